Source: an optimization exercise on an open RTL-to-GDS flow (aim: small area, a short achievable clock period and few clock cycles). Production flows keep margins and buffers that such runs may drop.
Only simulation tests tie the RTL to the original design; equivalence was not proved.
Runs are listed by start time; runs that overlapped did not see each other's results, and the first one shown may already differ from the original design.
Not every run is shown, and edits may drop behaviour that the tests do not exercise.
Power figures rest on the tool's default switching activity, not on a simulated workload.

===== flow/run.sh =====
#!/bin/bash
# synth_recipe.tcl (not shown) runs the flow's synth.tcl, then flattens the netlist and writes it again
# the make line also repeats each setting of config.mk as NAME=value (left out here)
make -C /OpenROAD-flow-scripts/flow DESIGN_CONFIG=/design/flow/config.mk WORK_HOME=/design/flow/orfs CLKGATE_MAP_FILE= SYNTH_SCRIPT=/design/flow/synth_recipe.tcl finish

===== flow/config.mk =====
export PLATFORM = sky130hd
export DESIGN_NAME = mips_cpu
export DESIGN_NICKNAME = mips_cpu
export VERILOG_FILES = /design/flow/design.v
export SDC_FILE = /design/flow/constraint.sdc
export NUM_CORES = 4
export LEC_CHECK = 0
export CAP_MARGIN = 20
export CORE_MARGIN = 2
export CORE_UTILIZATION = 40
export SLEW_MARGIN = 20

===== flow/constraint.sdc =====
create_clock -name core_clock -period 6.0 [get_ports {clock}]
set_input_delay 1.2000 -clock core_clock [delete_from_list [all_inputs] [get_ports {clock}]]
set_output_delay 1.2000 -clock core_clock [all_outputs]
set_load 0.01 [all_outputs]

===== flow/design.v =====
module mips_file (
	input clock,
	input [4:0] rd, input [3:0] we, input [31:0] D,
	input [4:0] rs, rt, output [31:0] S, T
);
	reg [7:0] R0[32], R1[32], R2[32], R3[32];
	always @(posedge clock) begin
		if (we[0])  R0[rd] <= D[7:0];
		if (we[1])  R1[rd] <= D[15:8];
		if (we[2])  R2[rd] <= D[23:16];
		if (we[3])  R3[rd] <= D[31:24];
	end
	wire [31:0] RS = {R3[rs], R2[rs], R1[rs], R0[rs]};
	wire [31:0] RT = {R3[rt], R2[rt], R1[rt], R0[rt]};
	wire [3:0] bs = (rs == rd) ? we : 4'b0;	 
	wire [3:0] bt = (rt == rd) ? we : 4'b0;
	assign S = (rs == 5'b0) ? 32'b0 : {bs[3] ? D[31:24] : RS[31:24],
					   bs[2] ? D[23:16] : RS[23:16],
					   bs[1] ? D[15: 8] : RS[15: 8],
					   bs[0] ? D[ 7: 0] : RS[ 7: 0]};
	assign T = (rt == 5'b0) ? 32'b0 : {bt[3] ? D[31:24] : RT[31:24],
					   bt[2] ? D[23:16] : RT[23:16],
					   bt[1] ? D[15: 8] : RT[15: 8],
					   bt[0] ? D[ 7: 0] : RT[ 7: 0]};
endmodule
module mips_if #(
	parameter START = 32'b0
) (
	input clock, reset,
	output reg [31:0] PC, input [31:0] op,	 
	output reg [31:0] RO, RN,		 
	input FV, input [31:0] FA		 
);
	localparam NOP = 32'b0;
	wire [31:0] next = PC + 4;		 
	always @(posedge clock) begin
		PC <= reset ? START : FV ? FA  : next;
		RO <= reset ? NOP   : FV ? NOP : op;
		RN <= next;
	end
endmodule
module mips_rf (
	input clock, input [31:0] op,
	input [4:0] ET, input [31:0] ER,	 
	input [4:0] MT, input [31:0] MR,	 
	output [4:0] rs, rt, input [31:0] GS, GT,   
	output [31:0] S, T
);
	assign rs = op[25:21];
	assign rt = op[20:16];
	assign S = (rs == 0) ? 32'b0 : (rs == ET) ? ER : (rs == MT) ? MR : GS;
	assign T = (rt == 0) ? 32'b0 : (rt == ET) ? ER : (rt == MT) ? MR : GT;
endmodule
module mips_pipe_jump (
	input clock, reset, input [31:0] op, next,
	input [31:0] S, T,				 
	output reg [31:0] result,			 
	output reg [4:0] target,			 
	output reg branch,				 
	output reg [31:0] address			 
);
	wire [5:0] C  = op[31:26];
	wire [4:0] rd = op[15:11];
	wire [5:0] F  = op[5:0];
	wire jr = !reset & C[5:0] == 6'b000000 & F[5:3] == 3'b001;
	wire ja = !reset & C[5:1] == 5'b00001;
	wire lr = jr & F[0];			 
	wire la = ja & C[0];			 
	always @(posedge clock) begin
		result  <= (lr | la) ? next + 4 : 32'b0;
		target  <= (lr ? rd : 0) | (la ? 31 : 0);
		branch  <= (jr | ja);
		address <= (jr ? S : 32'b0) | (ja ? {next[31:28], op[25:0], 2'b00} : 32'b0);
	end
endmodule
module mips_adder (
	input [2:0] F, input [31:0] S, T, output [31:0] R, output ov
);
	wire [33:0] s = {1'b0, S, F[1]} + {1'b0, F[1] ? ~T : T, F[1]};
	wire lt = F[0] ? !s[33] : (S[31] != T[31]) ? S[31] : s[32];   
	assign R  = F[2] ? {31'b0, lt} : s[32:1];   
	assign ov = F[0] ? 0 : T[31] == S[31] && T[31] != R[31];
endmodule
module mips_pipe_adder (
	input clock, reset, input [31:0] op, next,
	input [31:0] S, T,				 
	output [31:0] result,				 
	output reg [4:0] target,			 
	output [31:0] address				 
);
	wire [5:0] C  = op[31:26];
	wire [4:0] rt = op[20:16];
	wire [4:0] rd = op[15:11];
	wire [5:0] F  = op[5:0];
	wire add  = !reset & C[5:0] == 6'b000000 & F[5:4] == 2'b10 & !F[2];
	wire regi = !reset & C[5:0] == 6'b000001;
	wire cond = !reset & C[5:2] == 4'b0001;
	wire addi = !reset & C[5:2] == 4'b0010;
	wire mem  = !reset & C[5:5] == 1'b1;
	wire BO = (regi | cond);			 
	wire AO = (add | BO | addi | mem);		 
	reg AV, MV; reg [2:0] AF; reg [31:0] AS, AT;
	wire [31:0] SI = {{16 {op[15]}}, op[15:0]};	 
	always @(posedge clock) begin
		{AV, MV} <= {add | addi, BO | mem};
		if (AO)  AF <= add ? {F[3], F[1:0]} : addi ? {C[1], C[1:0]} : 3'b001;
		if (AO)  AS <= BO ? next : S;
		if (AO)  AT <= add ? T : BO ? SI << 2 : SI;
		target <= (add ? rd : 0) | (addi ? rt : 0);
	end
	wire [31:0] AR; mips_adder EX (AF, AS, AT, AR, );   
	assign result  = (AV ? AR : 32'b0);
	assign address = (MV ? AR : 32'b0);
endmodule
module mips_logic (
	input [2:0] F, input [31:0] S, T, output [31:0] R
);
	wire LU = F[2];   
	assign R = F[1] ? (F[0] ? LU ? T << 16 : ~(S | T) : S ^ T) :
			  (F[0] ? S | T : S & T);
endmodule
module mips_pipe_logic (
	input clock, reset, input [31:0] op, next,
	input [31:0] S, T,				 
	output [31:0] result,				 
	output reg [4:0] target				 
);
	wire [5:0] C  = op[31:26];
	wire [4:0] rt = op[20:16];
	wire [4:0] rd = op[15:11];
	wire [5:0] F  = op[5:0];
	wire log  = !reset & C[5:0] == 6'b000000 & F[5:2] == 4'b1001;
	wire logi = !reset & C[5:2] == 4'b0011;
	wire LO = (log | logi);				 
	reg LV; reg [2:0] LF; reg [31:0] LS, LT;
	always @(posedge clock) begin
		LV <= LO;
		if (LO)  LF <= {logi, log ? F[1:0] : C[1:0]};
		if (LO)  LS <= S;
		if (LO)  LT <= log ? T : {16'b0, op[15:0]};
		target <= (log ? rd : 0) | (logi ? rt : 0);
	end
	wire [31:0] LR; mips_logic EX (LF, LS, LT, LR);
	assign result = (LV ? LR : 32'b0);
endmodule
module mips_shift (
	input [1:0] F, input [31:0] T, input [4:0] sa, output [31:0] R
);
	wire [31:0] A = $signed(T) >>> sa;	 
	assign R = F[1] ? F[0] ? A : T >> sa : T << sa;
endmodule
module mips_pipe_shift (
	input clock, reset, input [31:0] op, next,
	input [31:0] S, T,				 
	output [31:0] result,				 
	output reg [4:0] target				 
);
	wire [5:0] C  = op[31:26];
	wire [4:0] rd = op[15:11];
	wire [4:0] sa = op[10:6];
	wire [5:0] F  = op[5:0];
	wire SO = !reset & C[5:0] == 6'b000000 & F[5:3] == 3'b000;
	reg SV; reg [1:0] SF; reg [31:0] ST; reg [4:0] SA;
	always @(posedge clock) begin
		SV <= SO;
		if (SO)  SF <= F[1:0];
		if (SO)  ST <= T;
		if (SO)  SA <= F[2] ? S[4:0] : sa;
		target <= (SO ? rd : 0);
	end
	wire [31:0] SR; mips_shift EX (SF, ST, SA, SR);
	assign result = (SV ? SR : 32'b0);
endmodule
module mips_cond (
	input [2:0] F, input [31:0] S, T, output R
);
	assign R = ((F[2] & (S == T)) | (F[1] & S[31])) ^ F[0];
endmodule
module mips_pipe_branch (
	input clock, reset, input [31:0] op, next,
	input [31:0] S, T,				 
	output reg [31:0] link,				 
	output reg [4:0] target,			 
	output branch					 
);
	wire [5:0] C  = op[31:26];
	wire [4:0] rt = op[20:16];
	wire [5:0] F  = op[5:0];
	wire regi = !reset & C[5:0] == 6'b000001;
	wire cond = !reset & C[5:2] == 4'b0001;
	wire BO = (regi | cond);			 
	wire bl = regi & rt[4];				 
	reg BV; reg [2:0] BF; reg [31:0] BS, BT;
	always @(posedge clock) begin
		BV <= BO;
		if (BO)  BF <= {C[2], C[2] == C[1], C[2] ? C[0] : rt[0]};	 
		if (BO)  BS <= S;
		if (BO)  BT <= T;
		link   <= bl ? next + 4 : 32'b0;
		target <= bl ? 31   : 0;
	end
	wire BB; mips_cond EX (BF, BS, BT, BB);
	assign branch = BV & BB;
endmodule
module mips_pipe_xfer (
	input clock, reset, input [31:0] op, next,
	input [31:0] S, T,				 
	output reg [31:0] result,			 
	output reg [4:0] target,			 
	output reg [3:0] SM, LM,			 
	output reg SE					 
);
	wire [5:0] C  = op[31:26];
	wire [4:0] rt = op[20:16];
	wire LO = !reset & C[5:3] == 3'b100;		 
	wire SO = !reset & C[5:3] == 3'b101;		 
	wire [3:0] BM = C[1] ? 15 : C[0] ? 3 : 1;	 
	always @(posedge clock) begin
		result  <= SO ? T : 32'b0;
		target  <= LO ? rt : 0;
		SM      <= SO ? BM : 0;
		LM      <= LO ? BM : 0;
		SE      <= LO ? C[2:1] == 2'b00 : SE;
	end
endmodule
module mips_mem (
	input clock,
	input [31:0] EA, ER,			 
	input [3:0] SM, LM,			 
	input SE,				 
	output [31:0] DA,			 
	output [3:0] we, output [31:0] DO,	 
	output re, input [31:0] DI,		 
	output [31:0] MR			 
);
	reg [31:0] MA, MD; reg [3:0] WE, RE; reg se;	 
	always @(posedge clock)
		{MA, MD, WE, RE, se} <= {EA, ER, SM, LM, SE};
	wire [1:0] sa = MA[1:0];
	assign DA = {MA[31:2], 2'b0};
	assign we = WE << sa;
	assign DO = MD << {sa, 3'b0};
	assign re = RE[0];
	wire [31:0] x = DI >> {sa, 3'b0};
	wire [7:0] a = RE[0] ? x[ 7: 0] : 0;
	wire [7:0] b = RE[1] ? x[15: 8] : {8 {a[7] & se}};
	wire [7:0] c = RE[2] ? x[23:16] : {8 {b[7] & se}};
	wire [7:0] d = RE[3] ? x[31:24] : {8 {b[7] & se}};
	assign MR = re ? {d, c, b, a} : MD;
endmodule
module mips_core (
	input clock, input reset,
	output reg [4:0] rd, output reg [31:0] GD,	 
	output [4:0] rs, rt, input [31:0] GS, GT,	 
	output reg [31:0] PC, input [31:0] op,		 
	output [31:0] DA,				 
	output [3:0] we, output [31:0] DO,		 
	output re, input [31:0] DI			 
);
	wire [31:0] RO, RN;		 
	wire [31:0] EA;				 
	wire EB;				 
	mips_if IC (clock, reset, PC, op, RO, RN, EB, EA);
	wire [4:0] ET; wire [31:0] ER;		 
	reg  [4:0] MT; wire [31:0] MR;		 
	wire [31:0] S, T;			 
	mips_rf RF (clock, RO, ET, ER, MT, MR, rs, rt, GS, GT, S, T);
	wire [31:0] JR, AR, LR, SR, BR, XR;	 
	wire [4:0]  JT, AT, LT, ST, BT, XT;	 
	wire        JV, BV;			 
	wire [31:0] JA, AA;			 
	wire [3:0]  SM, LM; wire SE;		 
	mips_pipe_jump   PJ (clock, reset, RO, RN, S, T, JR, JT, JV, JA);
	mips_pipe_adder  PA (clock, reset, RO, RN, S, T, AR, AT, AA);
	mips_pipe_logic  PL (clock, reset, RO, RN, S, T, LR, LT);
	mips_pipe_shift  PS (clock, reset, RO, RN, S, T, SR, ST);
	mips_pipe_branch PB (clock, reset, RO, RN, S, T, BR, BT, BV);
	mips_pipe_xfer   PX (clock, reset, RO, RN, S, T, XR, XT, SM, LM, SE);
	assign ER = JR | AR | LR | SR | BR | XR;	 
	assign ET = JT | AT | LT | ST | BT | XT;	 
	assign EB = JV | BV;				 
	assign EA = JA | AA;				 
	mips_mem MEM (clock, AA, ER, SM, LM, SE, DA, we, DO, re, DI, MR);
	always @(posedge clock)
		{MT, rd, GD} <= {ET, MT, MR};
endmodule
module mips_cpu (
	input clock, input reset,
	output [31:0] PC, input [31:0] op,		 
	output [31:0] DA,				 
	output [3:0] we, output [31:0] DO,		 
	output re, input [31:0] DI			 
);
	wire [4:0] rd, rs, rt;
	wire [31:0] GD, GS, GT;
	mips_file F (clock, rd, 4'b1111, GD, rs, rt, GS, GT);
	mips_core C (clock, reset, rd, GD, rs, rt, GS, GT, PC, op,
		     DA, we, DO, re, DI);
endmodule

==> results_dict.tcl, run 1 <==
set metrics [dict create \
    numCtsBuffers 176 \
    path_clk_slew_ns 0.06 \
    yosysWarnings 10 \
    grt_pass1_wl_um 408000 \
    wl_met2_um 140000 \
    totalWireLength_um 294000 \
    fmax_mhz 192 \
    highest_layer "met5" \
    max-cap-violations 0 \
    ys.flop_type "edfxtp_1" \
    path_common_cell "buf_4" \
    globalplace.congestion 1.01 \
    cellPowerDensity_nw_per_um2 324 \
    synth_top_area_share_pct 47.7 \
    period_share_pct 86.7 \
    rows 163 \
    vdd_ir_drop_max_mv 0.266 \
    ys_seq_elements 1640 \
    synth.avg_cell_area_um2 14.9 \
    antenna_left 0 \
    drcViolationCount 0 \
    vias 52400 \
    synthesis.area_um2 79600 \
    coreArea_um2 198000 \
    tightest_slew_ns 1.17 \
    min_period_ns 5.20 \
    initial_core_util_pct 40.3 \
    cp_max_fo 24 \
    synthCells 5357 \
    gr-total-overflow 0 \
    yosysMostFrequentCell "edfxtp_1" \
    ios 167 \
    setup-violations-final 0 \
    hold_class "reg -> reg" \
    clock-sinks 1640 \
    synthTopCellsByCount "edfxtp_1, mux4_2, nor2_1" \
    multi_input_area_um2 32000 \
    grt_max_degree 96 \
    htree_levels 4 \
    grt_setup_unrepaired "false" \
    cpPeakStageDelay_ns 0.73 \
    area_growth_pct 13.6 \
    cts_buffer_depth 3 \
    slew_viol_final 0 \
    drtIter0Drc 7978 \
    ys_types 90 \
    cp_data_arrival_time_ns 5.71 \
    crit_required_ns 6.51 \
    io_buffers 164 \
    worstPathCellList "buf_4 -> xor2_1 -> ha_1 -> a21o_1 -> o41ai_1 -> a2111oi_0 -> buf_4 -> o21a_1 -> a22o_1 -> a21boi_1 -> o2bb2ai_1 -> o21ai_0" \
    endpoint_kind "register" \
    fin_worst_skew_ns 0.0441 \
    nFillCells 17100 \
    status "no timing/DRC/antenna violations" \
    cts_tree "yes" \
    dr_wl_met3_um 26300 \
    grt_pass1_vias 51400 \
    die_w_um 450 \
    dp_hpwl_um 200000 \
    hold_violations 0 \
    synth_area_leaders "edfxtp_1, mux4_2, dfxtp_1, nor2_1, mux2i_1" \
    fin_tns_setup_ns 0 \
    avgRoutedWirePerCell_um 35.6 \
    insertion_delay_ns 0.85 \
    cts_root_buf "clkbuf_16" \
    post_cts_buffers 0 \
    power.leakage_uw 0.0299 \
    drive_gt1_share_pct 23.5 \
    cts_hold_buf 0 \
    wl_met1_um 107000 \
    synth_edf_count 1265 \
    critPathKind "reg -> reg" \
    antenna_found_initial 20 \
    utilization_pct 45.8 \
    critPathSlowestCell "o41ai_1" \
    synthArstFlopShare_pct 0 \
    slew_headroom_pct 20.0 \
    die_area_um2 203000 \
    seq_area_frac_synth_pct 57.1 \
    seqCellArea_um2 45600 \
    num-nets-final 5632 \
    firstDrtPassIters 8 \
    viasPerCell 6.34 \
    cp-start-kind "register" \
    cts.repair.resized 0 \
    die_y_um 450 \
    track_usage_pct 28.7 \
    yosysTopAreaCell "edfxtp_1" \
]
state kept, by name, indices dropped and copies added, names as in the netlist, 256 cells and up:
name  cells
F.R2    256
F.R3    256
F.R0    256
F.R1    256
power by group:
| group | internal [uW] | switching [uW] |
|---|---|---|
| Sequential | 12800 | 628 |
| Clock | 6170 | 4790 |
| Combinational | 1850 | 3070 |
cell families (layout without fill, tap and decap cells):
family | after synthesis | count (layout) | share of synthesized area [%]
xor+xnor | 178 | 178 | 1.96
simple gates | 1133 | 1133 | 6.45
flops | 1640 | 1640 | 57.1
buf+inv | 545 | 794 | 3.09
other cells | 1 | 8 | 0.00471
compound gates | 859 | 859 | 7.03
mux | 897 | 897 | 22.7
fa+ha+maj | 104 | 104 | 1.63
final timing paths:
check                                 from          end  slack [ns]  depth (start not counted)
worst max-delay path            C.PA.AF[1]  C.PA.AS[26]        0.80                         12
worst min register to register  C.PX.LM[1]  C.MEM.RE[1]        0.33                          0
worst max register to register  C.PA.AF[1]  C.PA.AS[26]        0.80                         12
worst min-delay path            C.PX.LM[1]  C.MEM.RE[1]        0.33                          0
critical path: cells and delay by family (launching register included):
family | cells | cell delay (ns)
compound gates | 8 | 2.91
xor+xnor | 1 | 0.13
fa+ha+maj | 1 | 0.41
buf+inv | 2 | 0.71
flops | 1 | 0.71
metal layers:
metal	global-route usage [%]	vias up
met4	15.9	12
met2	46.4	3093
met5	0	-
met1	36.4	27300
li1	-	21300
met3	5.30	701
metrics by stage:
| stage | hold WS, ns | setup WS, ns | total power, uW | instance area, um2 | cells |
|---|---|---|---|---|---|
| detailed placement | 0.314 | 1.04 | 18500 | 84600 | 7925 |
| CTS | 0.330 | 1.00 | 29300 | 90400 | 8247 |
| finish | 0.330 | 0.799 | 29300 | 90400 | 8253 |
| floorplan | 0.310 | 0.450 | 16400 | 79600 | 5358 |
| global route | 0.338 | 0.585 | 30100 | 90400 | 8251 |
| global placement | 0.317 | 1.10 | 18400 | 84600 | 7923 |
cells in the final DEF, fill, tap and decap left out, types with 77 or more instances in the layout:
master and count:
nand2_1 290, o21ai_0 209, xnor2_1 89, mux4_2 724, clkdlybuf4s50_1 163, clkbuf_16 180, buf_4 154, xor2_1 89
mux2i_1 143, and2_1 89, inv_1 128, a21oi_1 223, edfxtp_1 1265, ha_1 103, dfxtp_1 343, nor2_1 444
a211oi_1 77
final cells by class:
class | instances | area share (%)
Timing Repair Buffer | 342 | 3.63
Clock buffer | 227 | 5.18
Antenna cell | 6 | 0.0166
Tap cell | 2640 | 3.65
Multi-Input combinational cell | 3173 | 35.4
Inverter | 130 | 0.542
Sequential cell | 1640 | 50.4
Clock inverter | 95 | 1.20
Testbench counts, summed over its fixed seeds: cycles 53,254.
==> run 2: changes to the inputs <==
==> flow/design.v (replaced) <==
module mips_file (
	input clock,
	input [4:0] rd, input [31:0] D,
	input [4:0] rs, rt, output reg [31:0] S, T
);
	wire [32*32-1:0] R;
	assign R[31:0] = 32'b0;
	genvar i;
	generate
		for (i = 1; i < 32; i = i + 1) begin : g
			reg [31:0] r;
			always @(posedge clock)
				if (rd == i)  r <= D;
			assign R[i*32 +: 32] = r;
		end
	endgenerate
	integer k;
	always @(*) begin
		S = 32'b0;
		T = 32'b0;
		for (k = 1; k < 32; k = k + 1) begin
			S = S | ({32 {rs == k}} & R[k*32 +: 32]);
			T = T | ({32 {rt == k}} & R[k*32 +: 32]);
		end
	end
endmodule
module mips_core (
	input clock, input reset,
	output reg [4:0] wd, output [31:0] WD,		 
	output [4:0] rs, rt, input [31:0] GS, GT,	 
	output [31:0] PC, input [31:0] op,		 
	output [31:0] DA,				 
	output [3:0] we, output [31:0] DO,		 
	output re, input [31:0] DI			 
);
	wire [5:0] C  = op[31:26];
	wire [4:0] rd = op[15:11];
	wire [4:0] sa = op[10:6];
	wire [5:0] F  = op[5:0];
	assign rs = op[25:21];
	assign rt = op[20:16];
	wire special = C == 6'b000000;
	wire regimm  = C == 6'b000001;
	wire jump    = C[5:1] == 5'b00001;		 
	wire cond    = C[5:2] == 4'b0001;		 
	wire addi    = C[5:2] == 4'b0010;		 
	wire logi    = C[5:2] == 4'b0011;		 
	wire load    = C[5:3] == 3'b100;
	wire store   = C[5:3] == 3'b101;
	wire shift   = special & F[5:3] == 3'b000;
	wire jr      = special & F[5:3] == 3'b001;	 
	wire add     = special & F[5:4] == 2'b10 & !F[2];
	wire log     = special & F[5:2] == 4'b1001;
	wire lr = jr & F[0];				 
	wire la = jump & C[0];				 
	wire bl = regimm & rt[4];			 
	wire [4:0] dst = (shift | add | log | lr) ? rd :
			 (addi | logi | load)     ? rt :
			 (la | bl)                ? 5'd31 : 5'd0;
	reg  [4:0]  ed;				 
	reg         ev;				 
	wire [31:0] ER;				 
	wire fs = ev & (rs == ed);
	wire ft = ev & (rt == ed);
	wire [31:0] S = fs ? ER : GS;
	wire [31:0] T = ft ? ER : GT;
	wire useT = special | cond | regimm | store;
	wire [31:0] imm = jump ? {6'b0, op[25:0]} :
			  (logi & C[1:0] == 2'b11) ? {op[15:0], 16'b0} :
			  logi ? {16'b0, op[15:0]} :
			  {{16 {op[15]}}, op[15:0]};
	reg [31:0] A, B;			 
	reg [15:0] I;				 
	reg [4:0]  SA;				 
	reg x_sum, x_slt, x_sub, x_uns;		 
	reg x_and, x_or, x_xor, x_nor, x_lui;	 
	reg x_sh, x_left, x_arith;		 
	reg x_link;				 
	reg x_load, x_store, x_se;		 
	reg [3:0] x_mask;
	reg x_br, x_j, x_jr;			 
	reg [2:0] x_bf;
	wire [1:0] LF = log ? F[1:0] : C[1:0];
	always @(posedge clock) begin
		A  <= S;
		B  <= useT ? T : imm;
		I  <= op[15:0];
		SA <= F[2] ? S[4:0] : sa;
		ed <= dst;
		ev <= !reset & dst != 5'd0;
		x_sum   <= (add & !F[3]) | (addi & !C[1]);
		x_slt   <= (add &  F[3]) | (addi &  C[1]);
		x_sub   <= add ? F[1] : C[1];
		x_uns   <= add ? F[0] : C[0];
		x_and   <= (log | logi) & LF == 2'b00;
		x_or    <= (log | logi) & LF == 2'b01;
		x_xor   <= (log | logi) & LF == 2'b10;
		x_nor   <=  log         & LF == 2'b11;
		x_lui   <=        logi  & LF == 2'b11;
		x_sh    <= shift;
		x_left  <= !F[1];
		x_arith <= F[1] & F[0];
		x_link  <= lr | la | bl;
		x_load  <= !reset & load;
		x_store <= !reset & store;
		x_se    <= C[2:1] == 2'b00;
		x_mask  <= C[1] ? 4'b1111 : C[0] ? 4'b0011 : 4'b0001;
		x_br    <= !reset & (regimm | cond);
		x_j     <= !reset & jump;
		x_jr    <= !reset & jr;
		x_bf    <= {C[2], C[2] == C[1], C[2] ? C[0] : rt[0]};
	end
	wire [32:0] s = {1'b0, A} + {1'b0, x_sub ? ~B : B} + x_sub;
	wire lt = x_uns ? !s[32] : (A[31] != B[31]) ? A[31] : s[31];
	wire [31:0] lo = ({32 {x_and}} & (A & B)) |
			 ({32 {x_or }} & (A | B)) |
			 ({32 {x_xor}} & (A ^ B)) |
			 ({32 {x_nor}} & ~(A | B)) |
			 ({32 {x_lui}} & B);
	function [31:0] rev (input [31:0] x);
		integer i;
		for (i = 0; i < 32; i = i + 1)
			rev[i] = x[31 - i];
	endfunction
	wire [31:0] sx = x_left ? rev(B) : B;
	wire [63:0] sw = {{32 {x_arith & B[31]}}, sx} >> SA;
	wire [31:0] sr = x_left ? rev(sw[31:0]) : sw[31:0];
	reg  [31:2] pc;
	wire [31:2] pc4 = pc + 1;
	assign ER = ({32 {x_sum}} & s[31:0]) |
		    {31'b0, x_slt & lt} |
		    lo |
		    ({32 {x_sh}} & sr) |
		    ({32 {x_link}} & {pc4, 2'b00});
	wire [31:0] ea = A + {{16 {I[15]}}, I};
	wire [1:0]  ba = ea[1:0];
	assign DA = {ea[31:2], 2'b00};
	assign re = x_load;
	assign we = x_store ? x_mask << ba : 4'b0;
	assign DO = {x_mask[2] ? B[31:24] : x_mask[1] ? B[15:8] : B[7:0],
		     x_mask[2] ? B[23:16] : B[7:0],
		     x_mask[1] ? B[15: 8] : B[7:0],
		     B[7:0]};
	wire [15:0] dh = ba[1] ? DI[31:16] : DI[15:0];
	wire [7:0]  db = ba[0] ? dh[15:8]  : dh[7:0];
	wire        sb = x_se & (x_mask[1] ? dh[15] : db[7]);
	wire [31:0] LD = {x_mask[2] ? DI[31:16] : {16 {sb}},
			  x_mask[1] ? dh[15:8]  : { 8 {sb}},
			  db};
	assign WD = x_load ? LD : ER;
	always @(*)
		wd = ed;
	wire eq = A == B;
	wire taken = x_br & (((x_bf[2] & eq) | (x_bf[1] & A[31])) ^ x_bf[0]);
	wire [31:2] bt = pc + {{14 {I[15]}}, I};
	always @(posedge clock)
		pc <= reset ? 30'b0 :
		      x_jr  ? A[31:2] :
		      x_j   ? {pc[31:28], B[25:0]} :
		      taken ? bt : pc4;
	assign PC = {pc, 2'b00};
endmodule
module mips_cpu (
	input clock, input reset,
	output [31:0] PC, input [31:0] op,		 
	output [31:0] DA,				 
	output [3:0] we, output [31:0] DO,		 
	output re, input [31:0] DI			 
);
	wire [4:0] rd, rs, rt;
	wire [31:0] GD, GS, GT;
	mips_file F (clock, rd, GD, rs, rt, GS, GT);
	mips_core C (clock, reset, rd, GD, rs, rt, GS, GT, PC, op,
		     DA, we, DO, re, DI);
endmodule
==> run 2 against run 1 <==
Still clean on timing, DRC and antenna. Setup slack got worse by 0.58 ns. Maximum frequency decreased by 10%. Sequential power shrank 32%. Synthesized cell count decreased by 3.8%. Clock power fell by about 30%. Register-to-register slack improved by 0.02 ns. Critical path depth is 1 lower. Clock-buffer cell count decreased by 78. Wire length rose by 12%. First-iteration DRC count rose by 45%. Power down 27%. Critical endpoint is now DA[31].
==> results_dict.tcl, run 2 <==
set metrics [dict create \
    worst-path-buf-inv 1 \
    synthTopCellsByCount "edfxtp_1, a22oi_1, nand2_1" \
    vdd_ir_drop_max_mv 0.265 \
    power.leakage_uw 0.0246 \
    grt_max_degree 62 \
    path_clk_slew_ns 0.06 \
    cpPeakStageDelay_ns 0.75 \
    fin_tns_setup_ns 0 \
    setup-violations-final 0 \
    synth_top_area_share_pct 50.2 \
    synthArstFlopShare_pct 0 \
    avgRoutedWirePerCell_um 44.3 \
    synth.avg_cell_area_um2 11.5 \
    synthCells 5153 \
    insertion_delay_ns 0.83 \
    cts_hold_buf 0 \
    vias 55500 \
    setup_slack_ns 0.218 \
    ys.flop_type "edfxtp_1" \
    grt_pass1_vias 51500 \
    critPathKind "reg -> out" \
    largest_register_ffs 992 \
    period_share_pct 96.4 \
    cts_tree "yes" \
    cp_top_family "compound AO/OA/AOI/OAI gates" \
    worstPathCellList "ha_1 -> a21o_1 -> a21oi_1 -> a2bb2oi_1 -> o211ai_1 -> o211ai_1 -> o21ai_0 -> a221o_1 -> a21oi_1 -> xnor2_1 -> clkdlybuf4s50_1" \
    clock-sinks 1137 \
    nFillCells 13300 \
    cts_root_buf "clkbuf_16" \
    synth_area_leaders "edfxtp_1, a22oi_1, dfxtp_1, ha_1, nand2_1" \
    viasPerCell 7.48 \
    firstDrtPassIters 10 \
    synth_edf_count 992 \
    drcViolationCount 0 \
    die_y_um 389 \
    cp_num_cells 11 \
    final_cell_mix "edfxtp_1, a22oi_1, nand2_1" \
    cts_buffer_depth 3 \
    num-nets-final 5602 \
    initial_core_util_pct 40.2 \
    holdPathStages 2 \
    globalplace.congestion 1.07 \
    reg_top3 "F.g.r x992, C.A x32, C.B x32" \
    multi_input_area_um2 25500 \
    coreArea_um2 147000 \
    tightest_slew_ns 1.28 \
    seq_area_frac_synth_pct 55.1 \
    r2r_setup_slack_ns 0.82 \
    fmax_mhz 173 \
    min_period_ns 5.78 \
    cp_data_arrival_time_ns 4.58 \
    yosysTopAreaCell "edfxtp_1" \
    ys_seq_elements 1137 \
    ff2ff_path_depth 12 \
    grt_setup_unrepaired "false" \
    die_w_um 389 \
    max-cap-violations 0 \
    numCtsBuffers 117 \
    hold_violations 0 \
    dp_hpwl_um 214000 \
    rows 141 \
    antenna_left 0 \
    mostFrequentLayoutCell "edfxtp_1" \
    fin_worst_skew_ns 0.0830 \
    htree_levels 3 \
    yosysWarnings 2 \
    hold_class "reg -> reg" \
    cp_max_fo 5 \
    critPathSlowestCell "dfxtp_1" \
    ios 167 \
    grt_pass1_wl_um 438000 \
    cp-start-kind "register" \
    slew_viol_final 0 \
    max_flop_register "F.g.r" \
    drive_gt1_share_pct 14.2 \
    endpoint_kind "primary output" \
    yosysMostFrequentCell "edfxtp_1" \
    io_buffers 162 \
    slew_headroom_pct 13.9 \
    fin_total_pwr_uw 21300 \
    status "no timing/DRC/antenna violations" \
    area_growth_pct 17.1 \
    die_area_um2 151000 \
    totalWireLength_um 328000 \
    crit_required_ns 4.80 \
    dpl_worst_slack_ns 0.823 \
    antenna_found_initial 21 \
    synthesis.area_um2 59400 \
    ys_types 95 \
    cellPowerDensity_nw_per_um2 306 \
    drtIter0Drc 11600 \
    gr-total-overflow 0 \
    seqCellArea_um2 32700 \
    track_usage_pct 42.0 \
]
-- run 2: cell types whose count changed in the layout (fill, tap and decap cells not counted), sizes merged, moves of 80 or more --
cell | before | now
nor2 | 481 | 287
o21ai | 236 | 132
and2 | 90 | 10
dfxtp | 375 | 145
a22oi | 11 | 869
edfxtp | 1265 | 992
buf | 179 | 333
a222oi | 0 | 90
nand2 | 292 | 482
mux4 | 724 | 65
-- run 2: kinds of logic (layout without fill, tap and decap cells) --
logic type      count (synthesis)  in the layout  share of synthesized area, %
xor+xnor                      149            149                          2.20
simple gates                 1309           1309                          10.2
compound gates               1711           1711                          21.0
fa+ha+maj                     161            161                          3.43
buf+inv                       499            815                          3.40
other cells                     1             17                       0.00632
flops                        1137           1137                          55.1
mux                           186            186                          4.66
-- run 2: worst paths after layout --
kind,startpoint,end
max reg2reg,C.x_sub,F.g[29].r[25]
min,C.A[11],C.pc[11]
max,C.A[12],DA[31]
min reg2reg,C.A[11],C.pc[11]
-- run 2: metal layers --
layer / wire, um / GRT usage, %
met2: 133000 / 59.8
met1: 111000 / 51.4
met5: 217 / 0.478
met4: 32200 / 30.5
met3: 52500 / 16.5
-- run 2: worst register-to-register path, stage by stage, from the launching register on --
cell,delay [ns]
dfxtp_2,0.82
xor2_1,0.26
ha_1,0.57
nand4_1,0.22
or3_1,0.48
or3_1,0.45
nand2_1,0.15
nor2_1,0.10
o311ai_0,0.88
or4_1,0.44
nor2_1,0.09
a21oi_2,0.12
buf_4,0.34
-- run 2: per-stage QoR --
| step | instance area [um2] | utilization (%) | hold WS, ns | cells |
|---|---|---|---|---|
| after detailed placement | 65300 | 44.3 | 0.595 | 7182 |
| after global routing | 69500 | 47.1 | 0.652 | 7404 |
| final | 69500 | 47.1 | 0.607 | 7415 |
| after CTS | 69400 | 47.0 | 0.607 | 7398 |
| after global placement | 65300 | 44.3 | 0.590 | 7180 |
| after floorplan | 59400 | - | 0.481 | 5156 |
-- run 2: cell type report --
class | count | share of cell area [%]
flip-flops and latches | 1137 | 47.0
multi-input cells | 3520 | 36.7
repair buffers | 494 | 6.39
clock buffers | 149 | 4.52
well taps | 1930 | 3.47
clock inverters | 67 | 1.26
inverters | 105 | 0.567
diodes | 13 | 0.0468
-- run 2: power by group --
part	switching (uW)	internal, uW
registers	362	8840
logic	2800	1530
clock network	3410	4340
-- run 2: repair_timing --
action	CTS	global route
resized for setup	0	3
setup endpoints to repair	0	2
setup buffers	0	1
Testbench counts for the RTL of run 2, summed over its fixed seeds: cycles 48,819.
==> run 3: changes to the inputs <==
--- a/flow/design.v
+++ b/flow/design.v
@@ -57,13 +57,13 @@
 	wire [4:0] dst = (shift | add | log | lr) ? rd :
 			 (addi | logi | load)     ? rt :
 			 (la | bl)                ? 5'd31 : 5'd0;
-	reg  [4:0]  ed;				 
-	reg         ev;				 
-	wire [31:0] ER;				 
-	wire fs = ev & (rs == ed);
-	wire ft = ev & (rt == ed);
-	wire [31:0] S = fs ? ER : GS;
-	wire [31:0] T = ft ? ER : GT;
+	reg  [4:0]  ed, md;			 
+	reg         ev, mv;			 
+	wire [31:0] ER, MR;			 
+	wire fse = ev & (rs == ed), fsm = mv & (rs == md);
+	wire fte = ev & (rt == ed), ftm = mv & (rt == md);
+	wire [31:0] S = fse ? ER : fsm ? MR : GS;
+	wire [31:0] T = fte ? ER : ftm ? MR : GT;
 	wire useT = special | cond | regimm | store;
 	wire [31:0] imm = jump ? {6'b0, op[25:0]} :
 			  (logi & C[1:0] == 2'b11) ? {op[15:0], 16'b0} :
@@ -133,23 +133,39 @@
 		    ({32 {x_sh}} & sr) |
 		    ({32 {x_link}} & {pc4, 2'b00});
 	wire [31:0] ea = A + {{16 {I[15]}}, I};
-	wire [1:0]  ba = ea[1:0];
-	assign DA = {ea[31:2], 2'b00};
-	assign re = x_load;
-	assign we = x_store ? x_mask << ba : 4'b0;
-	assign DO = {x_mask[2] ? B[31:24] : x_mask[1] ? B[15:8] : B[7:0],
-		     x_mask[2] ? B[23:16] : B[7:0],
-		     x_mask[1] ? B[15: 8] : B[7:0],
-		     B[7:0]};
+	wire [31:0] SD = {x_mask[2] ? B[31:24] : x_mask[1] ? B[15:8] : B[7:0],
+			  x_mask[2] ? B[23:16] : B[7:0],
+			  x_mask[1] ? B[15: 8] : B[7:0],
+			  B[7:0]};
+	reg [31:0] MA, M;			 
+	reg [3:0]  m_we;
+	reg        m_load, m_se;
+	reg [2:1]  m_mask;
+	always @(posedge clock) begin
+		MA     <= ea;
+		M      <= x_store ? SD : ER;	 
+		m_we   <= x_store ? x_mask << ea[1:0] : 4'b0;
+		m_load <= x_load;
+		m_se   <= x_se;
+		m_mask <= x_mask[2:1];
+		md <= ed;
+		mv <= ev;
+	end
+	wire [1:0] ba = MA[1:0];
+	assign DA = {MA[31:2], 2'b00};
+	assign re = m_load;
+	assign we = m_we;
+	assign DO = M;
 	wire [15:0] dh = ba[1] ? DI[31:16] : DI[15:0];
 	wire [7:0]  db = ba[0] ? dh[15:8]  : dh[7:0];
-	wire        sb = x_se & (x_mask[1] ? dh[15] : db[7]);
-	wire [31:0] LD = {x_mask[2] ? DI[31:16] : {16 {sb}},
-			  x_mask[1] ? dh[15:8]  : { 8 {sb}},
+	wire        sb = m_se & (m_mask[1] ? dh[15] : db[7]);
+	wire [31:0] LD = {m_mask[2] ? DI[31:16] : {16 {sb}},
+			  m_mask[1] ? dh[15:8]  : { 8 {sb}},
 			  db};
-	assign WD = x_load ? LD : ER;
+	assign MR = m_load ? LD : M;
+	assign WD = MR;
 	always @(*)
-		wd = ed;
+		wd = md;
 	wire eq = A == B;
 	wire taken = x_br & (((x_bf[2] & eq) | (x_bf[1] & A[31])) ^ x_bf[0]);
 	wire [31:2] bt = pc + {{14 {I[15]}}, I};
==> run 3 against run 2 <==
Combinational power about the same. First-iteration DRC count rose by 1.8%. Clock skew decreased by 0.037 ns. Sequential share of layout area increased by 1.1 points. Non-clock buffer count shrank 43. Clock-buffer cell count rose by 21. Sequential cell count increased by 78. Final cell count shrank 0.67%. Die area grew 2.1%. Wire length fell by 1.0%. Worst hold slack got worse by 0.28 ns. Synthesized cell count decreased by 2.1%. Critical path type is now in -> reg.
==> results_dict.tcl, run 3 <==
set metrics [dict create \
    status "no timing/DRC/antenna violations" \
    grt_setup_unrepaired "false" \
    insertion_delay_ns 0.84 \
    slew_headroom_pct 9.24 \
    p_int_uw 15800 \
    holdPathStages 0 \
    p_sw_share_pct 30.6 \
    critPathSlowestCell "nor3_1" \
    synth_top_area_share_pct 49.2 \
    final_cell_mix "edfxtp_1, a22oi_1, a221oi_1" \
    initial_core_util_pct 40.4 \
    max-cap-violations 0 \
    endpoint_kind "register" \
    viasPerCell 7.50 \
    cp_num_cells 12 \
    grt_max_degree 53 \
    vias 55300 \
    track_usage_pct 41.1 \
    worst-path-buf-inv 3 \
    synthArstFlopShare_pct 0 \
    stdcell_count 7365 \
    crit_required_ns 6.61 \
    io_buffers 162 \
    hold_violations 0 \
    rows 142 \
    fin_worst_skew_ns 0.0465 \
    clkPwrFrac_pct 37.6 \
    grt_pass1_vias 51700 \
    cts_buffer_depth 3 \
    globalplace.congestion 1.11 \
    yosysWarnings 2 \
    power.leakage_uw 0.0248 \
    seq_area_frac_synth_pct 56.5 \
    die_y_um 393 \
    totalWireLength_um 325000 \
    nFillCells 13300 \
    ys.flop_type "edfxtp_1" \
    fin_hold_ws_ns 0.326 \
    largest_register_ffs 992 \
    setup_slack_ns 1.18 \
    mostFrequentLayoutCell "edfxtp_1" \
    min_period_ns 4.82 \
    antenna_found_initial 22 \
    ys_seq_elements 1215 \
    worstPathCellList "clkdlybuf4s50_1 -> nand2b_1 -> nor2_4 -> buf_4 -> a22o_1 -> a221oi_1 -> nand4_1 -> nor3_1 -> buf_4 -> nand2_1 -> o21ai_0 -> a221oi_1" \
    ys_types 82 \
    dp_hpwl_um 208000 \
    cp_max_fo 12 \
    synthesis.area_um2 60600 \
    numCtsBuffers 134 \
    path_clk_slew_ns 0.06 \
    clock-sinks 1215 \
    avgRoutedWirePerCell_um 44.1 \
    ff2ff_path_depth 12 \
    tightest_slew_ns 1.36 \
    firstDrtPassIters 13 \
    coreArea_um2 150000 \
    power_frac_comb_pct 18.9 \
    drtIter0Drc 11800 \
    cts_root_buf "clkbuf_16" \
    yosysTopAreaCell "edfxtp_1" \
    cp_data_arrival_time_ns 5.43 \
    slew_viol_final 0 \
    synth_area_leaders "edfxtp_1, dfxtp_1, a22oi_1, a221oi_1, a22o_1" \
    dpl_worst_slack_ns 0.804 \
    yosysMostFrequentCell "edfxtp_1" \
    cp-start-kind "input pin" \
    cts_tree "yes" \
    ios 167 \
    die_w_um 393 \
    dp_cells 7104 \
    setup-violations-final 0 \
    synthCells 5047 \
    hold_class "reg -> reg" \
    htree_levels 4 \
    die_area_um2 155000 \
    post_cts_buffers 0 \
    fin_tns_setup_ns 0 \
    critPathKind "in -> reg" \
    area_growth_pct 17.4 \
    drive_gt1_share_pct 13.6 \
    period_share_pct 80.4 \
    synthTopCellsByCount "edfxtp_1, a22oi_1, nor2_1" \
    grt_pass1_wl_um 435000 \
    antenna_left 0 \
    cp_top_family "simple AND/OR/NAND/NOR gates" \
    cts_hold_buf 0 \
    vdd_ir_drop_max_mv 0.192 \
    seqPwrFrac_pct 43.6 \
    max_flop_register "F.g.r" \
    cts.repair.resized 0 \
    drcViolationCount 0 \
    gr-total-overflow 0 \
    fmax_mhz 207 \
    synth.avg_cell_area_um2 12.0 \
    cellPowerDensity_nw_per_um2 321 \
    switching_power_uw 6970 \
    cpPeakStageDelay_ns 0.89 \
    synth_edf_count 992 \
    num-nets-final 5454 \
]
## run 3: cell count changes after synthesis, moves of 35 or more
cell	delta
dfxtp_1	+78
nand2_1	-234
nor3_1	-35
a22o_1	+224
a221oi_1	+239
a22oi_1	-463
nand4_1	+50
a21oi_1	+48
## run 3: metal layers
metal | part of all wire, % | vias to the layer above | track usage (%)
li1 | - | 20800 | -
met1 | 33 | 26500 | 47.8
met2 | 40 | 6004 | 58.8
met3 | 16 | 2006 | 17.8
met4 | 11 | 20 | 33.5
met5 | 0.064 | - | 0.383
## run 3: final timing paths
path	startpoint	end	slack, ns
max reg2reg	C.B[6]	C.B[29]	1.19
min reg2reg	C.x_load	C.m_load	0.33
max	op[19]	C.B[16]	1.18
min	C.x_load	C.m_load	0.33
## run 3: cell families (layout without fill, tap and decap cells)
group,Yosys count,in the layout,synth area share (%)
AOI/OAI and AO/OA,1726,1726,21.5
DFF,1215,1215,56.5
and+or+nand+nor,1059,1059,8.23
buffers and inverters,527,810,3.59
muxes,200,200,4.55
adders and majority gates,161,161,3.36
xor gates and xnor gates,158,158,2.28
other,1,20,0.00619
## run 3: worst register-to-register path, cell delays in order (launching register included)
cell	delay [ns]
dfxtp_1	0.95
xor2_1	0.18
ha_1	0.40
a211o_1	0.31
a21oi_1	0.20
and2_1	0.16
o31ai_1	0.16
a31oi_1	0.98
a21o_1	0.38
o21ai_1	0.12
mux2_2	0.27
nor2_1	0.34
o221ai_1	0.19
## run 3: final cells by class
cell class | count | area [um2] | share of cell area [%]
well taps | 2016 | 2520 | 3.55
diodes | 16 | 40.0 | 0.0563
multi-input cells | 3308 | 25100 | 35.2
clock buffers | 170 | 3650 | 5.14
repair buffers | 451 | 4230 | 5.95
clock inverters | 72 | 913 | 1.28
flip-flops and latches | 1215 | 34300 | 48.2
inverters | 117 | 439 | 0.617
## run 3: per-stage QoR
step | util, % | total power [uW] | area, um2
after detailed placement | 44.3 | 14100 | 66500
after floorplan | - | 12300 | 60600
after global routing | 47.4 | 23300 | 71100
after CTS | 47.3 | 22500 | 71100
after global placement | 44.3 | 14100 | 66400
final | 47.4 | 22800 | 71100
## run 3: power groups by stage
stage / sequential (uW) / clock [uW] / combinational [uW]
2_1_floorplan: 9870 / 0 / 2440
3_3_place_gp: 10100 / 0 / 4030
3_5_place_dp: 10100 / 0 / 4050
4_1_cts: 9900 / 8550 / 4060
5_1_grt: 9940 / 8890 / 4440
6_report: 9930 / 8570 / 4300
Testbench counts for the RTL of run 3, summed over its fixed seeds: cycles 48,867.
==> run 4: changes to the inputs <==
--- a/flow/design.v
+++ b/flow/design.v
@@ -74,7 +74,7 @@
 	reg [4:0]  SA;				 
 	reg x_sum, x_slt, x_sub, x_uns;		 
 	reg x_and, x_or, x_xor, x_nor, x_lui;	 
-	reg x_sh, x_left, x_arith;		 
+	reg x_shl, x_shr, x_arith;		 
 	reg x_link;				 
 	reg x_load, x_store, x_se;		 
 	reg [3:0] x_mask;
@@ -97,9 +97,9 @@
 		x_xor   <= (log | logi) & LF == 2'b10;
 		x_nor   <=  log         & LF == 2'b11;
 		x_lui   <=        logi  & LF == 2'b11;
-		x_sh    <= shift;
-		x_left  <= !F[1];
-		x_arith <= F[1] & F[0];
+		x_shl   <= shift & !F[1];
+		x_shr   <= shift &  F[1];
+		x_arith <= shift & F[1] & F[0];
 		x_link  <= lr | la | bl;
 		x_load  <= !reset & load;
 		x_store <= !reset & store;
@@ -110,29 +110,56 @@
 		x_jr    <= !reset & jr;
 		x_bf    <= {C[2], C[2] == C[1], C[2] ? C[0] : rt[0]};
 	end
-	wire [32:0] s = {1'b0, A} + {1'b0, x_sub ? ~B : B} + x_sub;
+	function [32:0] add32 (input [31:0] a, b, input c);
+		reg [32:0] g, p, t;
+		integer i, d;
+		begin
+			g = {a & b, c};
+			p = {a ^ b, 1'b0};
+			t = p;
+			for (d = 1; d < 33; d = d * 2) begin
+				for (i = 32; i >= d; i = i - 1) begin
+					g[i] = g[i] | (p[i] & g[i - d]);
+					p[i] = p[i] & p[i - d];
+				end
+			end
+			add32 = {g[32], t[32:1] ^ g[31:0]};
+		end
+	endfunction
+	wire [32:0] s = add32(A, x_sub ? ~B : B, x_sub);
 	wire lt = x_uns ? !s[32] : (A[31] != B[31]) ? A[31] : s[31];
 	wire [31:0] lo = ({32 {x_and}} & (A & B)) |
 			 ({32 {x_or }} & (A | B)) |
 			 ({32 {x_xor}} & (A ^ B)) |
 			 ({32 {x_nor}} & ~(A | B)) |
 			 ({32 {x_lui}} & B);
-	function [31:0] rev (input [31:0] x);
-		integer i;
-		for (i = 0; i < 32; i = i + 1)
-			rev[i] = x[31 - i];
+	function [31:0] bshift (input [31:0] x, input [4:0] n,
+			       input l, r, f);
+		reg [31:0] v, y;
+		integer i, k;
+		begin
+			v = x;
+			for (k = 0; k < 5; k = k + 1) begin
+				for (i = 0; i < 32; i = i + 1)
+					y[i] = (n[k] & l & (i >= (1 << k) ? v[i - (1 << k)] : 1'b0)) |
+					       (n[k] & (k == 0 ? r : !l) &
+						(i + (1 << k) < 32 ? v[i + (1 << k)] : f)) |
+					       (!n[k] & (k == 0 ? l | r : 1'b1) & v[i]);
+				v = y;
+			end
+			bshift = v;
+		end
 	endfunction
-	wire [31:0] sx = x_left ? rev(B) : B;
-	wire [63:0] sw = {{32 {x_arith & B[31]}}, sx} >> SA;
-	wire [31:0] sr = x_left ? rev(sw[31:0]) : sw[31:0];
+	wire [31:0] sr = bshift(B, SA, x_shl, x_shr, x_arith & B[31]);
 	reg  [31:2] pc;
 	wire [31:2] pc4 = pc + 1;
 	assign ER = ({32 {x_sum}} & s[31:0]) |
 		    {31'b0, x_slt & lt} |
 		    lo |
-		    ({32 {x_sh}} & sr) |
+		    sr |
 		    ({32 {x_link}} & {pc4, 2'b00});
-	wire [31:0] ea = A + {{16 {I[15]}}, I};
+	wire [32:0] eas = add32(A, {{16 {I[15]}}, I}, 1'b0);
+	wire [31:0] ea = eas[31:0];
 	wire [31:0] SD = {x_mask[2] ? B[31:24] : x_mask[1] ? B[15:8] : B[7:0],
 			  x_mask[2] ? B[23:16] : B[7:0],
 			  x_mask[1] ? B[15: 8] : B[7:0],
--- a/flow/config.mk
+++ b/flow/config.mk
@@ -8,4 +8,5 @@
 export CAP_MARGIN = 20
 export CORE_MARGIN = 2
 export CORE_UTILIZATION = 40
+export SETUP_SLACK_MARGIN = 3
 export SLEW_MARGIN = 20
==> run 4 against run 3 <==
Power rose by 10%. Sequential cell count did not move. Sequential share of layout area fell by 5.4 points. Register-to-register slack improved by 1.3 ns. Non-clock buffer count rose by 492. Area after synthesis rose by 2.3%. Clock-buffer cell count fell by 11. Sequential power rose by 5%. Setup slack improved by 1.3 ns. Die area rose by 2.2%. First-iteration DRC count rose by 18%. Highest routed layer unchanged.
==> results_dict.tcl, run 4 <==
set metrics [dict create \
    worstPathCellList "buf_6 -> buf_12 -> xor2_1 -> ha_2 -> a21oi_2 -> nand2_1 -> a221o_1 -> a221oi_4 -> nand2_2 -> a211oi_4 -> and3_4 -> o221ai_2" \
    critPathKind "reg -> reg" \
    ff2ff_path_depth 12 \
    ys.flop_type "edfxtp_1" \
    fmax_mhz 284 \
    slew_headroom_pct 11.4 \
    max_flop_register "F.g.r" \
    ios 167 \
    grt_setup_unrepaired "true" \
    setup-violations-final 0 \
    totalWireLength_um 372000 \
    tightest_slew_ns 1.32 \
    synth_edf_count 992 \
    insertion_delay_ns 0.84 \
    track_usage_pct 45.5 \
    coreArea_um2 154000 \
    cts_tree "yes" \
    vdd_ir_drop_max_mv 0.342 \
    drive_gt1_share_pct 27.9 \
    hold_start "C.x_load" \
    die_w_um 398 \
    synth_top_area_share_pct 48.1 \
    firstDrtPassIters 17 \
    synthArstFlopShare_pct 0 \
    endpoint_kind "register" \
    r2r_setup_slack_ns 2.47 \
    cp-start-kind "register" \
    dp_hpwl_um 218000 \
    globalplace.congestion 1.08 \
    grt_pass1_wl_um 491000 \
    synth_area_leaders "edfxtp_1, a22oi_1, dfxtp_1, ha_1, nand2_1" \
    drtIter0Drc 13900 \
    cts_root_buf "clkbuf_16" \
    area_growth_pct 30.2 \
    ys_seq_elements 1215 \
    numCtsBuffers 134 \
    crit-reg2reg-launch "C.x_sub" \
    synthTopCellsByCount "edfxtp_1, a22oi_1, nand2_1" \
    grt_pass1_vias 57400 \
    seq_area_frac_synth_pct 55.3 \
    synthCells 5454 \
    nFillCells 13100 \
    htree_levels 4 \
    synth.avg_cell_area_um2 11.4 \
    critPathSlowestCell "a221oi_4" \
    initial_core_util_pct 40.2 \
    period_share_pct 58.8 \
    fin_worst_skew_ns 0.0722 \
    cpPeakStageDelay_ns 0.51 \
    cellPowerDensity_nw_per_um2 311 \
    cts_buffer_depth 3 \
    synthesis.area_um2 62000 \
    cp_data_arrival_time_ns 4.17 \
    ys_types 99 \
    viasPerCell 7.58 \
    clock-sinks 1215 \
    power.leakage_uw 0.0292 \
    hold_violations 0 \
    antenna_found_initial 49 \
    die_y_um 398 \
    final_cell_mix "edfxtp_1, a22oi_1, buf_4" \
    largest_register_ffs 992 \
    rows 144 \
    cts_hold_buf 0 \
    fin_tns_setup_ns 0 \
    grt_max_degree 65 \
    fin_hold_ws_ns 0.330 \
    vias 62800 \
    cp_max_fo 6 \
    worst-path-buf-inv 2 \
    holdPathEnd "C.m_load" \
    gr-total-overflow 0 \
    io_buffers 162 \
    num-nets-final 6330 \
    holdPathStages 0 \
    die_area_um2 158000 \
    drcViolationCount 0 \
    antenna_left 0 \
    avgRoutedWirePerCell_um 44.9 \
    hold_class "reg -> reg" \
    mostFrequentLayoutCell "edfxtp_1" \
    status "no timing/DRC/antenna violations" \
    cp_top_family "compound AO/OA/AOI/OAI gates" \
    yosysMostFrequentCell "edfxtp_1" \
    min_period_ns 3.53 \
    r2r-end "C.B[0]" \
    path_clk_slew_ns 0.06 \
    yosysWarnings 2 \
    max-cap-violations 0 \
    yosysTopAreaCell "edfxtp_1" \
    slew_viol_final 0 \
    crit_required_ns 6.65 \
]
[run 4: cell count changes in the layout (fill, tap and decap cells not counted), sizes merged, moves of 35 or more]
cell / delta
clkdlybuf4s50: -36
a21oi: -35
a22o: -190
buf: +493
mux4: -35
a22oi: +471
a221oi: -200
nor4: +38
nand2: +208
[run 4: how the worst max path moves through the flow]
stage,startpoint,end,slack (ns),cells after the start
2_1_floorplan,C.md[3],F.g[5].r[0],2.51,4
3_3_place_gp,op[23],C.A[19],0.25,11
3_5_place_dp,op[23],C.A[19],0.19,11
4_1_cts,C.x_sub,C.B[0],2.54,12
5_1_grt,C.x_sub,C.B[0],2.48,12
6_report,C.x_sub,C.B[0],2.47,12
[run 4: repair_timing]
item                       in CTS  in global routing
setup endpoints to repair     788                262
cloned                         12                  5
pin swaps                     226                130
gates resized for setup       680                233
hold endpoints to repair        0                  0
buffers inserted              406                 74
[run 4: final cells by class]
type | count | area, um2 | area share, %
diodes | 32 | 80.1 | 0.0992
clock buffers | 159 | 3500 | 4.33
clock inverters | 83 | 1030 | 1.28
inverters | 110 | 454 | 0.563
multi-input cells | 3699 | 29400 | 36.4
flip-flops and latches | 1215 | 34500 | 42.8
well taps | 2044 | 2560 | 3.17
repair buffers | 943 | 9210 | 11.4
[run 4: routing by layer]
metal  wire length [um]  track usage [%]
met1             116000             50.9
met2             143000             61.1
met3              66900             25.3
met4              44700             40.0
met5               1280             4.30
[run 4: stage by stage]
step / setup slack (ns) / area, um2 / instances / utilization [%] / power, uW
6_report: 2.47 / 80700 / 8285 / 52.4 / 25100
5_1_grt: 2.48 / 80600 / 8262 / 52.3 / 25500
4_1_cts: 2.54 / 78800 / 8174 / 51.2 / 24300
3_5_place_dp: 0.193 / 67800 / 7514 / 44.0 / 14900
3_3_place_gp: 0.252 / 67700 / 7509 / 44.0 / 14900
2_1_floorplan: 2.51 / 63000 / 5457 / - / 12800
[run 4: kinds of logic (layout without fill, tap and decap cells)]
| family | after synthesis | count (layout) | share of synthesized area (%) |
|---|---|---|---|
| flip-flops | 1215 | 1215 | 55.3 |
| AND/OR/NAND/NOR | 1353 | 1355 | 10.2 |
| other | 1 | 36 | 0.00605 |
| XOR/XNOR | 151 | 151 | 2.13 |
| AO/OA/AOI/OAI | 1883 | 1890 | 22.7 |
| multiplexers | 138 | 138 | 2.66 |
| buffers and inverters | 552 | 1295 | 3.79 |
| adder cells (fa/ha/maj) | 161 | 161 | 3.27 |
[run 4: power breakdown]
group	leakage, uW	internal [uW]	total, uW	switching (uW)
sequential	0.0110	9900	10400	533
clock	0.00216	4780	8600	3820
combinational	0.0160	2200	6070	3870
Testbench counts for the RTL of run 4, summed over its fixed seeds: cycles 48,867.
==> run 5: changes to the inputs <==
--- a/flow/design.v
+++ b/flow/design.v
@@ -62,17 +62,32 @@
 	wire [31:0] ER, MR;			 
 	wire fse = ev & (rs == ed), fsm = mv & (rs == md);
 	wire fte = ev & (rt == ed), ftm = mv & (rt == md);
-	wire [31:0] S = fse ? ER : fsm ? MR : GS;
-	wire [31:0] T = fte ? ER : ftm ? MR : GT;
 	wire useT = special | cond | regimm | store;
 	wire [31:0] imm = jump ? {6'b0, op[25:0]} :
 			  (logi & C[1:0] == 2'b11) ? {op[15:0], 16'b0} :
 			  logi ? {16'b0, op[15:0]} :
 			  {{16 {op[15]}}, op[15:0]};
+	wire [31:0] AS;				 
+	wire        AL;				 
+	wire [31:0] EO;				 
+	reg x_sum, x_slt;
+	function [31:0] opsel (input fe, fm, ra, input [31:0] i,
+			       input xs, xl, input [31:0] as, input al,
+			       input [31:0] eo, mr);
+		opsel = ({32 {fe & xs}} & as) |
+			{31'b0, fe & xl & al} |
+			({32 {fe}} & eo) |
+			({32 {!fe & fm}} & mr) |
+			({32 {!fe & !fm & ra}} & i);
+	endfunction
+	wire [31:0] S  = opsel(fse, fsm, 1'b1, GS, x_sum, x_slt, AS, AL, EO, MR);
+	wire [31:0] BN = opsel(useT & fte, useT & ftm, useT, GT,
+			       x_sum, x_slt, AS, AL, EO, MR) |
+			 ({32 {!useT}} & imm);
 	reg [31:0] A, B;			 
 	reg [15:0] I;				 
 	reg [4:0]  SA;				 
-	reg x_sum, x_slt, x_sub, x_uns;		 
+	reg x_sub, x_uns;			 
 	reg x_and, x_or, x_xor, x_nor, x_lui;	 
 	reg x_shl, x_shr, x_arith;		 
 	reg x_link;				 
@@ -83,7 +98,7 @@
 	wire [1:0] LF = log ? F[1:0] : C[1:0];
 	always @(posedge clock) begin
 		A  <= S;
-		B  <= useT ? T : imm;
+		B  <= BN;
 		I  <= op[15:0];
 		SA <= F[2] ? S[4:0] : sa;
 		ed <= dst;
@@ -153,11 +168,10 @@
 	wire [31:0] sr = bshift(B, SA, x_shl, x_shr, x_arith & B[31]);
 	reg  [31:2] pc;
 	wire [31:2] pc4 = pc + 1;
-	assign ER = ({32 {x_sum}} & s[31:0]) |
-		    {31'b0, x_slt & lt} |
-		    lo |
-		    sr |
-		    ({32 {x_link}} & {pc4, 2'b00});
+	assign AS = s[31:0];
+	assign AL = lt;
+	assign EO = lo | sr | ({32 {x_link}} & {pc4, 2'b00});
+	assign ER = ({32 {x_sum}} & s[31:0]) | {31'b0, x_slt & lt} | EO;
 	wire [32:0] eas = add32(A, {{16 {I[15]}}, I}, 1'b0);
 	wire [31:0] ea = eas[31:0];
 	wire [31:0] SD = {x_mask[2] ? B[31:24] : x_mask[1] ? B[15:8] : B[7:0],
==> run 5 against run 4 <==
Global-route usage up 1.2 points. Clock skew is 0.0041 ns lower. Area after synthesis shrank 0.97%. Worst hold slack lost 0.00081 ns. Setup slack got worse by 0.18 ns. Power grew 1.1%. Via count down 2.5%. Core utilization shrank 0.25 points.
==> results_dict.tcl, run 5 <==
set metrics [dict create \
    seq_area_frac_synth_pct 55.8 \
    nFillCells 12900 \
    area_growth_pct 29.2 \
    synthesis.area_um2 61400 \
    drcViolationCount 0 \
    io_buffers 162 \
    htree_levels 4 \
    seqPwrFrac_pct 40.9 \
    crit_required_ns 6.65 \
    fin_tns_setup_ns 0 \
    antenna_found_initial 33 \
    largest_register_ffs 992 \
    cp-start-kind "register" \
    synth_area_leaders "edfxtp_1, dfxtp_1, a22oi_1, a221oi_1, a22o_1" \
    ff2ff_path_depth 12 \
    cellPowerDensity_nw_per_um2 320 \
    hold_class "reg -> reg" \
    grt_pass1_wl_um 497000 \
    max-cap-violations 0 \
    clkPwrFrac_pct 34.7 \
    tightest_slew_ns 1.45 \
    synth_edf_count 992 \
    coreArea_um2 152000 \
    multi_input_area_um2 29000 \
    critPathKind "reg -> reg" \
    grt_max_degree 54 \
    use_met3_pct 25.5 \
    drtIter0Drc 12500 \
    endpoint_kind "register" \
    cts_root_buf "clkbuf_16" \
    fmax_mhz 270 \
    ys_types 94 \
    yosysTopAreaCell "edfxtp_1" \
    dp_cells 7297 \
    drive_gt1_share_pct 27.5 \
    cp_data_arrival_time_ns 4.36 \
    globalplace.congestion 1.08 \
    r2r-end "C.A[25]" \
    power_frac_comb_pct 24.4 \
    grt_setup_unrepaired "true" \
    track_usage_pct 46.6 \
    crit-reg2reg-launch "C.SA[0]" \
    status "no timing/DRC/antenna violations" \
    slew_viol_final 0 \
    rows 143 \
    yosysMostFrequentCell "edfxtp_1" \
    clock-sinks 1215 \
    gr-total-overflow 0 \
    synthTopCellsByCount "edfxtp_1, a22oi_1, nor2_1" \
    ios 167 \
    insertion_delay_ns 0.83 \
    max_flop_register "F.g.r" \
    period_share_pct 61.7 \
    viasPerCell 7.68 \
    grt_pass1_vias 56900 \
    cts_buffer_depth 3 \
    ys_seq_elements 1215 \
    dpl_worst_slack_ns 0.640 \
    yosysWarnings 2 \
    p_int_uw 17200 \
    grt-busiest-layer "met2" \
    r2r_setup_slack_ns 2.30 \
    synthArstFlopShare_pct 0 \
    ys.flop_type "edfxtp_1" \
    seqCellArea_um2 34500 \
    die_w_um 396 \
    mostFrequentLayoutCell "edfxtp_1" \
    synthCells 5248 \
    cts_tree "yes" \
    avgRoutedWirePerCell_um 47.4 \
    setup_slack_ns 2.30 \
    final_cell_mix "edfxtp_1, buf_4, a22oi_1" \
    min_period_ns 3.70 \
    p_sw_share_pct 32.4 \
    power.leakage_uw 0.0280 \
    dp_hpwl_um 229000 \
    cp_max_fo 6 \
    synth_top_area_share_pct 48.5 \
    die_y_um 396 \
    use_met2_pct 64.6 \
    holdPathEnd "C.m_load" \
    slew_headroom_pct 2.39 \
    setup-violations-final 0 \
    die_area_um2 157000 \
    vias 61200 \
    vdd_ir_drop_max_mv 0.310 \
    switching_power_uw 8220 \
    path_clk_slew_ns 0.07 \
    firstDrtPassIters 17 \
    hold_violations 0 \
    fin_worst_skew_ns 0.0681 \
    initial_core_util_pct 40.4 \
    num-nets-final 6033 \
    totalWireLength_um 378000 \
    gr-usage-met1_pct 51.5 \
    synth.avg_cell_area_um2 11.7 \
    antenna_left 0 \
    hold_start "C.x_load" \
    holdPathStages 0 \
    stdcell_count 7968 \
    cts_hold_buf 0 \
    numCtsBuffers 134 \
]
[run 5: metal layers]
layer / vias to the layer above / wire length (um)
met4: 26 / 44000
met5: - / 673
met2: 6913 / 148000
met1: 29400 / 120000
li1: 22500 / -
met3: 2360 / 65600
[run 5: worst max-delay path by stage]
stage / startpoint / end / slack [ns] / cells past startpoint
2_1_floorplan: DI[23] / F.g[10].r[17] / 2.66 / 4
3_3_place_gp: op[17] / C.B[16] / 0.34 / 10
3_5_place_dp: op[17] / C.B[30] / 0.64 / 13
4_1_cts: C.x_sub / C.A[25] / 2.38 / 14
5_1_grt: C.x_sub / C.SA[0] / 2.27 / 16
6_report: C.SA[0] / C.A[25] / 2.30 / 12
[run 5: cell type report]
cell class              instances  share of cell area [%]
multi-input cells            3509                    36.5
flip-flops and latches       1215                    43.5
inverters                     111                   0.562
clock inverters                67                    1.17
diodes                         27                  0.0852
repair buffers                834                    10.4
clock buffers                 174                    4.59
repair inverters                1                 0.00631
well taps                    2030                    3.20
[run 5: kinds of logic (layout without fill, tap and decap cells)]
| kind of cell | Yosys count | count (layout) | share of synthesized area (%) |
|---|---|---|---|
| compound gates | 1901 | 1911 | 23.4 |
| xor+xnor | 156 | 156 | 2.23 |
| fa+ha+maj | 161 | 161 | 3.31 |
| buf+inv | 543 | 1187 | 3.65 |
| flops | 1215 | 1215 | 55.8 |
| mux | 165 | 166 | 2.98 |
| other cells | 1 | 31 | 0.00611 |
| simple gates | 1106 | 1111 | 8.62 |
[run 5: timing repair]
action                                 in CTS  in global routing
gates cloned                               23                  2
resized for setup                         735                195
setup endpoints to repair                 759                489
endpoints found under the hold margin       0                  0
pin swaps                                 220                135
buffers inserted                          297                 79
[run 5: through the flow]
step                utilization (%)  power (uW)  hold WS (ns)  instance area [um2]
floorplan                         -       12800         0.310                62100
global placement               44.1       15000         0.321                67100
detailed placement             44.2       15000         0.327                67300
CTS                            51.1       24600         0.334                77700
global route                   52.1       25700         0.342                79200
finish                         52.1       25400         0.329                79300
[run 5: worst max-delay path, stage by stage, from the launching register on]
cell and delay [ns]:
dfxtp_4 0.41, buf_12 0.13, buf_8 0.10, buf_4 0.11
mux2_2 0.34, a221oi_1 0.58, a221oi_4 0.12, mux2_2 0.30
a211oi_1 0.50, o21a_1 0.23, o21ai_0 0.15, a21oi_4 0.41
o21ai_2 0.12
[run 5: power groups by stage]
stage	logic (uW)	clock network (uW)	registers, uW
after floorplan	2580	0	10200
after global placement	4520	0	10500
after detailed placement	4530	0	10500
after CTS	5520	8730	10300
after global routing	6290	9080	10400
final	6200	8800	10400
Testbench counts for the RTL of run 5, summed over its fixed seeds: cycles 48,867.
==> run 6: changes to the inputs <==
--- a/flow/config.mk
+++ b/flow/config.mk
@@ -8,5 +8,6 @@
 export CAP_MARGIN = 20
 export CORE_MARGIN = 2
 export CORE_UTILIZATION = 40
-export SETUP_SLACK_MARGIN = 3
+export SETUP_SLACK_MARGIN = 3.5
 export SLEW_MARGIN = 20
+export TNS_END_PERCENT = 0
==> run 6 against run 5 <==
Final cell count fell by 3.4%. Clock-buffer cell count is the same. Worst hold slack lost 0.0043 ns. Power is 5.2% lower. Via count down 5.8%. First-iteration DRC count decreased by 5.2%. Register-to-register slack worse by 0.16 ns. Clock power is 1% lower. Core utilization is 3.7 points lower. Sequential share of layout area increased by 3.1 points. Largest cell class unchanged.
==> results_dict.tcl, run 6 <==
set metrics [dict create \
    status "no timing/DRC/antenna violations" \
    gr-total-overflow 0 \
    cts_root_buf "clkbuf_16" \
    critPathKind "reg -> reg" \
    crit-reg2reg-launch "C.x_sub" \
    r2r-end "C.A[7]" \
    critPathSlowestCell "a221oi_1" \
    die_y_um 396 \
    antenna_found_initial 14 \
    ys_seq_elements 1215 \
    cts_tree "yes" \
    ys_types 94 \
    grt_pass1_wl_um 461000 \
    initial_core_util_pct 40.4 \
    slew_viol_final 0 \
    worstPathCellList "buf_6 -> xor2_2 -> ha_4 -> a21o_1 -> buf_4 -> a22o_1 -> a21oi_1 -> xnor2_1 -> a221oi_1 -> o221ai_1 -> mux2_2" \
    synthTopCellsByCount "edfxtp_1, a22oi_1, nor2_1" \
    clkPwrFrac_pct 36.1 \
    dp_cells 7328 \
    slew_headroom_pct 15.5 \
    synth_area_leaders "edfxtp_1, dfxtp_1, a22oi_1, a221oi_1, a22o_1" \
    grt_max_degree 64 \
    ios 167 \
    mostFrequentLayoutCell "edfxtp_1" \
    switching_power_uw 7680 \
    p_sw_share_pct 31.9 \
    max-cap-violations 0 \
    vias 57700 \
    coreArea_um2 152000 \
    cp-startpoint "C.x_sub" \
    ys.flop_type "edfxtp_1" \
    path_clk_slew_ns 0.06 \
    endpoint_kind "register" \
    viasPerCell 7.50 \
    insertion_delay_ns 0.82 \
    synthesis.area_um2 61400 \
    power_frac_comb_pct 20.9 \
    yosysWarnings 2 \
    cpPeakStageDelay_ns 0.76 \
    r2r_setup_slack_ns 2.14 \
    period_share_pct 64.3 \
    clock-sinks 1215 \
    drive_gt1_share_pct 17.5 \
    largest_register_ffs 992 \
    power.leakage_uw 0.0256 \
    cts_buffer_depth 3 \
    die_w_um 396 \
    globalplace.congestion 1.06 \
    grt_pass1_vias 53500 \
    antenna_left 0 \
    firstDrtPassIters 14 \
    setup-violations-final 0 \
    fmax_mhz 259 \
    cp_data_arrival_time_ns 4.54 \
    synthArstFlopShare_pct 0 \
    max_flop_register "F.g.r" \
    cp-endpoint "C.A[7]" \
    setup_slack_ns 2.14 \
    cellPowerDensity_nw_per_um2 326 \
    io_buffers 162 \
    min_period_ns 3.86 \
    dpl_worst_slack_ns 0.362 \
    seqPwrFrac_pct 43.0 \
    rows 143 \
    synth_edf_count 992 \
    hold_class "reg -> reg" \
    final_cell_mix "edfxtp_1, a22oi_1, buf_4" \
    yosysMostFrequentCell "edfxtp_1" \
    p_int_uw 16400 \
    dp_hpwl_um 230000 \
    htree_levels 4 \
    grt_setup_unrepaired "true" \
    drcViolationCount 0 \
    synth.avg_cell_area_um2 11.7 \
    cp-start-kind "register" \
    synth_top_area_share_pct 48.5 \
    hold_violations 0 \
    seq_area_frac_synth_pct 55.8 \
    cts_hold_buf 0 \
    crit_required_ns 6.68 \
    track_usage_pct 42.8 \
    fin_tns_setup_ns 0 \
    num-nets-final 5765 \
    area_growth_pct 20.1 \
    numCtsBuffers 137 \
    synthCells 5248 \
    stdcell_count 7694 \
    fin_hold_ws_ns 0.325 \
    yosysTopAreaCell "edfxtp_1" \
    drtIter0Drc 11900 \
    tightest_slew_ns 1.25 \
    vdd_ir_drop_max_mv 0.269 \
    cp_max_fo 7 \
    die_area_um2 157000 \
    fin_worst_skew_ns 0.0684 \
    totalWireLength_um 348000 \
    avgRoutedWirePerCell_um 45.2 \
    ff2ff_path_depth 11 \
]
-- run 6: metrics by stage --
step | total power (uW) | utilization [%] | cell area, um2
final | 24000 | 48.5 | 73700
after global routing | 24500 | 48.5 | 73700
after CTS | 23700 | 48.0 | 73000
after detailed placement | 15100 | 44.4 | 67600
after global placement | 15000 | 44.3 | 67400
after floorplan | 12800 | - | 61700
-- run 6: repair_timing --
action / CTS / global route
buffers inserted: 60 / 38
pin swaps: 30 / 29
setup endpoints to repair: 1466 / 1562
gates resized for setup: 112 / 73
cloned: 0 / 0
-- run 6: how the worst min path moves through the flow --
stage	cells after the start	to	startpoint	slack, ns
CTS	0	C.m_load	C.x_load	0.33
global route	0	C.m_load	C.x_load	0.33
floorplan	0	C.m_load	C.x_load	0.31
finish	0	C.m_load	C.x_load	0.32
detailed placement	0	C.m_load	C.x_load	0.32
global placement	0	C.m_load	C.x_load	0.31
-- run 6: critical path, delay by kind of cell, from the launching register on --
| family | cells | cell delay (ns) |
|---|---|---|
| XOR/XNOR | 2 | 0.29 |
| multiplexers | 1 | 0.47 |
| adder cells (fa/ha/maj) | 1 | 0.23 |
| flip-flops | 1 | 0.44 |
| buffers and inverters | 2 | 0.32 |
| AO/OA/AOI/OAI | 5 | 2.00 |
-- run 6: kinds of logic (layout without fill, tap and decap cells) --
family / count (synthesis) / in the layout / share of synthesized area [%]
xor gates and xnor gates: 156 / 156 / 2.23
other: 1 / 20 / 0.00611
adders and majority gates: 161 / 161 / 3.31
buffers and inverters: 543 / 940 / 3.65
and+or+nand+nor: 1106 / 1106 / 8.62
DFF: 1215 / 1215 / 55.8
AOI/OAI and AO/OA: 1901 / 1901 / 23.4
muxes: 165 / 165 / 2.98
-- run 6: per-layer routing --
metal / global-route usage, % / vias to the layer above / wire (um)
met5: 0 / - / 170
met4: 31.7 / 18 / 34400
met3: 17.6 / 1797 / 54300
met2: 60.5 / 6065 / 139000
met1: 52.1 / 27900 / 120000
li1: - / 21900 / -
-- run 6: layout make-up --
type,instances,area [um2]
Antenna cell,16,40.0
Clock buffer,174,3650
Clock inverter,75,938
Fill cell,13600,78400
Inverter,111,417
Multi-Input combinational cell,3493,26400
Sequential cell,1215,34300
Tap cell,2030,2540
Timing Repair Buffer,580,5430
-- run 6: power groups by stage --
| stage | combinational [uW] | clock (uW) | sequential [uW] |
|---|---|---|---|
| floorplan | 2550 | 0 | 10200 |
| global placement | 4550 | 0 | 10500 |
| detailed placement | 4570 | 0 | 10500 |
| CTS | 4710 | 8650 | 10300 |
| global route | 5160 | 9010 | 10300 |
| finish | 5030 | 8680 | 10300 |
==> run 7: changes to the inputs <==
--- a/flow/config.mk
+++ b/flow/config.mk
@@ -7,7 +7,7 @@
 export LEC_CHECK = 0
 export CAP_MARGIN = 20
 export CORE_MARGIN = 2
-export CORE_UTILIZATION = 40
+export CORE_UTILIZATION = 50
 export SETUP_SLACK_MARGIN = 3.5
 export SLEW_MARGIN = 20
 export TNS_END_PERCENT = 0
==> run 7 against run 6 <==
First-iteration DRC count is 10% higher. Wire length down 6.0%. Register-to-register slack better by 0.12 ns. Global-route usage up 7.9 points. Critical path depth unchanged. Setup slack better by 0.12 ns. Power decreased by 1.5%. Non-clock buffer count decreased by 19. Via count is 0.61% higher. Highest routed layer unchanged.
==> results_dict.tcl, run 7 <==
set metrics [dict create \
    r2r_setup_slack_ns 2.26 \
    hold_start "C.x_load" \
    ys.flop_type "edfxtp_1" \
    max-cap-violations 0 \
    period_share_pct 62.4 \
    cts_tree "yes" \
    nFillCells 9778 \
    ios 167 \
    drtIter0Drc 13100 \
    critPathKind "reg -> reg" \
    synth_top_area_share_pct 48.5 \
    drive_gt1_share_pct 18.0 \
    grt_max_degree 63 \
    min_period_ns 3.74 \
    hold_class "reg -> reg" \
    cts_root_buf "clkbuf_16" \
    tightest_slew_ns 1.40 \
    seq_area_frac_synth_pct 55.8 \
    cts_buffer_depth 3 \
    max_flop_register "F.g.r" \
    grt_setup_unrepaired "true" \
    synthCells 5248 \
    holdPathEnd "C.m_load" \
    critPathSlowestCell "a221oi_1" \
    ys_types 94 \
    setup-violations-final 0 \
    fmax_mhz 267 \
    cellPowerDensity_nw_per_um2 324 \
    htree_levels 4 \
    clock-sinks 1215 \
    coreArea_um2 122000 \
    worstPathCellList "buf_8 -> xor2_1 -> ha_1 -> and3_4 -> a221oi_4 -> buf_4 -> xnor2_1 -> a221oi_1 -> o221ai_2 -> mux2_2 -> mux2_2" \
    cpPeakStageDelay_ns 0.68 \
    yosysTopAreaCell "edfxtp_1" \
    grt_pass1_wl_um 440000 \
    synth_compound_area_share_pct 23.4 \
    synth_edf_count 992 \
    place_area_um2 66700 \
    stdcell_count 7263 \
    gr-total-overflow 0 \
    cp_max_fo 7 \
    ff2ff_path_depth 11 \
    viasPerCell 7.99 \
    ys_seq_elements 1215 \
    yosys.area_share.simple_pct 8.62 \
    track_usage_pct 50.7 \
    cp-start-kind "register" \
    vdd_ir_drop_max_mv 0.413 \
    synthAdderAreaFrac_pct 3.31 \
    yosysWarnings 2 \
    path_clk_slew_ns 0.07 \
    die_y_um 354 \
    dp_hpwl_um 211000 \
    stdcell_area_um2 73100 \
    avgRoutedWirePerCell_um 45.0 \
    vias 58000 \
    synthArstFlopShare_pct 0 \
    synth_area_leaders "edfxtp_1, dfxtp_1, a22oi_1, a221oi_1, a22o_1" \
    antenna_left 0 \
    grt_pass1_vias 53600 \
    synthTopCellsByCount "edfxtp_1, a22oi_1, nor2_1" \
    slew_headroom_pct 6.41 \
    largest_register_ffs 992 \
    drcViolationCount 0 \
    cp_data_arrival_time_ns 4.41 \
    insertion_delay_ns 0.81 \
    crit_required_ns 6.67 \
    initial_core_util_pct 50.4 \
    totalWireLength_um 327000 \
    fin_worst_skew_ns 0.0271 \
    path_common_cell "mux2_2" \
    globalplace.congestion 1.06 \
    endpoint_kind "register" \
    synthesis.area_um2 61400 \
    antenna_found_initial 24 \
    area_growth_pct 19.1 \
    crit-reg2reg-launch "C.x_sub" \
    synth_xor_area_share_pct 2.23 \
    firstDrtPassIters 14 \
    hold_violations 0 \
    fin_tns_setup_ns 0 \
    holdPathStages 0 \
    die_w_um 354 \
    dp_cells 6895 \
    numCtsBuffers 131 \
    status "no timing/DRC/antenna violations" \
    power.leakage_uw 0.0255 \
    final_cell_mix "edfxtp_1, a22oi_1, buf_4" \
    mostFrequentLayoutCell "edfxtp_1" \
    yosysMostFrequentCell "edfxtp_1" \
    rows 128 \
    synth.avg_cell_area_um2 11.7 \
    num-nets-final 5742 \
    io_buffers 162 \
    die_area_um2 126000 \
    synth_top_family_by_area "compound AO/OA/AOI/OAI gates" \
    slew_viol_final 0 \
    r2r-end "C.SA[4]" \
    cts_hold_buf 0 \
    synth_mux_area_share_pct 2.98 \
]
run 7: cell counts after synthesis:
No cell type changed its count.
run 7: critical path: cells and delay by family (launching register included):
kind | cells | cell delay, ns
AOI/OAI and AO/OA | 3 | 1.46
xor gates and xnor gates | 2 | 0.22
adders and majority gates | 1 | 0.28
buffers and inverters | 2 | 0.35
DFF | 1 | 0.45
muxes | 2 | 0.67
and+or+nand+nor | 1 | 0.18
run 7: worst max path at each step:
stage	from	endpoint	slack, ns	cells past startpoint
after CTS	C.x_sub	C.SA[0]	2.46	13
final	C.x_sub	C.SA[4]	2.26	11
after global routing	C.pc[2]	C.pc[20]	2.28	13
after global placement	op[16]	C.B[12]	0.26	11
after detailed placement	op[20]	C.B[16]	0.87	12
after floorplan	C.x_sub	C.SA[0]	2.85	14
run 7: what timing repair did:
| item | CTS | global route |
|---|---|---|
| setup endpoints to repair | 1389 | 1392 |
| setup buffers | 74 | 30 |
| endpoints found under the hold margin | 0 | 0 |
| gates resized for setup | 184 | 67 |
| gates cloned | 2 | 0 |
| pin swaps | 48 | 28 |
run 7: final cells by class:
cell class	instances	area [um2]	share of cell area [%]
tap	1625	2030	2.78
multi-input combinational	3495	26600	36.4
inverter	111	435	0.596
antenna	22	55.1	0.0753
clock buffer	169	3640	4.98
sequential	1215	34400	47.0
timing repair buffer	561	5230	7.16
clock inverter	65	733	1.00
run 7: cells by family (layout without fill, tap and decap cells):
logic type,count (synthesis),in the layout
AOI/OAI and AO/OA,1901,1901
xor gates and xnor gates,156,156
adders and majority gates,161,161
buffers and inverters,543,906
DFF,1215,1215
muxes,165,165
other,1,26
and+or+nand+nor,1106,1108
run 7: layer usage:
metal / global-route usage (%) / routed length, um / up-vias
li1: - / - / 21900
met1: 57.7 / 104000 / 27600
met2: 72.6 / 133000 / 6318
met3: 24.0 / 52700 / 2243
met4: 40.4 / 36600 / 22
met5: 1.25 / 362 / -
run 7: power by group:
part,internal (uW),total (uW),switching (uW)
clock,4830,8410,3580
combinational,1700,4870,3170
sequential,9860,10400,551
run 7: metrics by stage:
step / hold WS, ns / power [uW] / setup slack (ns) / utilization (%)
floorplan: 0.310 / 12800 / 2.85 / -
global placement: 0.338 / 14800 / 0.259 / 54.5
detailed placement: 0.348 / 14800 / 0.869 / 54.8
CTS: 0.356 / 23200 / 2.46 / 59.5
global route: 0.352 / 24100 / 2.28 / 60.0
finish: 0.354 / 23700 / 2.26 / 60.0
==> run 8: changes to the inputs <==
--- a/flow/design.v
+++ b/flow/design.v
@@ -62,32 +62,17 @@
 	wire [31:0] ER, MR;			 
 	wire fse = ev & (rs == ed), fsm = mv & (rs == md);
 	wire fte = ev & (rt == ed), ftm = mv & (rt == md);
+	wire [31:0] S = fse ? ER : fsm ? MR : GS;
+	wire [31:0] T = fte ? ER : ftm ? MR : GT;
 	wire useT = special | cond | regimm | store;
 	wire [31:0] imm = jump ? {6'b0, op[25:0]} :
 			  (logi & C[1:0] == 2'b11) ? {op[15:0], 16'b0} :
 			  logi ? {16'b0, op[15:0]} :
 			  {{16 {op[15]}}, op[15:0]};
-	wire [31:0] AS;				 
-	wire        AL;				 
-	wire [31:0] EO;				 
-	reg x_sum, x_slt;
-	function [31:0] opsel (input fe, fm, ra, input [31:0] i,
-			       input xs, xl, input [31:0] as, input al,
-			       input [31:0] eo, mr);
-		opsel = ({32 {fe & xs}} & as) |
-			{31'b0, fe & xl & al} |
-			({32 {fe}} & eo) |
-			({32 {!fe & fm}} & mr) |
-			({32 {!fe & !fm & ra}} & i);
-	endfunction
-	wire [31:0] S  = opsel(fse, fsm, 1'b1, GS, x_sum, x_slt, AS, AL, EO, MR);
-	wire [31:0] BN = opsel(useT & fte, useT & ftm, useT, GT,
-			       x_sum, x_slt, AS, AL, EO, MR) |
-			 ({32 {!useT}} & imm);
 	reg [31:0] A, B;			 
 	reg [15:0] I;				 
 	reg [4:0]  SA;				 
-	reg x_sub, x_uns;			 
+	reg x_sum, x_slt, x_sub, x_uns;		 
 	reg x_and, x_or, x_xor, x_nor, x_lui;	 
 	reg x_shl, x_shr, x_arith;		 
 	reg x_link;				 
@@ -98,7 +83,7 @@
 	wire [1:0] LF = log ? F[1:0] : C[1:0];
 	always @(posedge clock) begin
 		A  <= S;
-		B  <= BN;
+		B  <= useT ? T : imm;
 		I  <= op[15:0];
 		SA <= F[2] ? S[4:0] : sa;
 		ed <= dst;
@@ -168,10 +153,11 @@
 	wire [31:0] sr = bshift(B, SA, x_shl, x_shr, x_arith & B[31]);
 	reg  [31:2] pc;
 	wire [31:2] pc4 = pc + 1;
-	assign AS = s[31:0];
-	assign AL = lt;
-	assign EO = lo | sr | ({32 {x_link}} & {pc4, 2'b00});
-	assign ER = ({32 {x_sum}} & s[31:0]) | {31'b0, x_slt & lt} | EO;
+	assign ER = ({32 {x_sum}} & s[31:0]) |
+		    {31'b0, x_slt & lt} |
+		    lo |
+		    sr |
+		    ({32 {x_link}} & {pc4, 2'b00});
 	wire [32:0] eas = add32(A, {{16 {I[15]}}, I}, 1'b0);
 	wire [31:0] ea = eas[31:0];
 	wire [31:0] SD = {x_mask[2] ? B[31:24] : x_mask[1] ? B[15:8] : B[7:0],
--- a/flow/config.mk
+++ b/flow/config.mk
@@ -7,7 +7,7 @@
 export LEC_CHECK = 0
 export CAP_MARGIN = 20
 export CORE_MARGIN = 2
-export CORE_UTILIZATION = 50
+export CORE_UTILIZATION = 40
 export SETUP_SLACK_MARGIN = 3.5
 export SLEW_MARGIN = 20
 export TNS_END_PERCENT = 0
==> run 8 against run 7 <==
Sequential share of layout area decreased by 1.3 points. Sequential cell count unchanged. Clock power increased by 3.9%. Non-clock buffer count increased by 109. Wire length increased by 8.8%. Power increased by 1.9%. Worst hold slack got worse by 0.021 ns. Core utilization decreased by 11 points. Area after synthesis increased by 0.98%. Maximum frequency about the same. Clock-buffer cell count decreased by 5. First-iteration DRC count decreased by 2.1%.
==> results_dict.tcl, run 8 <==
set metrics [dict create \
    largest_register_ffs 992 \
    ys.flop_type "edfxtp_1" \
    synthTopCellsByCount "edfxtp_1, a22oi_1, nand2_1" \
    dp_hpwl_um 223000 \
    clock-sinks 1215 \
    power.leakage_uw 0.0268 \
    antenna_found_initial 24 \
    setup_slack_ns 2.26 \
    power_frac_comb_pct 20.5 \
    insertion_delay_ns 0.87 \
    fin_tns_setup_ns 0 \
    clkPwrFrac_pct 36.2 \
    seq_area_frac_synth_pct 55.3 \
    drtIter0Drc 12800 \
    gr-total-overflow 0 \
    slew_viol_final 0 \
    cts_hold_buf 0 \
    critPathSlowestCell "mux2i_2" \
    p_sw_share_pct 31.9 \
    min_period_ns 3.74 \
    cts_root_buf "clkbuf_16" \
    max-cap-violations 0 \
    vias 60300 \
    period_share_pct 62.3 \
    multi_input_area_um2 26900 \
    status "no timing/DRC/antenna violations" \
    cellPowerDensity_nw_per_um2 322 \
    fin_worst_skew_ns 0.0669 \
    synthArstFlopShare_pct 0 \
    worstPathCellList "clkdlybuf4s50_1 -> mux4_2 -> mux2i_2 -> clkinvlp_4 -> nor2_1 -> a31oi_2 -> nand2_1 -> o21ai_1 -> mux2_2" \
    die_y_um 398 \
    cp_max_fo 17 \
    synth_edf_count 992 \
    track_usage_pct 43.7 \
    ys_types 99 \
    cts_buffer_depth 3 \
    initial_core_util_pct 40.2 \
    cp-endpoint "C.SA[3]" \
    ff2ff_path_depth 9 \
    synthesis.area_um2 62000 \
    r2r_setup_slack_ns 2.29 \
    hold_violations 0 \
    mostFrequentLayoutCell "edfxtp_1" \
    hold_class "reg -> reg" \
    die_area_um2 158000 \
    synthCells 5454 \
    yosysWarnings 2 \
    fin_total_pwr_uw 24100 \
    p_int_uw 16400 \
    seqPwrFrac_pct 43.3 \
    cp_data_arrival_time_ns 4.47 \
    htree_levels 4 \
    cp-startpoint "DI[27]" \
    final_cell_mix "edfxtp_1, a22oi_1, nand2_1" \
    totalWireLength_um 356000 \
    nFillCells 13700 \
    grt_max_degree 67 \
    path_clk_slew_ns 0.06 \
    r2r-end "C.B[14]" \
    coreArea_um2 154000 \
    dpl_worst_slack_ns 0.316 \
    grt_setup_unrepaired "true" \
    num-nets-final 6059 \
    yosysTopAreaCell "edfxtp_1" \
    drcViolationCount 0 \
    tightest_slew_ns 1.25 \
    io_buffers 162 \
    synth.avg_cell_area_um2 11.4 \
    vdd_ir_drop_max_mv 0.312 \
    ios 167 \
    fmax_mhz 267 \
    cpPeakStageDelay_ns 0.71 \
    grt_pass1_wl_um 472000 \
    ys_seq_elements 1215 \
    switching_power_uw 7700 \
    seqCellArea_um2 34300 \
    cts_tree "yes" \
    rows 144 \
    viasPerCell 7.53 \
    globalplace.congestion 1.11 \
    drive_gt1_share_pct 18.6 \
    grt_pass1_vias 55300 \
    crit-reg2reg-launch "C.A[14]" \
    avgRoutedWirePerCell_um 44.4 \
    setup-violations-final 0 \
    antenna_left 0 \
    slew_headroom_pct 16.7 \
    firstDrtPassIters 21 \
    endpoint_kind "register" \
    synth_top_area_share_pct 48.1 \
    yosysMostFrequentCell "edfxtp_1" \
    critPathKind "in -> reg" \
    cp-start-kind "input pin" \
    die_w_um 398 \
    max_flop_register "F.g.r" \
    synth_area_leaders "edfxtp_1, a22oi_1, dfxtp_1, ha_1, nand2_1" \
    area_growth_pct 21.1 \
    numCtsBuffers 136 \
    crit_required_ns 6.73 \
]
-- run 8: cell types whose count changed in the layout (fill, tap and decap cells not counted), sizes merged, moves of 46 or more --
cell	delta
buf	+109
nand2	+210
a221oi	-199
a22o	-201
a22oi	+438
mux2	-46
-- run 8: how the worst min path moves through the flow --
stage          cells after the start  slack [ns]      from        to
6_report                           0        0.33  C.x_load  C.m_load
5_1_grt                            0        0.34  C.x_load  C.m_load
4_1_cts                            0        0.33  C.x_load  C.m_load
3_5_place_dp                       0        0.32  C.x_load  C.m_load
3_3_place_gp                       0        0.31  C.x_load  C.m_load
2_1_floorplan                      0        0.31  C.x_load  C.m_load
-- run 8: final cells by class --
class,instances,area share (%)
inverters,110,0.559
repair buffers,670,8.26
well taps,2044,3.41
clock buffers,164,4.86
multi-input cells,3698,35.9
repair inverters,1,0.00667
flip-flops and latches,1215,45.7
clock inverters,87,1.25
diodes,15,0.0500
-- run 8: per-stage QoR --
step | utilization (%) | area, um2 | hold slack [ns] | std cells
after floorplan | - | 62000 | 0.310 | 5457
after global placement | 44.1 | 67900 | 0.314 | 7547
after detailed placement | 44.1 | 67900 | 0.318 | 7548
after CTS | 48.4 | 74600 | 0.330 | 7961
after global routing | 48.7 | 75000 | 0.337 | 7990
final | 48.7 | 75000 | 0.334 | 8004
-- run 8: power groups by stage --
stage          Combinational (uW)  Sequential (uW)  Clock [uW]
2_1_floorplan                2450            10200           0
3_3_place_gp                 4350            10600           0
3_5_place_dp                 4370            10600           0
4_1_cts                      4610            10400        8700
5_1_grt                      5060            10400        9040
6_report                     4960            10400        8740
-- run 8: timing repair --
action                                  CTS  global route
endpoints found under the hold margin     0             0
pin swaps                                79            20
setup buffers                           154            24
setup endpoints to repair              1714          1731
gates resized for setup                 162            43
cloned                                    8             1
-- run 8: cell families (layout without fill, tap and decap cells) --
group                    after synthesis  count (layout)  synth area share [%]
AO/OA/AOI/OAI                       1883            1887                  22.7
AND/OR/NAND/NOR                     1353            1357                  10.2
flip-flops                          1215            1215                  55.3
buffers and inverters                552            1032                  3.79
adder cells (fa/ha/maj)              161             161                  3.27
XOR/XNOR                             151             151                  2.13
multiplexers                         138             138                  2.66
other                                  1              19               0.00605
-- run 8: critical path: cells and delay by family --
family,cells,cell delay (ns)
AO/OA/AOI/OAI,2,0.21
multiplexers,3,1.57
AND/OR/NAND/NOR,2,0.40
buffers and inverters,2,1.09
-- run 8: per-layer routing --
metal	GRT usage, %	up-vias	wire length [um]
met2	60.0	6867	139000
met3	22.4	2162	62500
li1	-	22500	-
met4	34.5	20	38600
met1	51.0	28700	115000
met5	0.636	-	355
Testbench counts for the RTL of run 8, summed over its fixed seeds: cycles 48,867.

## re-timing with driven ports
How much do the figures lean on ideal ports? The routed layouts below were timed once more, with nothing changed but the port constraints.
Step 1 assumes that a clkbuf_16 drives the clock port and a buf_2 every other input.
Step 2, shift: input delay + t, output delay - t, t = (earliest + latest rising clock arrival at the registers) / 2. This alone moves slack from input paths to output paths.
Slacks: ideal / step 1 / step 2; pairs: ideal / step 1.
run	shift t [ns]	setup slack, ns	hold slack, ns	clock arrival spread, ns	slew at the worst register clock pin (ns)
run 1	0.920	0.799 / 0.799 / 0.799	0.330 / 0.330 / 0.330	0.045 / 0.044	0.07 / 0.07
run 2	0.865	0.218 / 0.139 / 0.153	0.607 / 0.607 / 0.607	0.083 / 0.083	0.07 / 0.07
run 3	0.889	1.178 / 1.188 / 0.342	0.326 / 0.326 / 0.326	0.054 / 0.055	0.07 / 0.07
run 4	0.895	2.473 / 2.473 / 1.650	0.330 / 0.330 / 0.330	0.075 / 0.075	0.07 / 0.07
run 5	0.877	2.296 / 2.296 / 1.626	0.329 / 0.329 / 0.329	0.069 / 0.070	0.07 / 0.07
run 6	0.867	2.140 / 2.140 / 1.332	0.325 / 0.325 / 0.325	0.068 / 0.069	0.07 / 0.07
run 7	0.873	2.259 / 2.206 / 1.333	0.354 / 0.354 / 0.354	0.031 / 0.032	0.07 / 0.07
run 8	0.914	2.260 / 2.235 / 1.320	0.334 / 0.334 / 0.334	0.067 / 0.067	0.07 / 0.07
After both steps setup and hold are still met in every run listed. The setup slack of run 8, which loses most, moves by -0.025 ns with the drivers and by -0.940 ns with both steps.
